Context: an optimization exercise on an open-source flow, tuned for small area, a short achievable clock period and few clock cycles. The choices shown serve that exercise and are no tape-out recipe.
In this exercise RTL edits were held to simulation tests only and were not proved equivalent to the original.
Order is by start time. A run may have started before the one above it ended, and the first run may already hold edits.
Some runs may be left out. An edit can pass the tests and still lose a function that they never use.
Power is estimated from default activity; no workload was simulated.

### flow/design.v
`timescale 1 ns / 1 ps
`default_nettype none
localparam
DECINVALID = 0,
DECREGRS = 1,
DECREGRT = 2,
DECREGFS = 3,
DECREGFT = 4,
DECZIMM = 5,
DECSIMM = 6,
DECALU = 7,  
DECSETRD = 12,
DECSETRT = 13,
DECMEMRD = 14,
DECMEMWR = 15,
DECSIGNED = 16,
DECSHIMM = 17,  
DECSHIMM32 = 18,
DECTARGR = 19,  
DECLOAD = 25,
DECSZ = 26,  
DECDWORD = 29,
DECLLSC = 30,
DECSTORE = 31,
DECCOND = 32,  
DECBRANCH = 36,
DECLIKELY = 37,
DECLINK = 38,
DECJUMP = 39,
DECJUMPREG = 40,
DECPANIC = 41,
DECWHY = 42,  
DECSYSCALL = 47,
DECBREAK = 48,
DECSETFD = 49,
DECSETFT = 50,
DECCACHE = 51,
DECDCACHE = 52,
DECCACHEOP = 53,  
DECERET = 56,
DECTLBR = 57,
DECTLBWI = 58,
DECTLBWR = 59,
DECTLBP = 60,
DECLONGALU = 61,
DECTRAP = 62,
DECCOP = 63,
DEC64 = 64,
DECMTC0 = 65,
DECMFC0 = 66,
ALUNOP = 0,
ALUADD = 1,
ALUSUB = 2,
ALUAND = 3,
ALUOR = 4,
ALUNOR = 5,
ALUXOR = 6,
ALUSLL = 7,
ALUSRL = 8,
ALUSRA = 9,
ALUMUL = 10,
ALUDIV = 11,
ALULUI = 12,
ALUADDIMM = 13,
ALUSLT = 14,
ALUMFLO = 15,
ALUMFHI = 16,
ALUMTLO = 17,
ALUMTHI = 18,
CONDAL = 0,
CONDEQ = 1,
CONDNE = 2,
CONDGE = 3,
CONDGT = 4,
CONDLE = 5,
CONDLT = 6,
CONDGET = 7,
CONDGEUT = 8,
CONDLTT = 9,
CONDLTUT = 10,
SZWORD = 0,
SZBYTE = 1,
SZHALF = 2,
SZLEFT = 3,
SZRIGHT = 4,
SZDWORD = 8,
SZDLEFT = 11,
SZDRIGHT = 12,
WHYINTR = 5'h0,
WHYTLBM = 5'h1,
WHYTLBL = 5'h2,
WHYTLBS = 5'h3,
WHYADEL = 5'h4,
WHYADES = 5'h5,
WHYIBE = 5'h6,
WHYDBE = 5'h7,
WHYSYSC = 5'h8,
WHYBRPT = 5'h9,
WHYRSVD = 5'h10,
WHYCPU = 5'h11,
WHYOVFL = 5'h12,
WHYTRAP = 5'h13,
WHYFPE = 5'h15,
WHYWAT = 5'h23,
WHYRST = 5'h31,
WHYNMI = 5'h30,
WHYIADE = 5'h29,
WHYITLB = 5'h28,
IE = 0,
EXL = 1,
ERL = 2,
KSU = 3,
UX = 5,
SX = 6,
KX = 7,
IM = 8,
SR = 20,
TS = 21,
BEV = 22,
RE = 25,
FR = 26,
RP = 27,
CU = 28,
KERN = 0,
SUPR = 1,
USER = 2,
IP = 8,
BD = 31,
K0 = 0,
BE = 15,
EP = 24
;
 `timescale 1 ns / 1 ps
`default_nettype none
module idec(
	input wire [31:0] rfinstr,
	output reg [66:0] rfdec
);
 localparam
DECINVALID = 0,
DECREGRS = 1,
DECREGRT = 2,
DECREGFS = 3,
DECREGFT = 4,
DECZIMM = 5,
DECSIMM = 6,
DECALU = 7,  
DECSETRD = 12,
DECSETRT = 13,
DECMEMRD = 14,
DECMEMWR = 15,
DECSIGNED = 16,
DECSHIMM = 17,  
DECSHIMM32 = 18,
DECTARGR = 19,  
DECLOAD = 25,
DECSZ = 26,  
DECDWORD = 29,
DECLLSC = 30,
DECSTORE = 31,
DECCOND = 32,  
DECBRANCH = 36,
DECLIKELY = 37,
DECLINK = 38,
DECJUMP = 39,
DECJUMPREG = 40,
DECPANIC = 41,
DECWHY = 42,  
DECSYSCALL = 47,
DECBREAK = 48,
DECSETFD = 49,
DECSETFT = 50,
DECCACHE = 51,
DECDCACHE = 52,
DECCACHEOP = 53,  
DECERET = 56,
DECTLBR = 57,
DECTLBWI = 58,
DECTLBWR = 59,
DECTLBP = 60,
DECLONGALU = 61,
DECTRAP = 62,
DECCOP = 63,
DEC64 = 64,
DECMTC0 = 65,
DECMFC0 = 66,
ALUNOP = 0,
ALUADD = 1,
ALUSUB = 2,
ALUAND = 3,
ALUOR = 4,
ALUNOR = 5,
ALUXOR = 6,
ALUSLL = 7,
ALUSRL = 8,
ALUSRA = 9,
ALUMUL = 10,
ALUDIV = 11,
ALULUI = 12,
ALUADDIMM = 13,
ALUSLT = 14,
ALUMFLO = 15,
ALUMFHI = 16,
ALUMTLO = 17,
ALUMTHI = 18,
CONDAL = 0,
CONDEQ = 1,
CONDNE = 2,
CONDGE = 3,
CONDGT = 4,
CONDLE = 5,
CONDLT = 6,
CONDGET = 7,
CONDGEUT = 8,
CONDLTT = 9,
CONDLTUT = 10,
SZWORD = 0,
SZBYTE = 1,
SZHALF = 2,
SZLEFT = 3,
SZRIGHT = 4,
SZDWORD = 8,
SZDLEFT = 11,
SZDRIGHT = 12,
WHYINTR = 5'h0,
WHYTLBM = 5'h1,
WHYTLBL = 5'h2,
WHYTLBS = 5'h3,
WHYADEL = 5'h4,
WHYADES = 5'h5,
WHYIBE = 5'h6,
WHYDBE = 5'h7,
WHYSYSC = 5'h8,
WHYBRPT = 5'h9,
WHYRSVD = 5'h10,
WHYCPU = 5'h11,
WHYOVFL = 5'h12,
WHYTRAP = 5'h13,
WHYFPE = 5'h15,
WHYWAT = 5'h23,
WHYRST = 5'h31,
WHYNMI = 5'h30,
WHYIADE = 5'h29,
WHYITLB = 5'h28,
IE = 0,
EXL = 1,
ERL = 2,
KSU = 3,
UX = 5,
SX = 6,
KX = 7,
IM = 8,
SR = 20,
TS = 21,
BEV = 22,
RE = 25,
FR = 26,
RP = 27,
CU = 28,
KERN = 0,
SUPR = 1,
USER = 2,
IP = 8,
BD = 31,
K0 = 0,
BE = 15,
EP = 24
;
	localparam [66:0] LOADINSTR = ALUADDIMM<<DECALU|1<<DECREGRS|1<<DECSETRT|1<<DECLOAD;
	localparam [66:0] STOREINSTR = ALUADDIMM<<DECALU|1<<DECREGRS|1<<DECREGRT|1<<DECSTORE;
	always @(*) begin
		rfdec = 1<<DECINVALID;
		casez(rfinstr)
		32'b000000_zzzzz_zzzzz_zzzzz_00000_100000: rfdec = ALUADD<<DECALU|1<<DECREGRS|1<<DECREGRT|1<<DECSETRD|1<<DECSIGNED;  
		32'b001000_zzzzz_zzzzz_zzzzzzzz_zzzzzzzz: rfdec = ALUADD<<DECALU|1<<DECREGRS|1<<DECSIMM|1<<DECSETRT|1<<DECSIGNED;  
		32'b001001_zzzzz_zzzzz_zzzzzzzz_zzzzzzzz: rfdec = ALUADD<<DECALU|1<<DECREGRS|1<<DECSIMM|1<<DECSETRT;  
		32'b000000_zzzzz_zzzzz_zzzzz_00000_100001: rfdec = ALUADD<<DECALU|1<<DECREGRS|1<<DECREGRT|1<<DECSETRD;  
		32'b000000_zzzzz_zzzzz_zzzzz_00000_100100: rfdec = ALUAND<<DECALU|1<<DECREGRS|1<<DECREGRT|1<<DECSETRD;  
		32'b001100_zzzzz_zzzzz_zzzzzzzz_zzzzzzzz: rfdec = ALUAND<<DECALU|1<<DECREGRS|1<<DECZIMM|1<<DECSETRT;  
		32'b000000_zzzzz_zzzzz_zzzzz_00000_101100: rfdec = ALUADD<<DECALU|1<<DECREGRS|1<<DECREGRT|1<<DECSETRD|1<<DECSIGNED|1<<DECDWORD|1<<DEC64;  
		32'b011000_zzzzz_zzzzz_zzzzzzzz_zzzzzzzz: rfdec = ALUADD<<DECALU|1<<DECREGRS|1<<DECSIMM|1<<DECSETRT|1<<DECSIGNED|1<<DECDWORD|1<<DEC64;  
		32'b011001_zzzzz_zzzzz_zzzzzzzz_zzzzzzzz: rfdec = ALUADD<<DECALU|1<<DECREGRS|1<<DECSIMM|1<<DECSETRT|1<<DECDWORD|1<<DEC64;  
		32'b000000_zzzzz_zzzzz_zzzzz_00000_101101: rfdec = ALUADD<<DECALU|1<<DECREGRS|1<<DECREGRT|1<<DECSETRD|1<<DECDWORD|1<<DEC64;  
		32'b000000_zzzzz_zzzzz_zzzzz_00000_011110: rfdec = ALUDIV<<DECALU|1<<DECREGRS|1<<DECREGRT|1<<DECDWORD|1<<DECSIGNED|1<<DEC64;  
		32'b000000_zzzzz_zzzzz_zzzzz_00000_011111: rfdec = ALUDIV<<DECALU|1<<DECREGRS|1<<DECREGRT|1<<DECDWORD|1<<DEC64;  
		32'b000000_zzzzz_zzzzz_zzzzz_00000_011010: rfdec = ALUDIV<<DECALU|1<<DECREGRS|1<<DECREGRT|1<<DECSIGNED;  
		32'b000000_zzzzz_zzzzz_zzzzz_00000_011011: rfdec = ALUDIV<<DECALU|1<<DECREGRS|1<<DECREGRT;  
		32'b000000_zzzzz_zzzzz_zzzzz_00000_011100: rfdec = ALUMUL<<DECALU|1<<DECREGRS|1<<DECREGRT|1<<DECDWORD|1<<DECSIGNED|1<<DEC64;  
		32'b000000_zzzzz_zzzzz_zzzzz_00000_011101: rfdec = ALUMUL<<DECALU|1<<DECREGRS|1<<DECREGRT|1<<DECDWORD|1<<DEC64;  
		32'b000000_00000_zzzzz_zzzzz_zzzzz_111000: rfdec = ALUSLL<<DECALU|1<<DECREGRT|1<<DECSHIMM|1<<DECSETRD|1<<DECDWORD|1<<DEC64;  
		32'b000000_zzzzz_zzzzz_zzzzz_00000_010100: rfdec = ALUSLL<<DECALU|1<<DECREGRS|1<<DECREGRT|1<<DECSETRD|1<<DECDWORD|1<<DEC64;  
		32'b000000_00000_zzzzz_zzzzz_zzzzz_111100: rfdec = ALUSLL<<DECALU|1<<DECREGRT|3<<DECSHIMM|1<<DECSETRD|1<<DECDWORD|1<<DEC64;  
		32'b000000_00000_zzzzz_zzzzz_zzzzz_111011: rfdec = ALUSRA<<DECALU|1<<DECREGRT|1<<DECSHIMM|1<<DECSETRD|1<<DECDWORD|1<<DEC64;  
		32'b000000_zzzzz_zzzzz_zzzzz_00000_010111: rfdec = ALUSRA<<DECALU|1<<DECREGRS|1<<DECREGRT|1<<DECSETRD|1<<DECDWORD;  
		32'b000000_00000_zzzzz_zzzzz_zzzzz_111111: rfdec = ALUSRA<<DECALU|1<<DECREGRT|3<<DECSHIMM|1<<DECSETRD|1<<DECDWORD;  
		32'b000000_00000_zzzzz_zzzzz_zzzzz_111010: rfdec = ALUSRL<<DECALU|1<<DECREGRT|1<<DECSHIMM|1<<DECSETRD|1<<DECDWORD;  
		32'b000000_zzzzz_zzzzz_zzzzz_00000_010110: rfdec = ALUSRL<<DECALU|1<<DECREGRS|1<<DECREGRT|1<<DECSETRD|1<<DECDWORD;  
		32'b000000_00000_zzzzz_zzzzz_zzzzz_111110: rfdec = ALUSRL<<DECALU|1<<DECREGRT|3<<DECSHIMM|1<<DECSETRD|1<<DECDWORD|1<<DEC64;  	
		32'b000000_zzzzz_zzzzz_zzzzz_00000_101110: rfdec = ALUSUB<<DECALU|1<<DECREGRS|1<<DECREGRT|1<<DECSETRD|1<<DECSIGNED|1<<DECDWORD|1<<DEC64;  
		32'b000000_zzzzz_zzzzz_zzzzz_00000_101111: rfdec = ALUSUB<<DECALU|1<<DECREGRS|1<<DECREGRT|1<<DECSETRD|1<<DECDWORD|1<<DEC64;  
		32'b001111_00000_zzzzz_zzzzzzzz_zzzzzzzz: rfdec = ALULUI<<DECALU|1<<DECSETRT|1<<DECZIMM;  
		32'b000000_zzzzz_zzzzz_zzzzz_00000_011000: rfdec = ALUMUL<<DECALU|1<<DECREGRS|1<<DECREGRT|1<<DECSIGNED;  
		32'b000000_zzzzz_zzzzz_zzzzz_00000_011001: rfdec = ALUMUL<<DECALU|1<<DECREGRS|1<<DECREGRT;  
		32'b000000_zzzzz_zzzzz_zzzzz_00000_100111: rfdec = ALUNOR<<DECALU|1<<DECREGRS|1<<DECREGRT|1<<DECSETRD;  
		32'b000000_zzzzz_zzzzz_zzzzz_00000_100101: rfdec = ALUOR<<DECALU|1<<DECREGRS|1<<DECREGRT|1<<DECSETRD;  
		32'b001101_zzzzz_zzzzz_zzzzzzzz_zzzzzzzz: rfdec = ALUOR<<DECALU|1<<DECREGRS|1<<DECZIMM|1<<DECSETRT;  
		32'b000000_00000_zzzzz_zzzzz_zzzzz_000000: rfdec = ALUSLL<<DECALU|1<<DECREGRT|1<<DECSHIMM|1<<DECSETRD;  
		32'b000000_zzzzz_zzzzz_zzzzz_00000_000100: rfdec = ALUSLL<<DECALU|1<<DECREGRS|1<<DECREGRT|1<<DECSETRD;  
		32'b000000_zzzzz_zzzzz_zzzzz_00000_101010: rfdec = ALUSLT<<DECALU|1<<DECREGRS|1<<DECREGRT|1<<DECSETRD|1<<DECSIGNED;  
		32'b001010_zzzzz_zzzzz_zzzzzzzz_zzzzzzzz: rfdec = ALUSLT<<DECALU|1<<DECREGRS|1<<DECSIMM|1<<DECSETRT|1<<DECSIGNED;  
		32'b000000_zzzzz_zzzzz_zzzzz_00000_101010: rfdec = ALUSLT<<DECALU|1<<DECREGRS|1<<DECREGRT|1<<DECSETRD;  
		32'b001011_zzzzz_zzzzz_zzzzzzzz_zzzzzzzz: rfdec = ALUSLT<<DECALU|1<<DECREGRS|1<<DECSIMM|1<<DECSETRT;  
		32'b000000_00000_zzzzz_zzzzz_zzzzz_000011: rfdec = ALUSRA<<DECALU|1<<DECREGRT|1<<DECSHIMM|1<<DECSETRD;  
		32'b000000_zzzzz_zzzzz_zzzzz_00000_000111: rfdec = ALUSRA<<DECALU|1<<DECREGRS|1<<DECREGRT|1<<DECSETRD;  
		32'b000000_00000_zzzzz_zzzzz_zzzzz_000010: rfdec = ALUSRL<<DECALU|1<<DECREGRT|1<<DECSHIMM|1<<DECSETRD;  
		32'b000000_zzzzz_zzzzz_zzzzz_00000_000110: rfdec = ALUSRL<<DECALU|1<<DECREGRS|1<<DECREGRT|1<<DECSETRD;  
		32'b000000_zzzzz_zzzzz_zzzzz_00000_100010: rfdec = ALUSUB<<DECALU|1<<DECREGRS|1<<DECREGRT|1<<DECSETRD|1<<DECSIGNED;  
		32'b000000_zzzzz_zzzzz_zzzzz_00000_100011: rfdec = ALUSUB<<DECALU|1<<DECREGRS|1<<DECREGRT|1<<DECSETRD;  
		32'b000000_zzzzz_zzzzz_zzzzz_00000_100110: rfdec = ALUXOR<<DECALU|1<<DECREGRS|1<<DECREGRT|1<<DECSETRD;  
		32'b001110_zzzzz_zzzzz_zzzzzzzz_zzzzzzzz: rfdec = ALUXOR<<DECALU|1<<DECREGRS|1<<DECZIMM|1<<DECSETRT;  
		32'b100000_zzzzz_zzzzz_zzzzzzzz_zzzzzzzz: rfdec = LOADINSTR|SZBYTE<<DECSZ|1<<DECSIGNED;  
		32'b100100_zzzzz_zzzzz_zzzzzzzz_zzzzzzzz: rfdec = LOADINSTR|SZBYTE<<DECSZ;  
		32'b110111_zzzzz_zzzzz_zzzzzzzz_zzzzzzzz: rfdec = LOADINSTR|SZDWORD<<DECSZ;  
		32'b110101_zzzzz_zzzzz_zzzzzzzz_zzzzzzzz: rfdec = LOADINSTR&~(1<<DECSETRT)|1<<DECSETFT|SZDWORD<<DECSZ|1<<DECCOP|1<<DEC64;  
		32'b011010_zzzzz_zzzzz_zzzzzzzz_zzzzzzzz: rfdec = LOADINSTR|1<<DECREGRT|SZDLEFT<<DECSZ|1<<DEC64;  
		32'b011011_zzzzz_zzzzz_zzzzzzzz_zzzzzzzz: rfdec = LOADINSTR|1<<DECREGRT|SZDRIGHT<<DECSZ|1<<DEC64;  
		32'b100001_zzzzz_zzzzz_zzzzzzzz_zzzzzzzz: rfdec = LOADINSTR|SZHALF<<DECSZ|1<<DECSIGNED;  
		32'b100101_zzzzz_zzzzz_zzzzzzzz_zzzzzzzz: rfdec = LOADINSTR|SZHALF<<DECSZ;  
		32'b110000_zzzzz_zzzzz_zzzzzzzz_zzzzzzzz: rfdec = LOADINSTR|SZWORD<<DECSZ|1<<DECLLSC;  
		32'b110100_zzzzz_zzzzz_zzzzzzzz_zzzzzzzz: rfdec = LOADINSTR|SZDWORD<<DECSZ|1<<DECLLSC|1<<DEC64;  
		32'b100011_zzzzz_zzzzz_zzzzzzzz_zzzzzzzz: rfdec = LOADINSTR|SZWORD<<DECSZ|1<<DECSIGNED;  
		32'b110001_zzzzz_zzzzz_zzzzzzzz_zzzzzzzz: rfdec = LOADINSTR&~(1<<DECSETRT)|1<<DECSETFT|SZWORD<<DECSZ|1<<DECCOP;  
		32'b100010_zzzzz_zzzzz_zzzzzzzz_zzzzzzzz: rfdec = LOADINSTR|1<<DECREGRT|SZLEFT<<DECSZ;  
		32'b100110_zzzzz_zzzzz_zzzzzzzz_zzzzzzzz: rfdec = LOADINSTR|1<<DECREGRT|SZRIGHT<<DECSZ;  
		32'b100111_zzzzz_zzzzz_zzzzzzzz_zzzzzzzz: rfdec = LOADINSTR|SZWORD<<DECSZ|1<<DEC64;  
		32'b101000_zzzzz_zzzzz_zzzzzzzz_zzzzzzzz: rfdec = STOREINSTR|SZBYTE<<DECSZ;  
		32'b111000_zzzzz_zzzzz_zzzzzzzz_zzzzzzzz: rfdec = STOREINSTR|SZWORD<<DECSZ|1<<DECSETRT|1<<DECLLSC;  
		32'b111100_zzzzz_zzzzz_zzzzzzzz_zzzzzzzz: rfdec = STOREINSTR|SZDWORD<<DECSZ|1<<DECSETRT|1<<DECLLSC|1<<DEC64;  
		32'b111111_zzzzz_zzzzz_zzzzzzzz_zzzzzzzz: rfdec = STOREINSTR|SZDWORD<<DECSZ|1<<DEC64;  
		32'b111101_zzzzz_zzzzz_zzzzzzzz_zzzzzzzz: rfdec = STOREINSTR&~(1<<DECREGRT)|1<<DECREGFT|SZDWORD<<DECSZ|1<<DECCOP|1<<DEC64;  
		32'b101100_zzzzz_zzzzz_zzzzzzzz_zzzzzzzz: rfdec = STOREINSTR|SZDLEFT<<DECSZ|1<<DEC64;  
		32'b101101_zzzzz_zzzzz_zzzzzzzz_zzzzzzzz: rfdec = STOREINSTR|SZDRIGHT<<DECSZ|1<<DEC64;  
		32'b101001_zzzzz_zzzzz_zzzzzzzz_zzzzzzzz: rfdec = STOREINSTR|SZHALF<<DECSZ;  
		32'b101011_zzzzz_zzzzz_zzzzzzzz_zzzzzzzz: rfdec = STOREINSTR|SZWORD<<DECSZ;  
		32'b111001_zzzzz_zzzzz_zzzzzzzz_zzzzzzzz: rfdec = STOREINSTR&~(1<<DECREGRT)|1<<DECREGFT|SZWORD<<DECSZ|1<<DECCOP;  
		32'b101010_zzzzz_zzzzz_zzzzzzzz_zzzzzzzz: rfdec = STOREINSTR|SZLEFT<<DECSZ;  
		32'b101110_zzzzz_zzzzz_zzzzzzzz_zzzzzzzz: rfdec = STOREINSTR|SZRIGHT<<DECSZ;  
		32'b000100_zzzzz_zzzzz_zzzzzzzz_zzzzzzzz: rfdec = 1<<DECBRANCH|1<<DECREGRS|1<<DECREGRT|CONDEQ<<DECCOND;  
		32'b010100_zzzzz_zzzzz_zzzzzzzz_zzzzzzzz: rfdec = 1<<DECBRANCH|1<<DECREGRS|1<<DECREGRT|CONDEQ<<DECCOND|1<<DECLIKELY;  
		32'b000001_zzzzz_00001_zzzzzzzz_zzzzzzzz: rfdec = 1<<DECBRANCH|1<<DECREGRS|CONDGE<<DECCOND;  
		32'b000001_zzzzz_10001_zzzzzzzz_zzzzzzzz: rfdec = 1<<DECBRANCH|1<<DECREGRS|CONDGE<<DECCOND|1<<DECLINK;  
		32'b000001_zzzzz_10011_zzzzzzzz_zzzzzzzz: rfdec = 1<<DECBRANCH|1<<DECREGRS|CONDGE<<DECCOND|1<<DECLINK|1<<DECLIKELY;  
		32'b000001_zzzzz_00011_zzzzzzzz_zzzzzzzz: rfdec = 1<<DECBRANCH|1<<DECREGRS|CONDGE<<DECCOND|1<<DECLIKELY;  
		32'b000111_zzzzz_00000_zzzzzzzz_zzzzzzzz: rfdec = 1<<DECBRANCH|1<<DECREGRS|CONDGT<<DECCOND;  
		32'b010111_zzzzz_00000_zzzzzzzz_zzzzzzzz: rfdec = 1<<DECBRANCH|1<<DECREGRS|CONDGT<<DECCOND|1<<DECLIKELY;  
		32'b000110_zzzzz_00000_zzzzzzzz_zzzzzzzz: rfdec = 1<<DECBRANCH|1<<DECREGRS|CONDLE<<DECCOND;  
		32'b010110_zzzzz_00000_zzzzzzzz_zzzzzzzz: rfdec = 1<<DECBRANCH|1<<DECREGRS|CONDLE<<DECCOND|1<<DECLIKELY;  
		32'b000001_zzzzz_00000_zzzzzzzz_zzzzzzzz: rfdec = 1<<DECBRANCH|1<<DECREGRS|CONDLT<<DECCOND;  
		32'b000001_zzzzz_10000_zzzzzzzz_zzzzzzzz: rfdec = 1<<DECBRANCH|1<<DECREGRS|CONDLT<<DECCOND|1<<DECLINK;  
		32'b000001_zzzzz_10010_zzzzzzzz_zzzzzzzz: rfdec = 1<<DECBRANCH|1<<DECREGRS|CONDLT<<DECCOND|1<<DECLINK|1<<DECLIKELY;  
		32'b000001_zzzzz_00010_zzzzzzzz_zzzzzzzz: rfdec = 1<<DECBRANCH|1<<DECREGRS|CONDLT<<DECCOND|1<<DECLIKELY;  
		32'b000101_zzzzz_zzzzz_zzzzzzzz_zzzzzzzz: rfdec = 1<<DECBRANCH|1<<DECREGRS|1<<DECREGRT|CONDNE<<DECCOND;  
		32'b010101_zzzzz_zzzzz_zzzzzzzz_zzzzzzzz: rfdec = 1<<DECBRANCH|1<<DECREGRS|1<<DECREGRT|CONDNE<<DECCOND|1<<DECLIKELY;  
		32'b000010_zz_zzzzzzzz_zzzzzzzz_zzzzzzzz: rfdec = 1<<DECBRANCH|1<<DECJUMP;  
		32'b000011_zz_zzzzzzzz_zzzzzzzz_zzzzzzzz: rfdec = 1<<DECBRANCH|1<<DECJUMP|1<<DECLINK;  
		32'b000000_zzzzz_00000_zzzzz_00000_001001: rfdec = 1<<DECBRANCH|1<<DECJUMPREG|1<<DECREGRS|1<<DECSETRD|1<<DECLINK;  
		32'b000000_zzzzz_00000_00000_00000_001000: rfdec = 1<<DECBRANCH|1<<DECJUMPREG|1<<DECREGRS;  
		32'b000000_zzzzzzzzzz_zzzzzzzzzz_001100: rfdec = 1<<DECSYSCALL;  
		32'b000000_zzzzzzzzzz_zzzzzzzzzz_001101: rfdec = 1<<DECBREAK;  
		32'b101111_zzzzz_zzz0z_zzzzzzzz_zzzzzzzz: rfdec = 1<<DECCACHE|ALUADD<<DECALU|1<<DECREGRS|1<<DECSIMM|rfinstr[16]<<DECDCACHE|rfinstr[20:18]<<DECCACHEOP|1<<DECCOP;  
		32'b010000_1000000000_0000000000_011000: rfdec = 1<<DECBRANCH|1<<DECERET;  
		32'b010000_1000000000_0000000000_000001: rfdec = 1<<DECTLBR|1<<DECCOP;  
		32'b010000_1000000000_0000000000_000010: rfdec = 1<<DECTLBWI|1<<DECCOP;  
		32'b010000_1000000000_0000000000_000110: rfdec = 1<<DECTLBWR|1<<DECCOP;  
		32'b010000_1000000000_0000000000_001000: rfdec = 1<<DECTLBP|1<<DECCOP;  
		32'b000000_0000000000_zzzzz_00000_010010: rfdec = ALUMFLO<<DECALU|1<<DECSETRD;  
		32'b000000_0000000000_zzzzz_00000_010000: rfdec = ALUMFHI<<DECALU|1<<DECSETRD;  
		32'b000000_zzzzz_000000000000000_010001: rfdec = ALUMTLO<<DECALU|1<<DECREGRS;  
		32'b000000_zzzzz_000000000000000_010011: rfdec = ALUMTHI<<DECALU|1<<DECREGRS;  
		32'b000000_zzzzz_zzzzz_zzzzzzzzzz_110100: rfdec = 1<<DECTRAP|1<<DECREGRS|1<<DECREGRT|CONDEQ<<DECCOND;  
		32'b000001_zzzzz_01100_zzzzzzzz_zzzzzzzz: rfdec = 1<<DECTRAP|1<<DECREGRS|1<<DECSIMM|CONDEQ<<DECCOND;  
		32'b000000_zzzzz_zzzzz_zzzzzzzzzz_110000: rfdec = 1<<DECTRAP|1<<DECREGRS|1<<DECREGRT|CONDGET<<DECCOND;  
		32'b000001_zzzzz_01000_zzzzzzzz_zzzzzzzz: rfdec = 1<<DECTRAP|1<<DECREGRS|1<<DECSIMM|CONDGET<<DECCOND;  
		32'b000000_zzzzz_zzzzz_zzzzzzzzzz_110001: rfdec = 1<<DECTRAP|1<<DECREGRS|1<<DECREGRT|CONDGEUT<<DECCOND;  
		32'b000001_zzzzz_01001_zzzzzzzz_zzzzzzzz: rfdec = 1<<DECTRAP|1<<DECREGRS|1<<DECSIMM|CONDGEUT<<DECCOND;  
		32'b000000_zzzzz_zzzzz_zzzzzzzzzz_110110: rfdec = 1<<DECTRAP|1<<DECREGRS|1<<DECREGRT|CONDNE<<DECCOND;  
		32'b000001_zzzzz_01110_zzzzzzzz_zzzzzzzz: rfdec = 1<<DECTRAP|1<<DECREGRS|1<<DECSIMM|CONDNE<<DECCOND;  
		32'b000000_zzzzz_zzzzz_zzzzzzzzzz_110010: rfdec = 1<<DECTRAP|1<<DECREGRS|1<<DECREGRT|CONDLTT<<DECCOND;  
		32'b000001_zzzzz_01010_zzzzzzzz_zzzzzzzz: rfdec = 1<<DECTRAP|1<<DECREGRS|1<<DECSIMM|CONDLTT<<DECCOND;  
		32'b000000_zzzzz_zzzzz_zzzzzzzzzz_110011: rfdec = 1<<DECTRAP|1<<DECREGRS|1<<DECREGRT|CONDLTUT<<DECCOND;  
		32'b000001_zzzzz_01011_zzzzzzzz_zzzzzzzz: rfdec = 1<<DECTRAP|1<<DECREGRS|1<<DECSIMM|CONDLTUT<<DECCOND;  
		32'b010000_00100_zzzzz_zzzzz_00000000000: rfdec = 1<<DECMTC0|1<<DECREGRT|1<<DECCOP;  
		32'b010000_00101_zzzzz_zzzzz_00000000000: rfdec = 1<<DECMTC0|1<<DECREGRT|1<<DECCOP|1<<DECDWORD|1<<DEC64;  
		32'b010000_00000_zzzzz_zzzzz_00000000000: rfdec = 1<<DECMFC0|1<<DECSETRT|1<<DECCOP;  
		32'b010000_00001_zzzzz_zzzzz_00000000000: rfdec = 1<<DECMFC0|1<<DECSETRT|1<<DECCOP|1<<DECDWORD|1<<DEC64;  
		endcase
		if(rfdec[DECSETRD])
			rfdec[DECTARGR+5:DECTARGR] = {1'b0, rfinstr[15:11]};
		else if(rfdec[DECSETRT])
			rfdec[DECTARGR+5:DECTARGR] = {1'b0, rfinstr[20:16]};
		else if(rfdec[DECLINK])
			rfdec[DECTARGR+5:DECTARGR] = 31;
		if(rfdec[DECALU+4:DECALU] == ALUMUL || rfdec[DECALU+4:DECALU] == ALUDIV)
			rfdec[DECLONGALU] = 1;
	end
endmodule
 `timescale 1 ns / 1 ps
`default_nettype none
module alu(
	input wire clk,
	input wire reset,
	input wire [66:0] exdec,
	input wire [31:0] exinstr,
	input wire [63:0] exr0,
	input wire [63:0] exr1,
	input wire [63:0] exlink,
	output reg [63:0] exalur,
	output reg exovfl,
	output reg exbcmp,
	input wire alugo,
	output reg alubusy,
	output wire [63:0] lo,
	output wire [63:0] hi
);
 localparam
DECINVALID = 0,
DECREGRS = 1,
DECREGRT = 2,
DECREGFS = 3,
DECREGFT = 4,
DECZIMM = 5,
DECSIMM = 6,
DECALU = 7,  
DECSETRD = 12,
DECSETRT = 13,
DECMEMRD = 14,
DECMEMWR = 15,
DECSIGNED = 16,
DECSHIMM = 17,  
DECSHIMM32 = 18,
DECTARGR = 19,  
DECLOAD = 25,
DECSZ = 26,  
DECDWORD = 29,
DECLLSC = 30,
DECSTORE = 31,
DECCOND = 32,  
DECBRANCH = 36,
DECLIKELY = 37,
DECLINK = 38,
DECJUMP = 39,
DECJUMPREG = 40,
DECPANIC = 41,
DECWHY = 42,  
DECSYSCALL = 47,
DECBREAK = 48,
DECSETFD = 49,
DECSETFT = 50,
DECCACHE = 51,
DECDCACHE = 52,
DECCACHEOP = 53,  
DECERET = 56,
DECTLBR = 57,
DECTLBWI = 58,
DECTLBWR = 59,
DECTLBP = 60,
DECLONGALU = 61,
DECTRAP = 62,
DECCOP = 63,
DEC64 = 64,
DECMTC0 = 65,
DECMFC0 = 66,
ALUNOP = 0,
ALUADD = 1,
ALUSUB = 2,
ALUAND = 3,
ALUOR = 4,
ALUNOR = 5,
ALUXOR = 6,
ALUSLL = 7,
ALUSRL = 8,
ALUSRA = 9,
ALUMUL = 10,
ALUDIV = 11,
ALULUI = 12,
ALUADDIMM = 13,
ALUSLT = 14,
ALUMFLO = 15,
ALUMFHI = 16,
ALUMTLO = 17,
ALUMTHI = 18,
CONDAL = 0,
CONDEQ = 1,
CONDNE = 2,
CONDGE = 3,
CONDGT = 4,
CONDLE = 5,
CONDLT = 6,
CONDGET = 7,
CONDGEUT = 8,
CONDLTT = 9,
CONDLTUT = 10,
SZWORD = 0,
SZBYTE = 1,
SZHALF = 2,
SZLEFT = 3,
SZRIGHT = 4,
SZDWORD = 8,
SZDLEFT = 11,
SZDRIGHT = 12,
WHYINTR = 5'h0,
WHYTLBM = 5'h1,
WHYTLBL = 5'h2,
WHYTLBS = 5'h3,
WHYADEL = 5'h4,
WHYADES = 5'h5,
WHYIBE = 5'h6,
WHYDBE = 5'h7,
WHYSYSC = 5'h8,
WHYBRPT = 5'h9,
WHYRSVD = 5'h10,
WHYCPU = 5'h11,
WHYOVFL = 5'h12,
WHYTRAP = 5'h13,
WHYFPE = 5'h15,
WHYWAT = 5'h23,
WHYRST = 5'h31,
WHYNMI = 5'h30,
WHYIADE = 5'h29,
WHYITLB = 5'h28,
IE = 0,
EXL = 1,
ERL = 2,
KSU = 3,
UX = 5,
SX = 6,
KX = 7,
IM = 8,
SR = 20,
TS = 21,
BEV = 22,
RE = 25,
FR = 26,
RP = 27,
CU = 28,
KERN = 0,
SUPR = 1,
USER = 2,
IP = 8,
BD = 31,
K0 = 0,
BE = 15,
EP = 24
;
	reg [63:0] v;
	wire [5:0] n = {exdec[DECSHIMM32], exr0[4:0]};
	wire signed [31:0] s32 = exr1[31:0];
	wire signed [63:0] s64 = exr1;
	wire signed [63:0] s640 = exr0;	
	wire sx = exdec[DECSIGNED];
	always @(*) begin
		exovfl = 0;
		v = 0;
		exalur = 64'bx;
		case(exdec[DECALU+4:DECALU])
		ALUNOP: exalur = exr0;
		ALUADD: begin
			exalur = exr0 + exr1;
			v = ~(exr0 ^ exr1) & (exr0 ^ exalur);
			exovfl = sx && (exdec[DECDWORD] ? v[63] : v[31]);
		end
		ALUSUB: begin
			exalur = exr0 - exr1;
			v = (exr0 ^ exr1) & (exr0 ^ exalur);
			exovfl = sx && (exdec[DECDWORD] ? v[63] : v[31]);
		end
		ALUAND: exalur = exr0 & exr1;
		ALUOR: exalur = exr0 | exr1;
		ALUNOR: exalur = ~(exr0 | exr1);
		ALUXOR: exalur = exr0 ^ exr1;
		ALUSLL: begin
			exalur = exr1 << n;
			if(!exdec[DECDWORD])
				exalur[63:32] = {32{exalur[31]}};
		end
		ALUSRL: begin
			if(exdec[DECDWORD])
				exalur = exr1 >> n;
			else
				exalur = {32'd0, exr1[31:0] >> n};
			if(!exdec[DECDWORD])
				exalur[63:32] = {32{exalur[31]}};
		end
		ALUSRA:
			if(exdec[DECDWORD])
				exalur = s64 >>> n;
			else
				exalur = {{32{s32[31]}}, s32 >>> n};
		ALULUI: exalur = {{32{exr1[15]}}, exr1[15:0], 16'd0};
		ALUADDIMM: exalur = {{48{exinstr[15]}}, exinstr[15:0]} + exr0;
		ALUSLT:
			if(sx)
				exalur = {63'd0, s640 < s64};
			else
				exalur = {63'd0, exr0 < exr1};
		ALUMFLO:
			exalur = lo;
		ALUMFHI:
			exalur = hi;
		endcase
		if(exdec[DECLINK])
			exalur = exlink;
	end
	always @(*) begin
		case(exdec[DECCOND+3:DECCOND])
		CONDAL: exbcmp = 1;
		CONDEQ: exbcmp = exr0 == exr1;
		CONDNE: exbcmp = exr0 != exr1;
		CONDGE: exbcmp = !exr0[63];
		CONDGT: exbcmp = !exr0[63] && exr0 != 0;
		CONDLT: exbcmp = exr0[63];
		CONDLE: exbcmp = exr0[63] || exr0 == 0;
		CONDGET: exbcmp = s640 >= s64;
		CONDGEUT: exbcmp = exr0 >= exr1;
		CONDLTT: exbcmp = s640 < s64;
		CONDLTUT: exbcmp = exr0 < exr1;
		default: exbcmp = 1'bx;
		endcase
	end
	reg signed [17:0] mula, mulb, mulc, muld;
	reg [7:0] src, src0;
	wire sx0 = sx && src[6] && (src[7] || !exdec[DECDWORD]);
	wire sx1 = sx && src[4] && (src[5] || !exdec[DECDWORD]);
	wire sx2 = sx && src[3:2] == 3;
	wire sx3 = sx && src[1:0] == 3;
	always @(*) begin
		mula[15:0] = exr0[src[7:6] * 16 +: 16];
		mulb[15:0] = exr1[src[5:4] * 16 +: 16];
		mulc[15:0] = exr0[src[3:2] * 16 +: 16];
		muld[15:0] = exr1[src[1:0] * 16 +: 16];
		mula[17:16] = {2{sx0 && mula[15]}};
		mulb[17:16] = {2{sx1 && mulb[15]}};
		mulc[17:16] = {2{sx2 && mulc[15]}};
		muld[17:16] = {2{sx3 && muld[15]}};
	end
	wire signed [35:0] mulr = mula * mulb;
	wire signed [35:0] muls = mulc * muld;
	reg [3:0] dst;
	reg lohifix, lohiclr, lohimul, lohidiv, lohiconv;
	reg [127:0] hilo, hilo_;
	reg [63:0] div, div_;
	wire [63:0] divisor = exdec[DECDWORD] ? exr1 : {{32{exdec[DECSIGNED] && exr1[31]}}, exr1[31:0]};
	reg d0sign, d1sign, d0sign_, d1sign_;
	reg [4:0] state, state_;
	localparam IDLE = 0;
	localparam MUL0 = 1;
	localparam MUL1 = 2;
	localparam MUL2 = 3;
	localparam MUL3 = 4;
	localparam DM0 = 5;
	localparam DM1 = 6;
	localparam DM2 = 7;
	localparam DM3 = 8;
	localparam DM4 = 9;
	localparam DM5 = 10;
	localparam DM6 = 11;
	localparam DIV0 = 12;
	localparam DIV1 = 13;
	localparam DIV2 = 14;
	localparam DIV3 = 15;
	localparam DIV4 = 16;
	reg [5:0] ctr, ctr_;
	always @(posedge clk)
		begin
			state <= reset ? IDLE : state_;
			hilo <= hilo_;
			src0 <= src;
			ctr <= ctr_;
			div <= div_;
			d0sign <= d0sign_;
			d1sign <= d1sign_;
		end
	assign lo = hilo[63:0];
	assign hi = hilo[127:64];
	always @(*) begin
		hilo_ = hilo;
		div_ = div;
		d0sign_ = d0sign;
		d1sign_ = d1sign;
		if(lohimul) begin
			if(lohiclr)
				hilo_ = 0;
			if(lohifix)
				hilo_ = {{32{hilo[63]}}, hilo[63:32], {32{hilo[31]}}, hilo[31:0]};
			else begin
				hilo_ = hilo_ + ({{96{(sx0 || sx1) && mulr[31]}}, mulr[31:0]} << {{1'b0, src[7:6]} + {1'b0, src[5:4]}, 4'd0});
				if(exdec[DECDWORD])
					hilo_ = hilo_ + ({{96{(sx2 || sx3) && muls[31]}}, muls[31:0]} << {{1'b0, src[3:2]} + {1'b0, src[1:0]}, 4'd0});
			end
		end else if(lohidiv) begin
			case(state)
			IDLE: begin
				hilo_ = exdec[DECDWORD] ? {64'd0, exr0} : {64'd0, exr0[31:0], 32'd0};
				d1sign_ = exdec[DECSIGNED] && (exdec[DECDWORD] ? exr1[63] : exr1[31]);
				if(d1sign_)
					div_ = -divisor;
				else
					div_ = divisor;
			end
			DIV0: begin
				d0sign_ = exdec[DECSIGNED] && hilo[63];
				if(d0sign_)
					hilo_[63:0] = -hilo[63:0];
			end
			DIV1: begin
				if(hilo[127])
					hilo_ = {hilo_[126:0], 1'b0} + {div, 64'd0};
				else
					hilo_ = {hilo_[126:0], 1'b0} - {div, 64'd0};
				hilo_[0] = !hilo_[127];
			end
			DIV2: begin
				if(hilo[127])
					hilo_ = hilo + {div, 64'd0};
				if(!exdec[DECDWORD]) begin
					hilo_[127:96] = {32{hilo_[95]}};
					hilo_[63:32] = {32{hilo_[31]}};
				end
			end
			DIV3:
				if(d0sign ^ d1sign)
					hilo_[63:0] = -hilo[63:0];
			DIV4:
				if(d0sign)
					hilo_[127:64] = -hilo[127:64];
			endcase
		end else if(exdec[DECALU+4:DECALU] == ALUMTLO)
			hilo_[63:0] = exr0;
		else if(exdec[DECALU+4:DECALU] == ALUMTHI)
			hilo_[127:64] = exr0;
	end
	always @(*) begin
		state_ = state;
		alubusy = 1;
		src = 0;
		dst = 0;
		lohifix = 0;
		lohiclr = 0;
		lohidiv = 0;
		lohimul = 0;
		ctr_ = ctr;
		case(state)
		IDLE: begin
			alubusy = 0;
			if(alugo)
				case(exdec[DECALU+4:DECALU])
				ALUMUL: begin
					lohimul = 1;
					lohiclr = 1;
					if(exdec[DECDWORD]) begin
						src = 8'b00000001;
						state_ = DM0;
					end else begin
						src = 8'b00000000;
						state_ = MUL0;
					end
				end
				ALUDIV: begin
					lohidiv = 1;
					ctr_ = 0;
					state_ = DIV0;
				end
				endcase
		end
		MUL0: begin
			lohimul = 1;
			src = 8'b00010000;
			state_ = MUL1;
		end
		MUL1: begin
			lohimul = 1;
			src = 8'b01000000;
			state_ = MUL2;
		end
		MUL2: begin
			lohimul = 1;
			src = 8'b01010000;
			state_ = MUL3;
		end
		MUL3: begin
			lohimul = 1;
			lohifix = 1;
			state_ = IDLE;
			alubusy = 0;
		end
		DM0, DM1, DM2, DM3, DM4, DM5: begin
			lohimul = 1;
			src = src0 + 8'b00100010;
			state_ = state + 1;
		end
		DM6: begin
			lohimul = 1;
			src = src0 + 8'b00100010;
			state_ = IDLE;
			alubusy = 0;
		end
		DIV0, DIV2, DIV3: begin
			lohidiv = 1;
			state_ = state + 1;
		end
		DIV1: begin
			lohidiv = 1;
			ctr_ = ctr + 1;
			if(ctr == {exdec[DECDWORD], 5'd31})
				state_ = state + 1;
		end
		DIV4: begin
			lohidiv = 1;
			state_ = IDLE;
			alubusy = 0;
		end
		endcase
	end
endmodule
 `timescale 1 ns / 1 ps
`default_nettype none
module exunit(
	input wire clk,
	input wire reset,
	input wire [31:0] exinstr,
	input wire [63:0] exr0,
	input wire [63:0] exr1,
	input wire [63:0] exlink,
	input wire alugo,
	output wire [63:0] exalur,
	output wire exovfl,
	output wire exbcmp,
	output wire alubusy,
	output wire [63:0] lo,
	output wire [63:0] hi
);
	wire [66:0] exdec;
	idec idec0(
		.rfinstr(exinstr),
		.rfdec(exdec)
	);
	alu alu0(
		.clk(clk),
		.reset(reset),
		.exdec(exdec),
		.exinstr(exinstr),
		.exr0(exr0),
		.exr1(exr1),
		.exlink(exlink),
		.exalur(exalur),
		.exovfl(exovfl),
		.exbcmp(exbcmp),
		.alugo(alugo),
		.alubusy(alubusy),
		.lo(lo),
		.hi(hi)
	);
endmodule
### flow/run.sh
#!/bin/bash
# synth_recipe.tcl (not shown) runs the flow's synth.tcl, then flattens the netlist and writes it again
# the make line also repeats each setting of config.mk as NAME=value (left out here)
make -C /OpenROAD-flow-scripts/flow DESIGN_CONFIG=/design/flow/config.mk WORK_HOME=/design/flow/orfs CLKGATE_MAP_FILE= SYNTH_SCRIPT=/design/flow/synth_recipe.tcl finish
### flow/config.mk
export PLATFORM = sky130hd
export DESIGN_NAME = exunit
export DESIGN_NICKNAME = exunit
export VERILOG_FILES = /design/flow/design.v
export SDC_FILE = /design/flow/constraint.sdc
export NUM_CORES = 4
export LEC_CHECK = 0
export CAP_MARGIN = 40
export CORE_MARGIN = 2
export CORE_UTILIZATION = 30
export GPL_ROUTABILITY_DRIVEN = 1
export PLACE_DENSITY = 0.45
export SLEW_MARGIN = 40
### flow/constraint.sdc
create_clock -name core_clock -period 20.0 [get_ports {clk}]
set_input_delay 4.0000 -clock core_clock [delete_from_list [all_inputs] [get_ports {clk}]]
set_output_delay 4.0000 -clock core_clock [all_outputs]
set_load 0.01 [all_outputs]
==> out/qor.yml, run 1 <==
setup_path:
  start_kind: "primary input"
  critical_path_class: "primary input to flip-flop"
  crit_required_ns: 20.43
  crit_path_max_incr_delay_ns: 0.80
  crit_slowest_cell: "clkdlybuf4s50_1"
  reg2reg_from: "alu0.state[0]"
  cp-startpoint: "exinstr[1]"
  cp_data_arrival_time_ns: 19.82
  worst_setup_path_end_kind: "flip-flop"
  cp_num_buf_inv: 8
  crit_fanout: 12
  critical_path.top_delay_family: "compound AO/OA/AOI/OAI gates"
  cpMostUsedCell: "fa_1"
sta:
  finClkSkew_ns: 0.0821
  fmax_ghz: 0.0516
  worst_pin_slew_ns: 1.16
  rsz0062_at_grt: "false"
  fin_crit_sh_pct: 97.0
  final_max_slew_viol_count: 0
  setup_viol: 0
  finalSetupTns_ns: 0
  hold_viol: 0
  layout_min_cycle_time_ns: 19.39
  setup_ws_ns: 0.609
  max-slew-margin-rel_pct: 21.9
outcome:
  status: "finished clean"
synth:
  syn_inst: 13100
  yosys.area.top_type_share_pct: 12.2
  synthFlopType: "edfxtp_1"
  yosysTopAreaCell: "fa_1"
  synth_area_leaders: "fa_1 12%, ha_1 11%, a21oi_1 7.5%"
  synth_edf_count: 200
  synth_fp_nets: 14700
  synth_area_mm2: 0.0938
  post_synth_num_cell_types: 114
  async_flop_share_pct: 0
  ys_ff_latch: 213
  synth.yosys.seq_area_share_pct: 6.68
  syn_avg_cell_area_um2: 7.17
  yosysWarningCount: 17
global_routing:
  grt_max_degree: 108
  grt_pass1_vias: 109000
  grt-ovfl-total: 0
  gr-usage-all-layers_pct: 44.7
  antenna_found_initial: 133
  grt_pass1_wl_um: 973000
cells_and_area:
  syn_to_final_growth_pct: 16.3
  fin_area_mm2: 0.109
  nFillCells: 34100
  post-route-util_pct: 35.0
  nets: 15200
  drive_gt1_share_pct: 10.6
placement:
  dpl_worst_slack_ns: -0.486
  gp_congestion: 1.14
  io_buffers: 421
  post_dp_cell_area_mm2: 0.108
  dp_hpwl_um: 588000
cts:
  clk_pin_slew_worst_paths_ns: 0.07
  ctsHoldBuffers: 0
  htree_levels: 1
  worst_skew_pair.late_latency_ns: 0.70
  clock_path_buffers: 3
  cts_root_buf: "clkbuf_16"
  cts_buffers: 29
  clock-sinks: 213
  cts_tree: "yes"
flow_run:
  drv_cap: 0
floorplan:
  die_h_um: 563
  die_x_um: 563
  start_util_pct: 30.1
  core_mm2: 0.312
  io_pins: 422
  dieArea_mm2: 0.317
  rows: 205
route:
  wl_per_cell_um: 41.2
  drtIter0Drc: 19100
  post-route-drc-count: 0
  wl_um: 734000
  firstDrtPassIters: 10
  num_vias: 118000
  avgViaCountPerCell: 6.61
  ant_nets: 0
hold_path:
  hold_class: "flip-flop to flip-flop"
  hp-start: "alu0.state[1]"
worst register-to-register path: cells and delay by family (launching register included):
kind,cells,cell delay [ns]
buf+inv,10,1.44
mux,1,0.65
compound gates,25,6.27
simple gates,15,2.80
xor+xnor,4,1.16
fa+ha+maj,10,4.61
flops,1,0.44
flip-flops by register name, indices dropped and copies added (netlist names):
register     cells
alu0.state       5
alu0.ctr         6
alu0.div        64
alu0.hilo      128
alu0.d1sign      1
alu0.d0sign      1
alu0.src0        8
final cells by class:
type / instances / area [µm²] / area share, %
multi-input combinational: 11000 / 81500 / 74.7
timing repair buffer: 1362 / 11500 / 10.5
sequential: 213 / 6270 / 5.74
tap: 4140 / 5180 / 4.75
inverter: 936 / 3520 / 3.23
clock buffer: 34 / 744 / 0.682
antenna: 93 / 233 / 0.213
clock inverter: 20 / 150 / 0.138
through the flow:
stage / std cells / hold slack (ns)
6_report: 17800 / 0.582
3_5_place_dp: 17700 / 0.567
2_1_floorplan: 13100 / 0.514
3_3_place_gp: 17600 / 0.554
4_1_cts: 17700 / 0.577
5_1_grt: 17700 / 0.639
Yosys cell counts, types with 107 or more instances:
cell and instances:
mux2i_1 204, nor3_1 255, o21ai_0 848, nor2b_1 231, o21bai_1 160, nor4_1 107, o22ai_1 138, nor2_1 1455
o211ai_1 160, xnor2_1 470, inv_1 927, a221oi_1 110, buf_1 108, nand3_1 224, xor2_1 286, nand4_1 165
edfxtp_1 200, nand2_1 1163, a211oi_1 153, clkbuf_1 761, fa_1 573, a21oi_1 1410, a31oi_1 122, mux4_2 114
nand2b_1 110, ha_1 812, a21o_1 387
path summary, 6_finish.rpt:
check	to	slack (ns)	cells after the start
setup reg to reg	alu0.hilo[127]	2.39	65
setup / recovery	alu0.hilo[127]	0.61	60
hold / removal	alu0.state[1]	0.58	2
hold reg to reg	alu0.state[1]	0.58	2
cells by family after synthesis:
group           share of synthesized area, %
mux                                     5.40
buf+inv                                 7.51
fa+ha+maj                               23.1
compound gates                          30.0
xor+xnor                                7.08
simple gates                            20.3
flops                                   6.68
routing by layer:
layer  vias up  share of wire, %  GRT usage (%)
met3      2504                12           15.5
li1      48300                 -              -
met1     58100                38           54.6
met2      8912                39           61.9
met4        32                11           38.8
met5         -             0.031          0.301
placed cells by master (no fill, tap or decap), types with 40 or more instances in the layout:
master / instances
a211oi_1: 142
a21o_1: 385
a21oi_1: 1392
a221o_1: 40
a221oi_1: 105
a222oi_1: 80
a22oi_1: 43
a31oi_1: 120
and2_1: 89
and3_1: 77
buf_4: 906
clkdlybuf4s50_1: 407
diode_2: 93
edfxtp_1: 200
fa_1: 573
ha_1: 810
inv_1: 924
mux2i_1: 201
mux4_2: 114
nand2_1: 1157
nand2b_1: 109
nand3_1: 221
nand4_1: 165
nor2_1: 1440
nor2b_1: 231
nor3_1: 241
nor4_1: 96
o2111ai_1: 61
o211ai_1: 160
o21a_1: 89
o21ai_0: 820
o21ai_1: 41
o21bai_1: 159
o221ai_1: 81
o22ai_1: 135
o31ai_1: 82
or2_2: 44
or3_1: 70
xnor2_1: 461
xor2_1: 283
repair_timing:
action / in CTS / in global routing
endpoints found under the setup margin: 0 / 36
gates resized for setup: 0 / 23
setup buffers: 0 / 1
endpoints found under the hold margin: 0 / 0
Testbench counts, summed over its fixed seeds: cycles 16,434.
Power of run 1 is not shown: the default activity estimate is doubtful for this run.
==> run 2, diff against run 1 <==
--- a/flow/design.v
+++ b/flow/design.v
@@ -554,24 +554,105 @@
 ;
-	reg [63:0] v;
-	wire [5:0] n = {exdec[DECSHIMM32], exr0[4:0]};
-	wire signed [31:0] s32 = exr1[31:0];
-	wire signed [63:0] s64 = exr1;
-	wire signed [63:0] s640 = exr0;	
+	wire [4:0] op = exdec[DECALU+4:DECALU];
+	wire [3:0] cond = exdec[DECCOND+3:DECCOND];
 	wire sx = exdec[DECSIGNED];
+	wire dw = exdec[DECDWORD];
+	reg [63:0] rlo, rhi;
+	assign lo = rlo;
+	assign hi = rhi;
+	wire opadd = op == ALUADD;
+	wire opsub = op == ALUSUB;
+	wire opimm = op == ALUADDIMM;
+	wire opslt = op == ALUSLT;
+	wire dosub = opsub | opslt | cond == CONDGET | cond[3];
+	wire [63:0] ysrc = opimm ? {{48{exinstr[15]}}, exinstr[15:0]} : exr1;
+	wire [63:0] yeff = ysrc ^ {64{dosub}};
+	wire [64:0] asum;
+	bkadd #(64) aadd(.a(exr0), .b(yeff), .c(dosub), .s(asum));
+	wire [63:0] sum = asum[63:0];
+	wire ltu = !asum[64];
+	wire lts = (exr0[63] ^ exr1[63]) ? exr0[63] : sum[63];
+	wire [63:0] v = ~(exr0 ^ yeff) & (exr0 ^ sum);
+	wire [63:0] aext = dw ? exr0 : {{32{sx & exr0[31]}}, exr0[31:0]};
+	wire [63:0] bext = dw ? exr1 : {{32{sx & exr1[31]}}, exr1[31:0]};
+	wire sa = sx & aext[63];
+	wire sb = sx & bext[63];
+	localparam S_IDLE = 3'd0;
+	localparam S_MUL = 3'd1;
+	localparam S_NORM = 3'd2;
+	localparam S_ITER = 3'd3;
+	localparam S_FIXQ = 3'd4;
+	localparam S_FIXR = 3'd5;
+	reg [2:0] state;
+	reg [6:0] cnt;
+	wire st_idle = state == S_IDLE;
+	wire st_mul = state == S_MUL;
+	wire st_norm = state == S_NORM;
+	wire st_iter = state == S_ITER;
+	wire st_fixq = state == S_FIXQ;
+	wire st_fixr = state == S_FIXR;
+	wire [63:0] xd = st_iter ? {rhi[62:0], rlo[63]} : st_idle ? aext ^ {64{sa}} : 64'd0;
+	wire [63:0] yd = st_iter ? bext ^ {64{!sb}} : st_fixr ? ~rhi : st_fixq ? ~rlo : 64'd0;
+	wire cind = st_iter ? !sb : st_idle ? sa : 1'b1;
+	wire [64:0] dsum;
+	bkadd #(64) dadd(.a(xd), .b(yd), .c(cind), .s(dsum));
+	wire qbit = dsum[64] & !(bzero & xd[63]);
+	function [6:0] clz64(input [63:0] x);
+		reg [31:0] y5;
+		reg [15:0] y4;
+		reg [7:0] y3;
+		reg [3:0] y2;
+		reg [1:0] y1;
+		reg n5, n4, n3, n2, n1, n0;
+		begin
+			n5 = x[63:32] == 0;
+			y5 = n5 ? x[31:0] : x[63:32];
+			n4 = y5[31:16] == 0;
+			y4 = n4 ? y5[15:0] : y5[31:16];
+			n3 = y4[15:8] == 0;
+			y3 = n3 ? y4[7:0] : y4[15:8];
+			n2 = y3[7:4] == 0;
+			y2 = n2 ? y3[3:0] : y3[7:4];
+			n1 = y2[3:2] == 0;
+			y1 = n1 ? y2[1:0] : y2[3:2];
+			n0 = !y1[1];
+			clz64 = (n0 && !y1[0]) ? 7'd64 : {1'b0, n5, n4, n3, n2, n1, n0};
+		end
+	endfunction
+	wire [6:0] cv = clz64(sa ? {~aext[62:0], 1'b1} : aext);
+	wire [6:0] cb1 = clz64({1'b0, bext[63:1] ^ {63{sb}}});
+	wire bzero = bext == 64'd0;
+	wire [7:0] nraw = {1'b0, cb1} - {1'b0, cv};
+	wire [6:0] ndiv = bzero ? 7'd64 : nraw[7] ? 7'd0 : nraw[6:0];
+	wire opsll = op == ALUSLL;
+	wire opsrl = op == ALUSRL;
+	wire opsra = op == ALUSRA;
+	wire opdiv = op == ALUDIV;
+	wire [5:0] nsh = {exdec[DECSHIMM32], exr0[4:0]};
+	wire [63:0] xsh = dw ? exr1 : opsra ? {{32{exr1[31]}}, exr1[31:0]} : opsrl ? {32'd0, exr1[31:0]} : exr1;
+	wire [63:0] rin = opdiv ? rlo : xsh;
+	wire [5:0] ramt = opdiv ? cnt[5:0] : opsll ? -nsh : nsh;
+	wire [6:0] mamt = opdiv ? cnt : {1'b0, nsh};
+	wire mright = !opsll;
+	wire [63:0] r0 = ramt[0] ? {rin[0], rin[63:1]} : rin;
+	wire [63:0] r1 = ramt[1] ? {r0[1:0], r0[63:2]} : r0;
+	wire [63:0] r2 = ramt[2] ? {r1[3:0], r1[63:4]} : r1;
+	wire [63:0] r3 = ramt[3] ? {r2[7:0], r2[63:8]} : r2;
+	wire [63:0] r4 = ramt[4] ? {r3[15:0], r3[63:16]} : r3;
+	wire [63:0] rot = ramt[5] ? {r4[31:0], r4[63:32]} : r4;
+	reg [63:0] therm, mask;
+	integer ti;
+	always @(*) begin
+		for(ti = 0; ti < 64; ti = ti + 1)
+			therm[ti] = mamt <= ti;
+		for(ti = 0; ti < 64; ti = ti + 1)
+			mask[ti] = mright ? therm[63 - ti] : therm[ti];
+	end
+	wire fill = opsra & xsh[63];
+	wire [63:0] shr = (rot & mask) | ({64{fill}} & ~mask);
+	wire [63:0] shres = dw ? shr : {{32{shr[31]}}, shr[31:0]};
 	always @(*) begin
-		exovfl = 0;
-		v = 0;
-		exalur = 64'bx;
-		case(exdec[DECALU+4:DECALU])
+		exalur = 64'd0;
+		case(op)
 		ALUNOP: exalur = exr0;
-		ALUADD: begin
-			exalur = exr0 + exr1;
-			v = ~(exr0 ^ exr1) & (exr0 ^ exalur);
-			exovfl = sx && (exdec[DECDWORD] ? v[63] : v[31]);
-		end
-		ALUSUB: begin
-			exalur = exr0 - exr1;
-			v = (exr0 ^ exr1) & (exr0 ^ exalur);
-			exovfl = sx && (exdec[DECDWORD] ? v[63] : v[31]);
-		end
+		ALUADD, ALUSUB, ALUADDIMM: exalur = sum;
 		ALUAND: exalur = exr0 & exr1;
@@ -580,31 +661,8 @@
 		ALUXOR: exalur = exr0 ^ exr1;
-		ALUSLL: begin
-			exalur = exr1 << n;
-			if(!exdec[DECDWORD])
-				exalur[63:32] = {32{exalur[31]}};
-		end
-		ALUSRL: begin
-			if(exdec[DECDWORD])
-				exalur = exr1 >> n;
-			else
-				exalur = {32'd0, exr1[31:0] >> n};
-			if(!exdec[DECDWORD])
-				exalur[63:32] = {32{exalur[31]}};
-		end
-		ALUSRA:
-			if(exdec[DECDWORD])
-				exalur = s64 >>> n;
-			else
-				exalur = {{32{s32[31]}}, s32 >>> n};
+		ALUSLL, ALUSRL, ALUSRA: exalur = shres;
 		ALULUI: exalur = {{32{exr1[15]}}, exr1[15:0], 16'd0};
-		ALUADDIMM: exalur = {{48{exinstr[15]}}, exinstr[15:0]} + exr0;
-		ALUSLT:
-			if(sx)
-				exalur = {63'd0, s640 < s64};
-			else
-				exalur = {63'd0, exr0 < exr1};
-		ALUMFLO:
-			exalur = lo;
-		ALUMFHI:
-			exalur = hi;
+		ALUSLT: exalur = {63'd0, sx ? lts : ltu};
+		ALUMFLO: exalur = rlo;
+		ALUMFHI: exalur = rhi;
+		default: exalur = 64'd0;
 		endcase
@@ -612,213 +670,209 @@
 			exalur = exlink;
+		exovfl = sx & (opadd | opsub) & (dw ? v[63] : v[31]);
 	end
+	wire eq = exr0 == exr1;
+	wire r0zero = exr0 == 64'd0;
 	always @(*) begin
-		case(exdec[DECCOND+3:DECCOND])
-		CONDAL: exbcmp = 1;
-		CONDEQ: exbcmp = exr0 == exr1;
-		CONDNE: exbcmp = exr0 != exr1;
+		case(cond)
+		CONDEQ: exbcmp = eq;
+		CONDNE: exbcmp = !eq;
 		CONDGE: exbcmp = !exr0[63];
-		CONDGT: exbcmp = !exr0[63] && exr0 != 0;
+		CONDGT: exbcmp = !exr0[63] && !r0zero;
 		CONDLT: exbcmp = exr0[63];
-		CONDLE: exbcmp = exr0[63] || exr0 == 0;
-		CONDGET: exbcmp = s640 >= s64;
-		CONDGEUT: exbcmp = exr0 >= exr1;
-		CONDLTT: exbcmp = s640 < s64;
-		CONDLTUT: exbcmp = exr0 < exr1;
-		default: exbcmp = 1'bx;
+		CONDLE: exbcmp = exr0[63] || r0zero;
+		CONDGET: exbcmp = !lts;
+		CONDGEUT: exbcmp = !ltu;
+		CONDLTT: exbcmp = lts;
+		CONDLTUT: exbcmp = ltu;
+		default: exbcmp = 1;
 		endcase
 	end
-	reg signed [17:0] mula, mulb, mulc, muld;
-	reg [7:0] src, src0;
-	wire sx0 = sx && src[6] && (src[7] || !exdec[DECDWORD]);
-	wire sx1 = sx && src[4] && (src[5] || !exdec[DECDWORD]);
-	wire sx2 = sx && src[3:2] == 3;
-	wire sx3 = sx && src[1:0] == 3;
+	wire [64:0] a65 = {sa, aext};
+	reg [7:1] red;
+	integer ri;
+	always @(*)
+		for(ri = 1; ri < 8; ri = ri + 1)
+			red[ri] = sx ? (bext[8*ri+7 -: 9] == {9{sb}}) : (bext[8*ri+7 -: 8] == 8'd0);
+	wire [2:0] j0 = !red[7] ? 3'd7 : !red[6] ? 3'd6 : !red[5] ? 3'd5 : !red[4] ? 3'd4 :
+		!red[3] ? 3'd3 : !red[2] ? 3'd2 : !red[1] ? 3'd1 : 3'd0;
+	wire [2:0] jsel = st_mul ? cnt[2:0] : j0;
+	wire [7:0] chunk = bext[jsel*8 +: 8];
+	wire [8:0] dig = {!st_mul & sx & chunk[7], chunk};
+	wire [10:0] dx = {dig[8], dig, 1'b0};
+	wire [127:0] pin = st_mul ? {rhi, rlo} : 128'd0;
+	wire [65:0] a66 = {a65[64], a65};
+	wire [65:0] a2 = {a65, 1'b0};
+	reg [65:0] row [0:4];
+	reg [4:0] negs;
+	integer bk;
+	always @(*)
+		for(bk = 0; bk < 5; bk = bk + 1) begin : booth
+			reg b2, b1, b0, one, two;
+			b2 = dx[2*bk+2]; b1 = dx[2*bk+1]; b0 = dx[2*bk];
+			one = b1 ^ b0;
+			two = b2 ? (!b1 & !b0) : (b1 & b0);
+			negs[bk] = b2;
+			row[bk] = (({66{one}} & a66) | ({66{two}} & a2)) ^ {66{b2}};
+			row[bk][65] = !row[bk][65];
+		end
+	localparam [77:0] SGNC = -((78'd1 << 65) + (78'd1 << 67) + (78'd1 << 69) + (78'd1 << 71) + (78'd1 << 73));
+	wire [77:0] tlow = {2'b0, pin[67:0], 1'b0, negs[3], 1'b0, negs[2], 1'b0, negs[1], 1'b0, negs[0]} +
+		{12'd0, row[0]} + {10'd0, row[1], 2'd0} + {8'd0, row[2], 4'd0} + {6'd0, row[3], 6'd0} + {4'd0, row[4], 8'd0} +
+		{69'd0, negs[4], 8'd0} + SGNC;
+	wire [51:0] upin = pin[119:68];
+	reg [52:0] pa, pz;
+	reg [51:0] upout;
+	integer ui;
 	always @(*) begin
-		mula[15:0] = exr0[src[7:6] * 16 +: 16];
-		mulb[15:0] = exr1[src[5:4] * 16 +: 16];
-		mulc[15:0] = exr0[src[3:2] * 16 +: 16];
-		muld[15:0] = exr1[src[1:0] * 16 +: 16];
-		mula[17:16] = {2{sx0 && mula[15]}};
-		mulb[17:16] = {2{sx1 && mulb[15]}};
-		mulc[17:16] = {2{sx2 && mulc[15]}};
-		muld[17:16] = {2{sx3 && muld[15]}};
-	end
-	wire signed [35:0] mulr = mula * mulb;
-	wire signed [35:0] muls = mulc * muld;
-	reg [3:0] dst;
-	reg lohifix, lohiclr, lohimul, lohidiv, lohiconv;
-	reg [127:0] hilo, hilo_;
-	reg [63:0] div, div_;
-	wire [63:0] divisor = exdec[DECDWORD] ? exr1 : {{32{exdec[DECSIGNED] && exr1[31]}}, exr1[31:0]};
-	reg d0sign, d1sign, d0sign_, d1sign_;
-	reg [4:0] state, state_;
-	localparam IDLE = 0;
-	localparam MUL0 = 1;
-	localparam MUL1 = 2;
-	localparam MUL2 = 3;
-	localparam MUL3 = 4;
-	localparam DM0 = 5;
-	localparam DM1 = 6;
-	localparam DM2 = 7;
-	localparam DM3 = 8;
-	localparam DM4 = 9;
-	localparam DM5 = 10;
-	localparam DM6 = 11;
-	localparam DIV0 = 12;
-	localparam DIV1 = 13;
-	localparam DIV2 = 14;
-	localparam DIV3 = 15;
-	localparam DIV4 = 16;
-	reg [5:0] ctr, ctr_;
-	always @(posedge clk)
-		begin
-			state <= reset ? IDLE : state_;
-			hilo <= hilo_;
-			src0 <= src;
-			ctr <= ctr_;
-			div <= div_;
-			d0sign <= d0sign_;
-			d1sign <= d1sign_;
+		pa[0] = 1'b1;
+		pz[0] = 1'b1;
+		for(ui = 0; ui < 52; ui = ui + 1) begin
+			pa[ui+1] = pa[ui] & upin[ui];
+			pz[ui+1] = pz[ui] & !upin[ui];
+			upout[ui] = upin[ui] ^ ((tlow[76] & !tlow[77] & pa[ui]) | (tlow[77] & pz[ui]));
 		end
-	assign lo = hilo[63:0];
-	assign hi = hilo[127:64];
-	always @(*) begin
-		hilo_ = hilo;
-		div_ = div;
-		d0sign_ = d0sign;
-		d1sign_ = d1sign;
-		if(lohimul) begin
-			if(lohiclr)
-				hilo_ = 0;
-			if(lohifix)
-				hilo_ = {{32{hilo[63]}}, hilo[63:32], {32{hilo[31]}}, hilo[31:0]};
-			else begin
-				hilo_ = hilo_ + ({{96{(sx0 || sx1) && mulr[31]}}, mulr[31:0]} << {{1'b0, src[7:6]} + {1'b0, src[5:4]}, 4'd0});
-				if(exdec[DECDWORD])
-					hilo_ = hilo_ + ({{96{(sx2 || sx3) && muls[31]}}, muls[31:0]} << {{1'b0, src[3:2]} + {1'b0, src[1:0]}, 4'd0});
-			end
-		end else if(lohidiv) begin
-			case(state)
-			IDLE: begin
-				hilo_ = exdec[DECDWORD] ? {64'd0, exr0} : {64'd0, exr0[31:0], 32'd0};
-				d1sign_ = exdec[DECSIGNED] && (exdec[DECDWORD] ? exr1[63] : exr1[31]);
-				if(d1sign_)
-					div_ = -divisor;
-				else
-					div_ = divisor;
-			end
-			DIV0: begin
-				d0sign_ = exdec[DECSIGNED] && hilo[63];
-				if(d0sign_)
-					hilo_[63:0] = -hilo[63:0];
-			end
-			DIV1: begin
-				if(hilo[127])
-					hilo_ = {hilo_[126:0], 1'b0} + {div, 64'd0};
-				else
-					hilo_ = {hilo_[126:0], 1'b0} - {div, 64'd0};
-				hilo_[0] = !hilo_[127];
-			end
-			DIV2: begin
-				if(hilo[127])
-					hilo_ = hilo + {div, 64'd0};
-				if(!exdec[DECDWORD]) begin
-					hilo_[127:96] = {32{hilo_[95]}};
-					hilo_[63:32] = {32{hilo_[31]}};
-				end
-			end
-			DIV3:
-				if(d0sign ^ d1sign)
-					hilo_[63:0] = -hilo[63:0];
-			DIV4:
-				if(d0sign)
-					hilo_[127:64] = -hilo[127:64];
-			endcase
-		end else if(exdec[DECALU+4:DECALU] == ALUMTLO)
-			hilo_[63:0] = exr0;
-		else if(exdec[DECALU+4:DECALU] == ALUMTHI)
-			hilo_[127:64] = exr0;
 	end
+	wire [127:0] mres = {upout, tlow[75:0]};
+	wire opmul = op == ALUMUL;
+	wire start = st_idle & alugo;
+	wire fixq = sa ^ sb;
+	reg [2:0] state_;
+	reg [6:0] cnt_;
+	reg [63:0] lo_, hi_;
+	reg last, fix32;
 	always @(*) begin
 		state_ = state;
+		cnt_ = cnt;
+		lo_ = rlo;
+		hi_ = rhi;
+		last = 0;
+		fix32 = 0;
 		alubusy = 1;
-		src = 0;
-		dst = 0;
-		lohifix = 0;
-		lohiclr = 0;
-		lohidiv = 0;
-		lohimul = 0;
-		ctr_ = ctr;
 		case(state)
-		IDLE: begin
+		S_IDLE: begin
 			alubusy = 0;
-			if(alugo)
-				case(exdec[DECALU+4:DECALU])
-				ALUMUL: begin
-					lohimul = 1;
-					lohiclr = 1;
-					if(exdec[DECDWORD]) begin
-						src = 8'b00000001;
-						state_ = DM0;
-					end else begin
-						src = 8'b00000000;
-						state_ = MUL0;
-					end
-				end
-				ALUDIV: begin
-					lohidiv = 1;
-					ctr_ = 0;
-					state_ = DIV0;
+			if(start & opmul) begin
+				{hi_, lo_} = mres;
+				cnt_ = {4'd0, j0 - 3'd1};
+				if(j0 == 0) begin
+					last = 1;
+					fix32 = 1;
 				end
-				endcase
-		end
-		MUL0: begin
-			lohimul = 1;
-			src = 8'b00010000;
-			state_ = MUL1;
-		end
-		MUL1: begin
-			lohimul = 1;
-			src = 8'b01000000;
-			state_ = MUL2;
-		end
-		MUL2: begin
-			lohimul = 1;
-			src = 8'b01010000;
-			state_ = MUL3;
-		end
-		MUL3: begin
-			lohimul = 1;
-			lohifix = 1;
-			state_ = IDLE;
-			alubusy = 0;
-		end
-		DM0, DM1, DM2, DM3, DM4, DM5: begin
-			lohimul = 1;
-			src = src0 + 8'b00100010;
-			state_ = state + 1;
+				else
+					state_ = S_MUL;
+			end else if(start & opdiv) begin
+				lo_ = dsum[63:0];
+				cnt_ = ndiv;
+				state_ = S_NORM;
+			end else if(op == ALUMTLO)
+				lo_ = exr0;
+			else if(op == ALUMTHI)
+				hi_ = exr0;
+		end
+		S_MUL: begin
+			{hi_, lo_} = mres;
+			cnt_ = cnt - 7'd1;
+			if(cnt[2:0] == 0) begin
+				fix32 = 1;
+				last = 1;
+				alubusy = 0;
+				state_ = S_IDLE;
+			end
 		end
-		DM6: begin
-			lohimul = 1;
-			src = src0 + 8'b00100010;
-			state_ = IDLE;
-			alubusy = 0;
+		S_NORM: begin
+			hi_ = rot & mask;
+			lo_ = rot & ~mask;
+			if(cnt != 0)
+				state_ = S_ITER;
+			else begin
+				fix32 = 1;
+				if(fixq)
+					state_ = S_FIXQ;
+				else if(sa)
+					state_ = S_FIXR;
+				else begin
+					last = 1;
+					alubusy = 0;
+					state_ = S_IDLE;
+				end
+			end
 		end
-		DIV0, DIV2, DIV3: begin
-			lohidiv = 1;
-			state_ = state + 1;
+		S_ITER: begin
+			hi_ = qbit ? dsum[63:0] : xd;
+			lo_ = {rlo[62:0], qbit};
+			cnt_ = cnt - 7'd1;
+			if(cnt == 1) begin
+				fix32 = 1;
+				if(fixq)
+					state_ = S_FIXQ;
+				else if(sa)
+					state_ = S_FIXR;
+				else begin
+					last = 1;
+					alubusy = 0;
+					state_ = S_IDLE;
+				end
+			end
 		end
-		DIV1: begin
-			lohidiv = 1;
-			ctr_ = ctr + 1;
-			if(ctr == {exdec[DECDWORD], 5'd31})
-				state_ = state + 1;
+		S_FIXQ: begin
+			lo_ = dsum[63:0];
+			if(sa)
+				state_ = S_FIXR;
+			else begin
+				last = 1;
+				alubusy = 0;
+				state_ = S_IDLE;
+			end
 		end
-		DIV4: begin
-			lohidiv = 1;
-			state_ = IDLE;
+		S_FIXR: begin
+			hi_ = dsum[63:0];
+			last = 1;
 			alubusy = 0;
+			state_ = S_IDLE;
 		end
+		default: state_ = S_IDLE;
 		endcase
+		if(fix32 && !dw) begin
+			if(opmul && last)
+				hi_[31:0] = mres[63:32];
+			hi_[63:32] = {32{hi_[31]}};
+			lo_[63:32] = {32{lo_[31]}};
+		end
+	end
+	always @(posedge clk) begin
+		state <= reset ? S_IDLE : state_;
+		cnt <= cnt_;
+		rlo <= lo_;
+		rhi <= hi_;
+	end
+endmodule
+module bkadd #(
+	parameter N = 64
+) (
+	input wire [N-1:0] a,
+	input wire [N-1:0] b,
+	input wire c,
+	output wire [N:0] s
+);
+	localparam L = N > 32 ? 6 : N > 16 ? 5 : N > 8 ? 4 : 3;
+	reg [N-1:0] g, p;
+	integer i, l;
+	always @(*) begin
+		g = a & b;
+		p = a ^ b;
+		g[0] = g[0] | (p[0] & c);
+		for(l = 0; l < L; l = l + 1)
+			for(i = N - 1; i >= 0; i = i - 1)
+				if(((i + 1) % (2 << l)) == 0) begin
+					g[i] = g[i] | (p[i] & g[i - (1 << l)]);
+					p[i] = p[i] & p[i - (1 << l)];
+				end
+		for(l = L - 2; l >= 0; l = l - 1)
+			for(i = N - 1; i >= 0; i = i - 1)
+				if(((i + 1) % (2 << l)) == (1 << l) && i >= (2 << l)) begin
+					g[i] = g[i] | (p[i] & g[i - (1 << l)]);
+					p[i] = p[i] & p[i - (1 << l)];
+				end
 	end
+	assign s = {g[N-1], (a ^ b) ^ {g[N-2:0], c}};
 endmodule
==> run 2 against run 1 <==
  * Utilization up 0.80 points
  * Critical endpoint is now exbcmp
  * Clock skew down 0.058 ns
  * Final cell count down 35%
  * Clock-buffer cell count down 14
  * Setup slack better by 0.030 ns
  * Hold slack better by 0.20 ns
  * Sequential cell count down 75
  * First-iteration DRC count down 33%
  * Register-to-register slack better by 2.4 ns
==> out/qor.yml, run 2 <==
route:
  wl_per_cell_um: 43.6
  avgViaCountPerCell: 6.75
  firstDrtPassIters: 10
  post-route-drc-count: 0
  num_vias: 78100
  wl_um: 504000
  drtIter0Drc: 12800
  ant_nets: 0
sta:
  finalSetupTns_ns: 0
  worst_pin_slew_ns: 1.06
  setup_ws_ns: 0.640
  setup_viol: 0
  max-slew-margin-rel_pct: 29.1
  finClkSkew_ns: 0.0239
  final_max_slew_viol_count: 0
  layout_min_cycle_time_ns: 19.36
  hold_viol: 0
  fmax_ghz: 0.0517
  rsz0062_at_grt: "false"
  fin_crit_sh_pct: 96.8
setup_path:
  cp.depth: 39
  crit_path_max_incr_delay_ns: 0.75
  crit_required_ns: 16.00
  cp_data_arrival_time_ns: 15.36
  cpMostUsedCell: "a21o_1"
  crit_slowest_cell: "a21oi_1"
  start_kind: "primary input"
  worst_setup_path_end_kind: "primary output"
  cp_num_buf_inv: 4
  reg2reg_depth: 51
  critical_path.top_delay_family: "compound AO/OA/AOI/OAI gates"
  critical_path_class: "primary input to primary output"
  crit_fanout: 23
synth:
  synthFlopType: "edfxtp_1"
  synth_edf_count: 102
  synth_area_mm2: 0.0601
  synth_area_leaders: "ha_1 10%, fa_1 8.7%, xnor2_1 6.2%"
  synth_most_common_cell: "nand2_1"
  syn_avg_cell_area_um2: 7.03
  yosysWarningCount: 19
  ys_ff_latch: 138
  synthTopCellsByCount: "848 x nand2_1, 733 x o21ai_0, 702 x nor2_1, 629 x a21oi_1, 614 x clkbuf_1"
  post_synth_num_cell_types: 115
  synth.yosys.seq_area_share_pct: 6.30
  syn_inst: 8540
  yosysTopAreaCell: "ha_1"
  synth_fp_nets: 9521
  async_flop_share_pct: 0
  yosys.area.top_type_share_pct: 10.3
cts:
  htree_levels: 4
  worst_skew_pair.late_latency_ns: 0.55
  postCtsSetupRepairBufs: 0
  post_cts_resized: 0
  clock_path_buffers: 2
  cts_root_buf: "clkbuf_16"
  ctsHoldBuffers: 0
  clock-sinks: 138
  cts_buffers: 17
  clk_pin_slew_worst_paths_ns: 0.07
  cts_tree: "yes"
cells_and_area:
  multi_input_area_mm2: 0.0526
  fin_area_mm2: 0.0714
  final_cell_mix: "835 x nand2_1, 693 x o21ai_0, 689 x nor2_1"
  nets: 9815
  regArea_mm2: 0.00379
  drive_gt1_share_pct: 11.8
  top_regs: "alu0.rhi (64), alu0.rlo (64), alu0.cnt (7)"
  nFillCells: 21600
  syn_to_final_growth_pct: 18.9
  final_common_cell: "nand2_1"
  post-route-util_pct: 35.8
power:
  p_leak_uw: 0.0303
  ir_worst_vdd_v: 0.000402
  power_switching_uw: 7920
  p_seq_share_pct: 3.4
  p_int_uw: 3990
  p_total_uw: 11900
  sw_frac_of_total_pct: 66.5
  power.density_mw_per_mm2: 167
  pwr-share-clk_pct: 2.9
  comb_power_share_pct: 93.8
floorplan:
  die_x_um: 451
  core_mm2: 0.199
  rows: 164
  io_pins: 422
  dieArea_mm2: 0.204
  die_h_um: 451
  start_util_pct: 30.1
placement:
  dpl_worst_slack_ns: 0.542
  dp_hpwl_um: 396000
  io_buffers: 421
  gp_congestion: 1.09
  post_dp_cell_area_mm2: 0.0705
global_routing:
  grt-ovfl-total: 0
  grtUsageMet3_pct: 16.9
  grt_max_degree: 94
  met1_usage_pct: 58.8
  grt_pass1_vias: 71600
  grt_pass1_wl_um: 662000
  top_usage_layer: "met2"
  gr-usage-all-layers_pct: 47.5
  antenna_found_initial: 83
  use_met2_pct: 66.6
hold_path:
  hold_class: "flip-flop to flip-flop"
  hold_path_depth: 1
flow_run:
  drv_cap: 0
outcome:
  status: "finished clean"
run 2: changes by cell type after synthesis, sizes merged, moves of 313 or more:
cell	previous run	this run
a21oi	1412	633
nor2	1458	702
inv	930	505
ha	812	494
nand2	1163	848
fa	573	260
run 2: metrics by stage:
stage,hold WS [ns],std cells
final,0.778,11600
after global routing,0.808,11500
after CTS,0.785,11500
after detailed placement,0.772,11500
after global placement,0.775,11500
after floorplan,0.632,8540
run 2: final timing paths:
| kind | end | slack, ns | start |
|---|---|---|---|
| max | exbcmp | 0.64 | exinstr[30] |
| min | alu0.cnt[0] | 0.78 | alu0.cnt[0] |
| max reg2reg | alu0.rhi[59] | 4.75 | alu0.state[0] |
| min reg2reg | alu0.cnt[0] | 0.78 | alu0.cnt[0] |
run 2: power by group through the flow:
stage	Clock, µW	Combinational (µW)	Sequential (µW)
detailed placement	0	10600	400
floorplan	0	5030	377
finish	340	11200	399
global route	345	11500	394
CTS	336	10600	393
global placement	0	10400	400
run 2: per-layer routing:
| layer | up-vias | routed length [µm] |
|---|---|---|
| met5 | - | 227 |
| li1 | 31700 | - |
| met2 | 6178 | 200000 |
| met3 | 1593 | 63400 |
| met1 | 38600 | 193000 |
| met4 | 36 | 47400 |
run 2: layout make-up:
type / count / share of cell area [%]
well taps: 2656 / 4.65
multi-input cells: 7119 / 73.7
inverters: 510 / 2.68
repair buffers: 1048 / 12.7
clock inverters: 10 / 0.112
diodes: 66 / 0.231
clock buffers: 20 / 0.611
flip-flops and latches: 138 / 5.30
run 2: kinds of logic (layout without fill, tap and decap cells):
| family | Yosys count | in the layout | share of synthesized area (%) |
|---|---|---|---|
| adders and majority gates | 754 | 754 | 19.0 |
| xor gates and xnor gates | 637 | 637 | 9.29 |
| DFF | 138 | 138 | 6.30 |
| AOI/OAI and AO/OA | 2964 | 2964 | 32.5 |
| and+or+nand+nor | 2356 | 2356 | 17.8 |
| other | 0 | 66 | 0 |
| muxes | 408 | 408 | 7.08 |
| buffers and inverters | 1283 | 1588 | 8.11 |
Testbench counts for the RTL of run 2, summed over its fixed seeds: cycles 10,149.
==> run 3, diff against run 2 <==
--- a/flow/config.mk
+++ b/flow/config.mk
@@ -12,2 +12,3 @@
 export PLACE_DENSITY = 0.45
+export SETUP_SLACK_MARGIN = 5
 export SLEW_MARGIN = 40
==> run 3 against run 2 <==
  * The layout now fails its checks (antenna rules)
  * Sequential cell count unchanged
  * Global-route usage rose by 0.53 points
  * Largest power group unchanged
  * Hold slack better by 0.094 ns
  * Setup slack gained 2.5 ns
  * Synthesized cell count did not move
==> out/qor.yml, run 3 <==
outcome:
  status: "failed layout checks"
  so.violations: "antenna rules"
sta:
  worst_pin_slew_ns: 1.21
  finalSetupTns_ns: 0
  layout_min_cycle_time_ns: 16.84
  max-slew-margin-rel_pct: 19.2
  fin_crit_sh_pct: 84.2
  setup_viol: 0
  fmax_ghz: 0.0594
  rsz0062_at_grt: "true"
  whs_ns: 0.872
  hold_viol: 0
  finClkSkew_ns: 0.0146
  final_max_slew_viol_count: 0
cts:
  htree_levels: 4
  clk_pin_slew_worst_paths_ns: 0.08
  cts_tree: "yes"
  ctsHoldBuffers: 0
  cts_buffers: 17
  worst_skew_pair.late_latency_ns: 0.57
  clock-sinks: 138
  clock_path_buffers: 2
  cts_root_buf: "clkbuf_16"
floorplan:
  die_x_um: 451
  start_util_pct: 30.1
  io_pins: 422
  die_h_um: 451
  core_mm2: 0.199
  dieArea_mm2: 0.204
  rows: 164
route:
  num_vias: 79200
  drtIter0Drc: 12500
  wl_um: 511000
  ant_nets: 1
  firstDrtPassIters: 10
  wl_per_cell_um: 43.7
  post-route-drc-count: 0
  avgViaCountPerCell: 6.77
power:
  p_total_uw: 13300
  ir_worst_vdd_v: 0.000416
  power.density_mw_per_mm2: 176
  p_leak_uw: 0.0319
cells_and_area:
  drive_gt1_share_pct: 17.5
  post-route-util_pct: 37.9
  top_regs: "alu0.rhi (64), alu0.rlo (64), alu0.cnt (7)"
  nets: 9947
  final_cell_mix: "816 x nand2_1, 668 x nor2_1, 663 x buf_4"
  final_common_cell: "nand2_1"
  syn_to_final_growth_pct: 25.7
setup_path:
  crit_path_max_incr_delay_ns: 0.67
  start_kind: "primary input"
  critical_path_class: "primary input to flip-flop"
  crit_required_ns: 20.28
  cp_data_arrival_time_ns: 17.12
  r2r_slack_ns: 6.88
  reg2reg_from: "alu0.state[2]"
  reg2reg_depth: 55
  worst_setup_path_end_kind: "flip-flop"
  cpMostUsedCell: "buf_4"
  r2r-end: "alu0.rhi[40]"
  crit_slowest_cell: "clkdlybuf4s50_1"
  crit_fanout: 12
synth:
  synthTopCellsByCount: "848 x nand2_1, 733 x o21ai_0, 702 x nor2_1, 629 x a21oi_1, 614 x clkbuf_1"
  async_flop_share_pct: 0
  syn_avg_cell_area_um2: 7.03
  synth.yosys.seq_area_share_pct: 6.30
  yosysWarningCount: 19
  syn_inst: 8540
  ys_ff_latch: 138
  yosysTopAreaCell: "ha_1"
  synth_fp_nets: 9521
  yosys.area.top_type_share_pct: 10.3
  synth_area_leaders: "ha_1 10%, fa_1 8.7%, xnor2_1 6.2%"
  synth_most_common_cell: "nand2_1"
  synth_edf_count: 102
  synthFlopType: "edfxtp_1"
  synth_area_mm2: 0.0601
  post_synth_num_cell_types: 115
flow_run:
  drv_cap: 0
hold_path:
  hp-start: "alu0.rhi[13]"
  hold_class: "flip-flop to flip-flop"
  hold_path_depth: 4
  holdPathEnd: "alu0.rhi[21]"
placement:
  dp_hpwl_um: 397000
  gp_congestion: 1.08
  io_buffers: 421
global_routing:
  grt-ovfl-total: 0
  grt_max_degree: 78
  antenna_found_initial: 72
  gr-usage-all-layers_pct: 48.0
  grt_pass1_wl_um: 670000
  grt_pass1_vias: 72400
## run 3: changes by cell type in the layout (fill, tap and decap cells not counted), moves of 21 or more
cell             delta
nor2_1             -21
o21ai_1            +34
o21ai_2            +25
ha_1               -28
a21oi_2            +44
a21oi_1            -55
buf_4              +62
clkdlybuf4s50_1    -61
nor3_1             -21
o21ai_0            -70
dlygate4sd2_1      +24
buf_6              +43
## run 3: worst max-delay path: cells and delay by family
| family | cells | cell delay [ns] |
|---|---|---|
| xor gates and xnor gates | 2 | 0.31 |
| and+or+nand+nor | 9 | 1.86 |
| adders and majority gates | 5 | 2.00 |
| buffers and inverters | 12 | 2.40 |
| AOI/OAI and AO/OA | 30 | 6.51 |
## run 3: area by class of cell
cell class	count	area, µm²
clock inverters	13	86.3
well taps	2656	3320
multi-input cells	7123	55200
clock buffers	19	475
flip-flops and latches	138	3790
fillers	21300	124000
inverters	510	1920
repair buffers	1176	10600
diodes	58	145
## run 3: what timing repair did
action | CTS | global route
setup endpoints to repair | 183 | 163
pin swaps | 183 | 123
resized for setup | 526 | 248
gates cloned | 15 | 2
buffers inserted | 147 | 60
## run 3: how the worst max path moves through the flow
stage / slack, ns / cells after the start / end / startpoint
after floorplan: 3.75 / 59 / alu0.rhi[63] / exinstr[6]
after global placement: 0.92 / 56 / alu0.rhi[54] / exinstr[3]
after detailed placement: 0.80 / 54 / alu0.rhi[63] / exinstr[31]
after CTS: 3.47 / 60 / alu0.rhi[54] / exr1[60]
after global routing: 2.85 / 62 / alu0.rhi[40] / exinstr[8]
final: 3.16 / 58 / alu0.rhi[40] / exr1[19]
## run 3: logic make-up after synthesis
family / count (synthesis) / synth area share, %
fa+ha+maj: 754 / 19.0
mux: 408 / 7.08
simple gates: 2356 / 17.8
compound gates: 2964 / 32.5
flops: 138 / 6.30
buf+inv: 1283 / 8.11
xor+xnor: 637 / 9.29
## run 3: metrics by stage
| step | cell area (µm²) | cells | worst slack [ns] |
|---|---|---|---|
| finish | 75500 | 11700 | 3.16 |
| global route | 75400 | 11600 | 2.85 |
| CTS | 73600 | 11600 | 3.47 |
| detailed placement | 69900 | 11400 | 0.798 |
| global placement | 69400 | 11400 | 0.918 |
| floorplan | 60400 | 8540 | 3.75 |
## run 3: where the power goes
group / internal, µW / total (µW) / switching, µW
Sequential: 335 / 378 / 42.6
Clock: 173 / 362 / 189
Combinational: 4140 / 12600 / 8440
## run 3: routing by layer
metal / track usage, % / part of all wire [%]
met5: 0.746 / 0.049
met4: 39.5 / 10
met3: 16.2 / 12
met2: 66.2 / 39
met1: 60.0 / 38
==> run 4, diff against run 3 <==
--- a/flow/design.v
+++ b/flow/design.v
@@ -569,3 +569,3 @@
 	wire [64:0] asum;
-	bkadd #(64) aadd(.a(exr0), .b(yeff), .c(dosub), .s(asum));
+	ksadd #(64, 6) aadd(.a(exr0), .b(yeff), .c(dosub), .s(asum));
 	wire [63:0] sum = asum[63:0];
@@ -718,5 +718,22 @@
 	localparam [77:0] SGNC = -((78'd1 << 65) + (78'd1 << 67) + (78'd1 << 69) + (78'd1 << 71) + (78'd1 << 73));
-	wire [77:0] tlow = {2'b0, pin[67:0], 1'b0, negs[3], 1'b0, negs[2], 1'b0, negs[1], 1'b0, negs[0]} +
-		{12'd0, row[0]} + {10'd0, row[1], 2'd0} + {8'd0, row[2], 4'd0} + {6'd0, row[3], 6'd0} + {4'd0, row[4], 8'd0} +
-		{69'd0, negs[4], 8'd0} + SGNC;
+	wire [77:0] m0 = {2'b0, pin[67:0], 1'b0, negs[3], 1'b0, negs[2], 1'b0, negs[1], 1'b0, negs[0]};
+	wire [77:0] m1 = {12'd0, row[0]};
+	wire [77:0] m2 = {10'd0, row[1], 2'd0};
+	wire [77:0] m3 = {8'd0, row[2], 4'd0};
+	wire [77:0] m4 = {6'd0, row[3], 6'd0};
+	wire [77:0] m5 = {4'd0, row[4], 8'd0};
+	wire [77:0] m6 = SGNC | {69'd0, negs[4], 8'd0};
+	wire [77:0] s1 = m1 ^ m2 ^ m3;
+	wire [77:0] c1 = {(m1[76:0] & m2[76:0]) | (m1[76:0] & m3[76:0]) | (m2[76:0] & m3[76:0]), 1'b0};
+	wire [77:0] s2 = m4 ^ m5 ^ m6;
+	wire [77:0] c2 = {(m4[76:0] & m5[76:0]) | (m4[76:0] & m6[76:0]) | (m5[76:0] & m6[76:0]), 1'b0};
+	wire [77:0] s3 = s1 ^ c1 ^ s2;
+	wire [77:0] c3 = {(s1[76:0] & c1[76:0]) | (s1[76:0] & s2[76:0]) | (c1[76:0] & s2[76:0]), 1'b0};
+	wire [77:0] s4 = s3 ^ c3 ^ c2;
+	wire [77:0] c4 = {(s3[76:0] & c3[76:0]) | (s3[76:0] & c2[76:0]) | (c3[76:0] & c2[76:0]), 1'b0};
+	wire [77:0] s5 = s4 ^ c4 ^ m0;
+	wire [77:0] c5 = {(s4[76:0] & c4[76:0]) | (s4[76:0] & m0[76:0]) | (c4[76:0] & m0[76:0]), 1'b0};
+	wire [78:0] tsum;
+	ksadd #(78, 7) madd(.a(s5), .b(c5), .c(1'b0), .s(tsum));
+	wire [77:0] tlow = tsum[77:0];
 	wire [51:0] upin = pin[119:68];
@@ -873,2 +890,26 @@
 					g[i] = g[i] | (p[i] & g[i - (1 << l)]);
+					p[i] = p[i] & p[i - (1 << l)];
+				end
+	end
+	assign s = {g[N-1], (a ^ b) ^ {g[N-2:0], c}};
+endmodule
+module ksadd #(
+	parameter N = 64,
+	parameter L = 6
+) (
+	input wire [N-1:0] a,
+	input wire [N-1:0] b,
+	input wire c,
+	output wire [N:0] s
+);
+	reg [N-1:0] g, p;
+	integer i, l;
+	always @(*) begin
+		g = a & b;
+		p = a ^ b;
+		g[0] = g[0] | (p[0] & c);
+		for(l = 0; l < L; l = l + 1)
+			for(i = N - 1; i >= 0; i = i - 1)
+				if(i >= (1 << l)) begin
+					g[i] = g[i] | (p[i] & g[i - (1 << l)]);
 					p[i] = p[i] & p[i - (1 << l)];
--- a/flow/config.mk
+++ b/flow/config.mk
@@ -8,2 +8,3 @@
 export CAP_MARGIN = 40
+export CELL_PAD_IN_SITES_DETAIL_PLACEMENT = 1
 export CORE_MARGIN = 2
==> run 4 against run 3 <==
  * Now clean on timing, DRC and antenna
  * Highest routed layer unchanged
  * Non-clock buffer count rose by 52
  * Register-to-register slack improved by 2.2 ns
  * Synthesized cell count rose by 4.2%
==> out/qor.yml, run 4 <==
route:
  drtIter0Drc: 17700
  firstDrtPassIters: 11
  wl_um: 635000
  avgViaCountPerCell: 7.62
  ant_nets: 0
  wl_per_cell_um: 52.0
  post-route-drc-count: 0
  num_vias: 93000
setup_path:
  endpoint: "exalur[49]"
  worst_setup_path_end_kind: "primary output"
  reg2reg_depth: 31
  cp-startpoint: "exinstr[17]"
  r2r_slack_ns: 9.11
  reg2reg_from: "alu0.state[0]"
  crit_required_ns: 16.00
  r2r-end: "alu0.rlo[32]"
  cp_data_arrival_time_ns: 11.25
  crit_fanout: 53
  start_kind: "primary input"
  critical_path_class: "primary input to primary output"
global_routing:
  gr-usage-all-layers_pct: 56.8
  grt-ovfl-total: 0
  grt_pass1_wl_um: 811000
  grt_max_degree: 102
  grt_pass1_vias: 83200
  antenna_found_initial: 134
cts:
  worst_skew_pair.late_latency_ns: 0.55
  cts_tree: "yes"
  clock-sinks: 138
  cts_buffers: 17
  clock_path_buffers: 2
  clk_pin_slew_worst_paths_ns: 0.08
  cts_root_buf: "clkbuf_16"
  htree_levels: 4
cells_and_area:
  nets: 10200
  top_regs: "alu0.rhi (64), alu0.rlo (64), alu0.cnt (7)"
  drive_gt1_share_pct: 16.7
  syn_to_final_growth_pct: 26.0
  final_cell_mix: "718 x nand2_1, 694 x a21oi_1, 669 x buf_4"
  final_common_cell: "nand2_1"
  fin_area_mm2: 0.0788
sta:
  layout_min_cycle_time_ns: 15.25
  max-slew-margin-rel_pct: 20.7
  fmax_ghz: 0.0656
  hold_viol: 0
  rsz0062_at_grt: "true"
  worst_pin_slew_ns: 1.18
  final_max_slew_viol_count: 0
  finalSetupTns_ns: 0
  setup_viol: 0
  fin_crit_sh_pct: 76.2
  finClkSkew_ns: 0.0259
floorplan:
  start_util_pct: 30.2
  die_h_um: 460
  rows: 167
  dieArea_mm2: 0.212
  die_x_um: 460
  io_pins: 422
  core_mm2: 0.207
synth:
  synth_most_common_cell: "a21oi_1"
  yosys.area.top_type_share_pct: 9.26
  yosysWarningCount: 21
  synthTopCellsByCount: "785 x a21oi_1, 730 x nand2_1, 694 x nor2_1, 692 x clkbuf_1, 591 x o21ai_0"
  syn_inst: 8899
  synthFlopType: "edfxtp_1"
  async_flop_share_pct: 0
  ys_ff_latch: 138
  post_synth_num_cell_types: 108
  synth.yosys.seq_area_share_pct: 6.05
  synth_area_leaders: "fa_1 9.3%, ha_1 8.7%, a21oi_1 6.3%"
  yosysTopAreaCell: "fa_1"
  synth_fp_nets: 9848
  synth_area_mm2: 0.0625
  synth_edf_count: 102
  syn_avg_cell_area_um2: 7.02
placement:
  post_dp_cell_area_mm2: 0.0727
  io_buffers: 421
  dp_hpwl_um: 478000
  gp_congestion: 1.15
flow_run:
  drv_cap: 0
hold_path:
  hold_class: "flip-flop to flip-flop"
outcome:
  status: "finished clean"
[run 4: cell types whose count changed in the layout (fill, tap and decap cells not counted), moves of 86 or more]
cell and change:
a21oi_1 +143, a211oi_1 +128, xor2_1 -123, o21ai_0 -111, nand2_1 -98, a221o_1 +93
mux2_2 -92, diode_2 +86
[run 4: how the worst min path moves through the flow]
stage / startpoint / endpoint / slack, ns / depth (start not counted)
final: alu0.rhi[31] / alu0.rhi[31] / 0.85 / 2
after global routing: alu0.rhi[31] / alu0.rhi[31] / 0.83 / 2
after CTS: alu0.rhi[31] / alu0.rhi[31] / 0.80 / 2
after detailed placement: alu0.rhi[31] / alu0.rhi[31] / 0.79 / 2
after global placement: alu0.rhi[24] / alu0.rhi[24] / 0.81 / 3
after floorplan: alu0.rlo[31] / alu0.rlo[31] / 0.67 / 3
[run 4: stage by stage]
| stage | utilization [%] | cells | worst slack [ns] | hold slack (ns) |
|---|---|---|---|---|
| after global placement | 34.7 | 11800 | 1.22 | 0.815 |
| after detailed placement | 35.1 | 11800 | 1.20 | 0.787 |
| after global routing | 37.9 | 12100 | 4.87 | 0.834 |
| after CTS | 36.7 | 11900 | 4.92 | 0.797 |
| final | 38.0 | 12200 | 4.75 | 0.854 |
| after floorplan | - | 8899 | 5.01 | 0.668 |
[run 4: what timing repair did]
| action | in CTS | in global routing |
|---|---|---|
| hold buffers | 0 | 0 |
| setup buffers | 108 | 103 |
| setup endpoints to repair | 182 | 132 |
| pin swaps | 76 | 160 |
| gates cloned | 11 | 7 |
| gates resized for setup | 349 | 285 |
[run 4: cells by family (layout without fill, tap and decap cells)]
logic type,count (synthesis),after routing,synth area share [%]
adders and majority gates,722,722,17.9
and+or+nand+nor,2350,2353,17.4
DFF,138,138,6.05
buffers and inverters,1417,1783,8.76
muxes,310,310,5.16
AOI/OAI and AO/OA,3488,3489,38.1
other,0,144,0
xor gates and xnor gates,474,474,6.64
[run 4: cell type report]
cell class,count,area [µm²]
fillers,25000,128000
multi-input cells,7348,57000
repair buffers,1228,11500
flip-flops and latches,138,3780
well taps,2788,3490
inverters,523,1980
clock buffers,19,453
diodes,144,360
clock inverters,13,143
[run 4: layer usage]
layer | GRT usage, % | wire, µm | up-vias
met2 | 72.4 | 233000 | 9592
li1 | - | - | 34200
met1 | 68.7 | 233000 | 46700
met3 | 30.6 | 104000 | 2493
met5 | 1.68 | 759 | -
met4 | 46.4 | 62900 | 44
[run 4: worst max-delay path, stage by stage]
cell	delay [ns]
clkdlybuf4s50_1	0.56
and4b_1	0.22
o2111ai_1	0.36
o41ai_1	0.23
or4_1	0.66
o21ai_4	0.38
buf_12	0.30
mux2i_4	0.31
buf_12	0.31
a211oi_1	0.11
nor3_1	0.74
a211oi_1	0.15
nor2_1	0.36
a211oi_1	0.13
o22ai_1	0.68
o21ai_0	0.35
a21oi_2	0.55
o22a_1	0.23
clkdlybuf4s50_1	0.55
Testbench counts for the RTL of run 4, summed over its fixed seeds: cycles 10,149.
Power of run 4 is not shown: the default activity estimate is doubtful for this run.

## port drivers added, routing unchanged
Ports are ideal in the flow. The routed layouts listed here were re-timed in OpenROAD.
Step 1: set_driving_cell puts a clkbuf_16 on clk and a buf_2 on each other input, an assumption about the parent block.
Step 2 also shifts input and output timing later by t, the mid clock arrival at the registers, as if the neighbouring blocks saw the same clock.
Slacks: ideal / step 1 / step 2; pairs: ideal / step 1.
run | shift t [ns] | setup slack, ns | worst hold slack (ns) | worst setup path at the end | worst slew at a driven data input, ns
run 1 | 0.752 | 0.609 / 0.664 / -0.088 | 0.582 / 0.582 / 0.582 | input to register | 0.29
run 2 | 0.621 | 0.640 / 0.610 / 0.168 | 0.778 / 0.778 / 0.778 | input to register | 0.15
run 3 | 0.645 | 3.163 / 3.222 / 2.577 | 0.872 / 0.872 / 0.872 | input to register | 0.11
run 4 | 0.634 | 4.750 / 4.728 / 4.344 | 0.854 / 0.854 / 0.854 | input to register | 0.12
Met with ideal ports but missed after step 2: setup timing in run 1. For run 1, which loses most, drivers alone change the setup slack by +0.055 ns; drivers and shift together by -0.697 ns.
